This design comes from an exercise in tuning for small area on the open sky130 flow, not from production work. RTL that was checked went through simulation tests only; none was proved equivalent to the original. Order is by start time. A run may have started before the one above it ended, and the first run may already hold edits. The series may have gaps, and a smaller design here may also do less where the tests do not look. The RTL of run 9 was laid out without a check of its function. The clock cells of runs 6 and 7 come from the design's own scripts or RTL, not from TritonCTS. The flow treats the clock pin as an ideal source. Dropping or thinning the clock tree relies on that and would not hold on a real chip. Power and IR drop assume default switching activity.

==> design/flow/design.v <==
`timescale 1ns / 1ps
module MUX21(D1, D2, S, Y );
    input         S;
    input  [31:0] D1, D2;
    output [31:0] Y;
    assign Y = S ? D2:D1;
endmodule
`timescale 1ns / 1ps
module FlipFlop(
   input  clk , reset,
   input  [7:0] d,
   output reg [7:0] q
   );
    always @(posedge clk)
    begin
    if (reset == 1'b1)
        begin
        q <= 1'b0;
        end
    else
        begin
        q <= d;
        end
    end
endmodule
`timescale 1ns / 1ps
module ImmGen(InstCode ,ImmOut);
input [31:0] InstCode;
output reg [31:0] ImmOut;
always @(InstCode)
    begin
    case (InstCode [6:0])
    7'b0000011 :
        ImmOut = {InstCode [31]? {20{1 'b1 }}:20 'b0 , InstCode [31:20]};
    7'b0010011 :
        ImmOut = {InstCode [31]? {20{1 'b1 }}:20 'b0 , InstCode [31:20]};
    7'b0100011 :
        ImmOut = {InstCode [31]? {20{1 'b1 }}:20 'b0 , InstCode [31:25] , InstCode [11:7]};
    7'b0010111 :
        ImmOut = {InstCode [31:12] , 12'b0};
    default :
        ImmOut = {32'b0};
    endcase
    end
endmodule
`timescale 1ns / 1ps
module RegFile(
  input clk, reset, rg_wrt_en,
  input [4:0] rg_wrt_addr, 
  input [4:0] rg_rd_addr1,
  input [4:0] rg_rd_addr2, 
  input [31:0] rg_wrt_data,
  output wire [31:0] rg_rd_data1,
  output wire [31:0] rg_rd_data2
);
    reg [31:0] reg16 [31:0];   
    integer i;
    always@(posedge clk) begin
        if(reset) begin
            for(i=0; i<32; i= i+1) 
                reg16[i] <= 32'b0;
        end
        else
            if(rg_wrt_en)
                reg16[rg_wrt_addr] <= rg_wrt_data;
    end
    assign rg_rd_data1 = reg16[rg_rd_addr1];
    assign rg_rd_data2 = reg16[rg_rd_addr2];
endmodule
`timescale 1ns / 1ps
module alu_32(
    input [31:0] A_in, B_in,  
    input [3:0] ALU_Sel,  
    output [31:0] ALU_Out,  
    output reg Carry_Out,
    output Zero,  
    output reg Overflow  
);
    reg [31:0] ALU_Result;
    reg [32:0] temp;
    reg [32:0] twos_com;  
    assign ALU_Out = ALU_Result;  
    assign Zero = (ALU_Result == 0);  
    always @(*)
    begin
        Overflow = 1'b0;
        Carry_Out = 1'b0;
        temp = 33'b0;
        twos_com = 33'b0;
        case (ALU_Sel)
        4'b0000:  
            ALU_Result = A_in & B_in;
        4'b0001:  
            ALU_Result = A_in | B_in;
        4'b0010:  
        begin
            ALU_Result = $signed(A_in) + $signed(B_in);
            temp = {1'b0, A_in } + {1'b0, B_in };
            Carry_Out = temp[32];
            if ((A_in[31] & B_in[31] & ~ALU_Out[31]) |
            (~A_in[31] & ~B_in[31] & ALU_Out[31]))
                Overflow = 1'b1;
            else
                Overflow = 1'b0;
        end
        4'b0110:  
        begin
            ALU_Result = $signed(A_in) - $signed(B_in);
            twos_com = ~(B_in) + 1'b1;
            if ((A_in[31] & twos_com[31] & ~ALU_Out[31]) |
            (~A_in[31] & ~twos_com[31] & ALU_Out[31]))
                Overflow = 1'b1;
            else
                Overflow = 1'b0;
        end
        4'b0111:  
            ALU_Result = ($signed(A_in) < $signed(B_in)) ? 32'd1 : 32'd0;
        4'b1100:  
            ALU_Result = ~(A_in | B_in);
        4'b1111:  
            ALU_Result = (A_in == B_in) ? 32'd1 : 32'd0;
        default:
            ALU_Result = A_in + B_in;
        endcase
    end
endmodule
`timescale 1ns / 1ps
module Controller(
    Opcode,
    ALUSrc, MemtoReg, RegWrite, MemRead, MemWrite,
    ALUOp
    );
    input [6:0] Opcode;
    output reg ALUSrc;
    output reg MemtoReg;
    output reg RegWrite;
    output reg MemRead;
    output reg MemWrite;
    output reg [1:0] ALUOp;  
    always@(*)
        case(Opcode)          
            7'b0000011 : 
                begin                   
                     MemtoReg = 1'b1;
                     MemWrite = 1'b0;
                     MemRead = 1'b1;
                     ALUSrc = 1'b1;
                     RegWrite = 1'b1;
                     ALUOp = 2'b01;
                end
        7'b0100011 : 
                begin                   
                     MemtoReg = 1'b0;
                     MemWrite = 1'b1;
                     MemRead = 1'b0;
                     ALUSrc = 1'b1;
                     RegWrite = 1'b0;
                     ALUOp = 2'b01;
                 end 
        7'b0010011 : 
                begin                   
                     MemtoReg = 1'b0;
                     MemWrite = 1'b0;
                     MemRead = 1'b0;
                     ALUSrc = 1'b1;
                     RegWrite = 1'b1;
                     ALUOp = 2'b00;
                end
        7'b0110011 :
                begin                    
                     MemtoReg = 1'b0;
                     MemWrite = 1'b0;
                     MemRead = 1'b0;
                     ALUSrc = 1'b0;
                     RegWrite = 1'b1;
                     ALUOp = 2'b10;
                end
        default    :
                begin                    
                     MemtoReg = 1'b0;
                     MemWrite = 1'b0;
                     MemRead = 1'b0;
                     ALUSrc = 1'b0;
                     RegWrite = 1'b0;
                     ALUOp = 2'b00;
                end                   
        endcase    
endmodule  
`timescale 1ns / 1ps
module ALUController(
    ALUOp, Funct7, Funct3, Operation
    );
    input  [1:0] ALUOp;
    input  [6:0] Funct7;
    input  [2:0] Funct3;
    output [3:0] Operation;  
    reg [3:0] Operation;   
    always@(*) 
    begin
        case({Funct3,ALUOp})
            5'b11110 : Operation = 4'b0000;      
            5'b11010 : Operation = 4'b0001;      
            5'b10010 : Operation = 4'b1100;      
            5'b01010 : Operation = 4'b0111;      
            5'b00010 : 
                if(Funct7 == 7'h00)              
                   Operation = 4'b0010; 
                else if (Funct7 == 7'h20)        
                   Operation = 4'b0110;
                else                             
                   Operation = 4'b0000;
            5'b11100 : Operation = 4'b0000;      
            5'b11000 : Operation = 4'b0001;      
            5'b10000 : Operation = 4'b1100;      
            5'b01000 : Operation = 4'b0111;      
            5'b00000 : Operation = 4'b0010;      
            5'b01001 : Operation = 4'b0010;      
            default  : Operation = 4'b0000;      
        endcase
    end
endmodule  
`timescale 1ns / 1ps
module data_path #(
    parameter PC_W = 8,        
    parameter INS_W = 32,      
    parameter RF_ADDRESS = 5,  
    parameter DATA_W = 32,     
    parameter DM_ADDRESS = 9,  
    parameter ALU_CC_W = 4     
 )(
    input                  clk ,     
    input                  reset,    
    input                  reg_write,    
    input                  mem2reg,      
    input                  alu_src,      
    input                  mem_write,    
    input                  mem_read,     
    input  [ALU_CC_W-1:0]  alu_cc,       
    output          [6:0]  opcode,       
    output          [6:0]  funct7,       
    output          [2:0]  funct3,       
    output   [DATA_W-1:0]  alu_result,   
    output          [5:0]  imem_addr,    
    input     [INS_W-1:0]  imem_data,    
    output          [6:0]  dmem_addr,    
    output   [DATA_W-1:0]  dmem_wdata,   
    output                 dmem_we,      
    input    [DATA_W-1:0]  dmem_rdata    
 );
    wire  [PC_W-1:0]  pc, pc_next;
    wire  [INS_W-1:0] Instruction;
    wire  [DATA_W-1:0] reg1;
    wire  [DATA_W-1:0] reg2;
    wire  [DATA_W-1:0] SrcB;
    wire  [DATA_W-1:0] ExtImm;
    wire  [DATA_W-1:0] DataMem_Read;
    wire  [DATA_W-1:0] WriteBack_Data;
    wire  [DATA_W-1:0] l_alu_result;
    assign pc_next = pc + 4;
    FlipFlop FF( .clk(clk), .reset(reset), .d(pc_next), .q(pc));
    assign imem_addr = pc[7:2];
    assign Instruction = imem_data;
    assign opcode = Instruction[6:0];
    assign funct3 = Instruction[14:12];
    assign funct7 = Instruction[31:25];
    RegFile RF( 
         .clk           (clk),
         .reset         (reset),
         .rg_wrt_en     (reg_write),
         .rg_wrt_addr   (Instruction[11:11-RF_ADDRESS+1]),
         .rg_rd_addr1   (Instruction[19:19-RF_ADDRESS+1]),
         .rg_rd_addr2   (Instruction[24:24-RF_ADDRESS+1]),
         .rg_wrt_data   (WriteBack_Data),
         .rg_rd_data1   (reg1),
         .rg_rd_data2   (reg2) );
    MUX21 M1( .D1(reg2), .D2(ExtImm), .S(alu_src), .Y(SrcB) );
    ImmGen IG( .InstCode(Instruction), .ImmOut(ExtImm) );
    alu_32 ALU( .A_in(reg1), .B_in(SrcB), .ALU_Sel(alu_cc),
    .ALU_Out(alu_result), .Carry_Out(), .Zero(), .Overflow() );
    assign dmem_addr = alu_result[DM_ADDRESS-1:2];
    assign dmem_wdata = reg2;
    assign dmem_we = mem_write & ~reset;
    assign DataMem_Read = dmem_rdata;
    MUX21 M2( .D1(alu_result), .D2(DataMem_Read), .S(mem2reg), .Y(WriteBack_Data) );
endmodule
`timescale 1ns / 1ps
module processor
(
    input clk, reset,
    output [5:0]  imem_addr,
    input  [31:0] imem_data,
    output [6:0]  dmem_addr,
    output [31:0] dmem_wdata,
    output        dmem_we,
    input  [31:0] dmem_rdata,
    output        result_valid,
    output [31:0] Result
);
    wire reg_write;
    wire mem2reg;
    wire alu_src;
    wire mem_write;
    wire mem_read;
    wire [3:0] alu_cc;
    wire [6:0] opcode, funct7;
    wire [2:0] funct3;
    wire [1:0] alu_op;
     Controller controller( .Opcode(opcode), .ALUSrc(alu_src), .MemtoReg(mem2reg),
     .MemWrite(mem_write), .MemRead(mem_read), .RegWrite(reg_write), .ALUOp(alu_op) );
     ALUController ALU_controller( .ALUOp(alu_op), .Funct3(funct3), 
     .Funct7(funct7), .Operation(alu_cc) );
     data_path datapath(  .clk(clk), .reset(reset), .reg_write(reg_write), .mem2reg(mem2reg),
     .alu_src(alu_src), .mem_write(mem_write), .mem_read(mem_read), .alu_cc(alu_cc),
     .opcode(opcode), .funct3(funct3), .funct7(funct7), .alu_result(Result),
     .imem_addr(imem_addr), .imem_data(imem_data), .dmem_addr(dmem_addr),
     .dmem_wdata(dmem_wdata), .dmem_we(dmem_we), .dmem_rdata(dmem_rdata) );
    assign result_valid = ~reset;
endmodule  
==> design/flow/run.sh <==
#!/bin/bash
# synth_recipe.tcl (not shown) runs the flow's synth.tcl, then flattens the netlist and writes it again
# the make line also repeats each setting of config.mk as NAME=value (left out here)
make -C /OpenROAD-flow-scripts/flow DESIGN_CONFIG=/design/flow/config.mk WORK_HOME=/design/flow/orfs CLKGATE_MAP_FILE= SYNTH_SCRIPT=/design/flow/synth_recipe.tcl finish
==> design/flow/config.mk <==
export PLATFORM = sky130hd
export DESIGN_NAME = processor
export DESIGN_NICKNAME = processor
export VERILOG_FILES = /design/flow/design.v
export SDC_FILE = /design/flow/constraint.sdc
export NUM_CORES = 8
export LEC_CHECK = 0
export CAP_MARGIN = 20
export CORE_MARGIN = 2
export CORE_UTILIZATION = 40
export SLEW_MARGIN = 20
==> design/flow/constraint.sdc <==
create_clock -name core_clock -period 11.0 [get_ports {clk}]
set_input_delay 2.2000 -clock core_clock [delete_from_list [all_inputs] [get_ports {clk}]]
set_output_delay 2.2000 -clock core_clock [all_outputs]
set_load 0.01 [all_outputs]
==> flow_summary.json, run 1 <==
{
  "status": "timing/DRC/antenna clean",
  "grt_pass1_vias": 40542,
  "clockPowerShare_pct": 34.6,
  "async_flop_share_pct": 0,
  "netlist.area_leader.share_pct": 51.78,
  "skew_ps": 42.34,
  "finalWorstPathRequiredPeriod_ps": 10520,
  "ff2ff_path_depth": 18,
  "min-delay-start": "datapath.FF.q[2]",
  "syn_inst": 4200,
  "h-tree-depth": 3,
  "ys_ff_latch": 1030,
  "use_met3_pct": 9.226,
  "cellInternalPower_mw": 7.342,
  "start_util_pct": 40.26,
  "viasPerCell": 6.603,
  "dp.final_hpwl_mm": 133.0,
  "cts_made_buffers": 111,
  "use_met2_pct": 44.32,
  "critPathCaptureType": "primary output",
  "cts_tree": "yes",
  "die_w_um": 389.3,
  "grt_first_pass_wirelength_mm": 314.8,
  "synth_mux_area_share_pct": 26.18,
  "power.leakage_nw": 22.64,
  "vias": 41142,
  "grt_use_total_pct": 29.59,
  "die_area_mm2": 0.1516,
  "tightestPinTransition_ps": 1037,
  "cp-start-kind": "input port",
  "ioPinCount": 145,
  "ctsHoldBuffers": 0,
  "worstHoldPathCells": 1,
  "num-fill-cells": 12979,
  "swShare_pct": 30.47,
  "synth.most_common_cell": "edfxtp_1",
  "rsz0062_at_grt": "no",
  "seq_power_share_pct": 42.6,
  "rows": 141,
  "synth_top_family_by_area": "multiplexers",
  "r2r-end": "datapath.RF.reg16[10][28]",
  "path_cells": "buf_8 > buf_12 > buf_12 > mux4_2 > mux4_2 > mux2_2 > o21ai_0 > ha_1 > nor4_1 > buf_4 > a21boi_0 > nor4b_1 > and3_1 > o211a_1 > xor2_1 > a21oi_1 > o21ai_0 > clkdlybuf4s50_1",
  "final_util_pct": 45.36,
  "hold_violations": 0,
  "synth_area_leaders": "edfxtp_1, mux4_2, nor2_1",
  "ys.flop_type": "edfxtp_1",
  "syn_nets": 4389,
  "p_per_area_mw_per_mm2": 157.8,
  "final_max_slew_viol_count": 0,
  "synth_fa_ha_area_share_pct": 2.617,
  "syn_area_per_cell_um2": 14.14,
  "die_y_um": 389.3,
  "maxCapViolations": 0,
  "yosys_warnings": 6,
  "drtAntennaViolNets": 0,
  "clock-root-buffer": "clkbuf_16",
  "seq_area_frac_synth_pct": 51.98,
  "cts_buffer_depth": 3,
  "layout.nets": 4390,
  "hold_ws_ps": 500.5,
  "drtIter0Drc": 6416,
  "slowest_stage": "clkdlybuf4s50_1",
  "r2r_start": "datapath.RF.reg16[11][0]",
  "top_usage_layer": "met2",
  "ctsResizeCount": 0,
  "drive_above_1_share_pct": 28.07,
  "io_buffers": 144,
  "drc": 0,
  "min_delay_worst_endpoint": "datapath.FF.q[2]",
  "hold_path_class": "register to register",
  "clk-insertion-delay-late_ps": 740,
  "p_sw_mw": 3.217,
  "slew_headroom_pct": 29.37,
  "comb_power_share_pct": 22.8,
  "setup_viol": 0,
  "antenna_found_initial": 11,
  "ir_worst_vdd_mv": 0.1282,
  "synth_edf_count": 1024,
  "slowest_delay_ps": 620,
  "cts_setup_buffers": 0,
  "clock_sinks": 1030,
  "path_class": "input port to primary output",
  "routedWlPerCell_um": 36.14,
  "synth_top_area_cell": "edfxtp_1",
  "synthTopCellsByCount": "edfxtp_1, nor2_1, mux4_2",
  "tns_ps": 0,
  "synth_compound_area_share_pct": 4.020,
  "gp_congestion": 0.9524,
  "syn_to_final_growth_pct": 12.67,
  "grt-ovfl-total": 0,
  "core_area_mm2": 0.1475,
  "first_pass_iters": 6,
  "crit_arrival_ps": 8320,
  "max_freq_mhz": 95.02,
  "grt_max_degree": 93,
  "clk_pin_slew_worst_paths_ps": 60,
  "synth_cell_types": 96,
  "syn_area_mm2": 0.05938,
  "synthSimpleGateAreaFrac_pct": 10.23,
  "drt-total-wl_mm": 225.2,
  "synthXorXnorAreaFrac_pct": 1.121,
  "worstPathMaxFanout": 45,
  "cp.required_ps": 8800,
  "grt_util_met1_pct": 40.09,
  "final.period_utilization_pct": 95.67,
  "r2r_slack_ps": 4730
}
-- cells by family (layout without fill, tap and decap cells) --
family / count (synthesis) / after routing
simple gates: 1376 / 1376
flops: 1030 / 1030
mux: 734 / 734
buf+inv: 527 / 623
compound gates: 334 / 334
fa+ha+maj: 123 / 123
xor+xnor: 76 / 76
other cells: 0 / 5
-- critical path: cells and delay by family --
family | cells | cell delay (ps)
and+or+nand+nor | 3 | 770
AOI/OAI and AO/OA | 5 | 1260
muxes | 3 | 1410
buffers and inverters | 5 | 1880
xor gates and xnor gates | 1 | 280
adders and majority gates | 1 | 400
-- through the flow --
stage	power, mW	setup slack, ps	cell area (um^2)	cells
final	10.56	476.0	66910	6231
after global routing	10.84	137.2	66890	6226
after CTS	10.50	524.3	66710	6219
after detailed placement	6.910	542.3	63250	6011
after global placement	6.890	552.4	63140	6007
after floorplan	6.063	1899	59380	4200
-- area by class of cell --
| type | instances | area [um^2] | area share [%] |
|---|---|---|---|
| clock inverters | 82 | 628.1 | 0.9388 |
| clock buffers | 126 | 2834 | 4.236 |
| flip-flops and latches | 1030 | 30870 | 46.14 |
| well taps | 1930 | 2415 | 3.609 |
| multi-input cells | 2643 | 26670 | 39.86 |
| inverters | 101 | 379.1 | 0.5666 |
| repair buffers | 314 | 3100 | 4.634 |
| diodes | 5 | 12.51 | 0.01870 |
-- power by group through the flow --
| stage | clock network [mW] | logic, mW | registers [mW] |
|---|---|---|---|
| finish | 3.65 | 2.41 | 4.50 |
| CTS | 3.66 | 2.33 | 4.50 |
| detailed placement | 0 | 2.33 | 4.58 |
| global route | 3.81 | 2.52 | 4.52 |
| global placement | 0 | 2.32 | 4.57 |
| floorplan | 0 | 1.50 | 4.56 |
-- per-layer routing --
layer	part of all wire, %	routed length (um)	up-vias
li1	-	-	16286
met1	37	83510	21267
met2	44	100100	3015
met3	14	30720	568
met4	4.8	10860	6
met5	0.016	36	-
-- layout by cell type (no fill, tap or decap), types with 34 or more instances in the layout --
master | Yosys | routed
nand2_1 | 115 | 51
clkbuf_16 | 0 | 112
nor2_1 | 857 | 849
nand2_2 | 0 | 47
inv_1 | 99 | 99
nor3_1 | 219 | 219
xor2_1 | 48 | 48
clkinv_1 | 1 | 44
buf_4 | 41 | 146
nor2_2 | 30 | 36
clkdlybuf4s50_1 | 0 | 133
mux2i_1 | 45 | 38
mux2_2 | 34 | 34
a21oi_1 | 54 | 53
edfxtp_1 | 1024 | 1024
ha_1 | 121 | 121
mux4_2 | 640 | 640
o21ai_0 | 68 | 68
-- flip-flops by register name, indices dropped and copies added (netlist names) --
register,flops
datapath.RF.reg16,1024
datapath.FF.q,6
-- how the worst max path moves through the flow --
stage,start,endpoint,slack (ps),cells past startpoint
5_1_grt,imem_data[20],Result[27],140,18
4_1_cts,imem_data[20],Result[15],520,15
2_1_floorplan,imem_data[20],Result[31],1900,16
3_3_place_gp,imem_data[20],Result[17],550,16
6_report,imem_data[20],Result[27],480,18
3_5_place_dp,imem_data[20],Result[15],540,15
==> run 2, diff against run 1 <==
==> design/flow/design.v (replaced) <==
`timescale 1ns / 1ps
module processor
(
    input clk, reset,
    output [5:0]  imem_addr,
    input  [31:0] imem_data,
    output [6:0]  dmem_addr,
    output [31:0] dmem_wdata,
    output        dmem_we,
    input  [31:0] dmem_rdata,
    output        result_valid,
    output [31:0] Result
);
    wire [31:0] w = imem_data;
    reg  [10:0] cnt;
    wire [4:0]  c = cnt[4:0];
    wire        last = &c;
    wire        first = ~|c;
    assign imem_addr = cnt[10:5];
    always @(posedge clk)
        if (reset) cnt <= 11'd0;
        else       cnt <= cnt + 11'd1;
    reg clr;
    always @(posedge clk)
        clr <= reset | (clr & ~last);
    wire is_r  = w[6:0] == 7'b0110011;
    wire is_i  = w[6:0] == 7'b0010011;
    wire is_l  = w[6:0] == 7'b0000011;
    wire is_s  = w[6:0] == 7'b0100011;
    wire ls    = is_l | is_s;
    wire [2:0] f3 = w[14:12];
    wire [6:0] f7 = w[31:25];
    wire op_sub = ~ls & is_r & (f3 == 3'd0) & (f7 == 7'h20);
    wire op_add = ls ? (f3 == 3'd2) : ((f3 == 3'd0) & (~is_r | (f7 == 7'h00)));
    wire op_slt = ~ls & (f3 == 3'd2);
    wire op_nor = ~ls & (f3 == 3'd4);
    wire op_or  = ~ls & (f3 == 3'd6);
    wire alu_src = ls | is_i;
    wire wr_rd  = is_r | is_i | is_l;
    reg  [4:0] rd_prev;
    reg        wb_en;
    reg  [31:0] s;           
    wire wd = s[0] & ~clr;
    reg  [1023:0] rf;
    wire [31:0] rin;         
    genvar k;
    generate
        for (k = 0; k < 32; k = k + 1) begin : g_ring
            wire we = clr | (wb_en & (rd_prev == k));
            assign rin[k] = we ? wd : rf[32*k];
            always @(posedge clk)
                rf[32*k +: 32] <= {rin[k], rf[32*k+1 +: 31]};
        end
    endgenerate
    wire a  = rin[w[19:15]];
    wire r2 = rin[w[24:20]];
    reg imm;
    always @(*) begin
        if (c >= 5'd11)            imm = w[31];
        else if (is_s && c < 5'd5) imm = w[7 + c];
        else                       imm = w[20 + c];
    end
    wire b   = alu_src ? imm : r2;
    wire inv = op_sub | op_slt;
    wire bb  = b ^ inv;
    reg  carry;
    wire cin  = first ? inv : carry;
    wire sum  = a ^ bb ^ cin;
    wire cout = (a & bb) | (a & cin) | (bb & cin);
    always @(posedge clk) carry <= cout;
    wire alu = (op_add | op_sub) ? sum :
               op_slt ? 1'b0 :
               op_or  ? (a | b) :
               op_nor ? ~(a | b) :
               (a & b);
    wire lt = a ^ bb ^ cout;
    wire slt_fix = op_slt & lt & last;
    wire ld_cap = is_l & last;
    always @(posedge clk) begin
        if (ld_cap) s <= dmem_rdata;
        else        s <= {alu, s[31:2], s[1] | slt_fix};
    end
    reg [31:1] d;
    always @(posedge clk) d <= {r2, d[31:2]};
    always @(posedge clk)
        if (last) begin
            rd_prev <= w[11:7];
            wb_en   <= wr_rd;
        end
    assign Result       = {alu, s[31:2], s[1] | slt_fix};
    assign result_valid = last & ~reset;
    assign dmem_addr    = s[9:3];
    assign dmem_wdata   = {r2, d[31:1]};
    assign dmem_we      = is_s & last & ~reset;
endmodule
==> flow_summary.json, run 2 <==
{
  "status": "timing/DRC/antenna clean",
  "syn_nets": 1644,
  "p_sw_mw": 1.519,
  "ff2ff_path_depth": 11,
  "cp.required_ps": 8800,
  "drt-total-wl_mm": 39.75,
  "rows": 92,
  "first_pass_iters": 5,
  "dp.final_hpwl_mm": 24.95,
  "grt_first_pass_wirelength_mm": 62.82,
  "final_common_cell": "dfxtp_1",
  "clock_sinks": 1106,
  "skew_ps": 21.60,
  "syn_area_per_cell_um2": 16.13,
  "clk_pin_slew_worst_paths_ps": 60,
  "maxCapViolations": 0,
  "grt_use_total_pct": 12.21,
  "die_area_mm2": 0.06546,
  "power.leakage_nw": 12.14,
  "drtAntennaViolNets": 0,
  "h-tree-depth": 3,
  "synthTopCellsByCount": "dfxtp_1, nor2_1, buf_4",
  "start_util_pct": 40.37,
  "hold_path_class": "register to register",
  "cellInternalPower_mw": 6.176,
  "worstPathMaxFanout": 10,
  "synth_top_area_cell": "dfxtp_1",
  "max_freq_mhz": 112.6,
  "top_register": "rf",
  "seq_power_share_pct": 52.8,
  "synth.most_common_cell": "dfxtp_1",
  "synth_cell_types": 75,
  "grt_pass1_vias": 11482,
  "cp-start-kind": "input port",
  "largest_reg_flops": 1024,
  "cts_setup_buffers": 0,
  "ctsResizeCount": 0,
  "seq_area_frac_synth_pct": 87.50,
  "clockPowerShare_pct": 44.9,
  "tightestPinTransition_ps": 717.8,
  "die_y_um": 255.9,
  "dp_slack_ps": 2049,
  "comb_power_share_pct": 2.3,
  "ys.flop_type": "dfxtp_1",
  "final.period_utilization_pct": 80.75,
  "drc": 0,
  "slew_headroom_pct": 52.08,
  "cts_buffer_depth": 3,
  "vias": 11244,
  "tns_ps": 0,
  "clock-root-buffer": "clkbuf_16",
  "io_buffers": 144,
  "rsz0062_at_grt": "no",
  "swShare_pct": 19.74,
  "hold_violations": 0,
  "syn_to_final_growth_pct": 21.66,
  "routedWlPerCell_um": 14.85,
  "critPathCaptureType": "primary output",
  "ioPinCount": 145,
  "die_w_um": 255.9,
  "yosys_warnings": 1,
  "crit_arrival_ps": 6680,
  "clk-insertion-delay-late_ps": 630,
  "grt-ovfl-total": 0,
  "cts_made_buffers": 99,
  "layout.nets": 1818,
  "layout_setup_ws_ps": 2118,
  "gp_congestion": 0.8107,
  "cts_tree": "yes",
  "syn_inst": 1573,
  "reg_top3": "rf: 1024 flops, s: 32 flops, d: 31 flops",
  "drtIter0Drc": 456,
  "finalWorstPathRequiredPeriod_ps": 8882,
  "setup_viol": 0,
  "antenna_found_initial": 1,
  "grt_max_degree": 40,
  "core_area_mm2": 0.06285,
  "ir_worst_vdd_mv": 0.1510,
  "synth_edf_count": 6,
  "p_per_area_mw_per_mm2": 249.3,
  "ctsHoldBuffers": 0,
  "drive_above_1_share_pct": 12.08,
  "final_cell_mix": "dfxtp_1, clkdlybuf4s50_1, clkbuf_16",
  "viasPerCell": 4.202,
  "ys_ff_latch": 1106,
  "path_class": "input port to primary output",
  "netlist.area_leader.share_pct": 86.79,
  "async_flop_share_pct": 0,
  "total_power_mw": 7.695,
  "synth_area_leaders": "dfxtp_1, mux2_2, buf_4",
  "final_max_slew_viol_count": 0,
  "worstHoldPathCells": 0,
  "syn_area_mm2": 0.02537
}
run 2: changes by cell type in the layout (fill, tap and decap cells not counted), sizes merged, moves of 47 or more:
cell	previous run	this run
inv	105	33
o21ai	84	15
nand2	115	38
nor3	249	9
buf	180	6
ha	121	3
edfxtp	1024	6
dfxtp	6	1100
mux4	640	4
clkinv	67	20
nor2	887	48
run 2: area by class of cell:
| cell class | instances | area [um^2] |
|---|---|---|
| tap | 846 | 1059 |
| sequential | 1106 | 22200 |
| clock inverter | 44 | 514.2 |
| clock buffer | 139 | 2879 |
| fill | 5339 | 31980 |
| antenna | 1 | 2.502 |
| timing repair buffer | 150 | 1486 |
| multi-input combinational | 369 | 2649 |
| inverter | 21 | 78.83 |
run 2: kinds of logic (layout without fill, tap and decap cells):
| logic type | Yosys count | in the layout | synth area share [%] |
|---|---|---|---|
| DFF | 1106 | 1106 | 87.50 |
| AOI/OAI and AO/OA | 109 | 109 | 3.033 |
| other | 0 | 1 | 0 |
| adders and majority gates | 5 | 5 | 0.3058 |
| xor gates and xnor gates | 10 | 10 | 0.3452 |
| and+or+nand+nor | 177 | 177 | 3.669 |
| buffers and inverters | 98 | 354 | 2.086 |
| muxes | 68 | 68 | 3.062 |
run 2: stage by stage:
| step | cell area (um^2) | hold slack (ps) | utilization (%) | cells |
|---|---|---|---|---|
| 3_5_place_dp | 27470 | 312.1 | 43.71 | 2492 |
| 5_1_grt | 30870 | 318.5 | 49.11 | 2675 |
| 6_report | 30870 | 318.7 | 49.12 | 2676 |
| 4_1_cts | 30870 | 312.8 | 49.11 | 2675 |
| 2_1_floorplan | 25370 | 309.6 | - | 1573 |
| 3_3_place_gp | 27470 | 309.7 | 43.71 | 2492 |
run 2: final timing paths:
check	end	slack [ps]	startpoint
min	rf[897]	320	rf[898]
max reg2reg	s[0]	6440	wb_en
min reg2reg	rf[897]	320	rf[898]
max	Result[0]	2120	imem_data[21]
run 2: critical path, cell delays in order:
cell and delay (ps):
clkdlybuf4s50_1 650, nor2_1 470, nand2_1 170, o221a_2 290
a221oi_1 340, a211oi_1 130, a221oi_2 480, xnor2_1 220
fa_1 430, o41ai_1 630, clkdlybuf4s50_1 680
run 2: power groups by stage:
stage | sequential, mW | combinational, mW | clock [mW]
after CTS | 4.06 | 0.180 | 3.55
after global placement | 4.15 | 0.179 | 0
after detailed placement | 4.15 | 0.179 | 0
after global routing | 4.06 | 0.190 | 3.73
after floorplan | 4.15 | 0.0948 | 0
final | 4.06 | 0.178 | 3.46
run 2: per-layer routing:
metal / up-vias / share of wire (%) / track usage (%)
li1: 5458 / - / -
met1: 5410 / 49 / 16.37
met5: - / 0 / 0
met4: 0 / 2.6 / 4.630
met3: 88 / 6.0 / 3.912
met2: 288 / 43 / 18.44
==> run 3, diff against run 2 <==
--- a/design/flow/config.mk
+++ b/design/flow/config.mk
@@ -9,3 +9,6 @@
 export CORE_MARGIN = 2
 export CORE_UTILIZATION = 40
+export CTS_BUF_LIST = sky130_fd_sc_hd__clkbuf_16
+export CTS_CLUSTER_DIAMETER = 100
+export CTS_CLUSTER_SIZE = 32
 export SLEW_MARGIN = 20
==> flow_summary.json, run 3 <==
{
  "synth_area_leaders": "dfxtp_1, mux2_2, buf_4",
  "rsz0062_at_grt": "no",
  "ir_worst_vdd_mv": 0.1559,
  "largest_reg_flops": 1024,
  "grt-ovfl-total": 0,
  "diodes": 0,
  "slew_headroom_pct": 50.50,
  "ys_ff_latch": 1106,
  "drtAntennaViolNets": 0,
  "finalNonFillerCells": 2543,
  "hold_violations": 0,
  "critPathCaptureType": "primary output",
  "clk-insertion-delay-late_ps": 600,
  "grt_use_total_pct": 11.63,
  "rows": 92,
  "r2r-end": "s[0]",
  "syn_inst": 1573,
  "grt_first_pass_wirelength_mm": 60.22,
  "syn_to_final_growth_pct": 13.07,
  "clockPowerShare_pct": 30.5,
  "seq_power_share_pct": 66.6,
  "finalWorstPathRequiredPeriod_ps": 8913,
  "p_per_area_mw_per_mm2": 212.5,
  "h-tree-depth": 2,
  "routedWlPerCell_um": 14.98,
  "cts_buffer_depth": 3,
  "cts_setup_buffers": 0,
  "final_common_cell": "dfxtp_1",
  "die_area_mm2": 0.06546,
  "worstHoldPathCells": 0,
  "synth_edf_count": 6,
  "async_flop_share_pct": 0,
  "min-delay-start": "rf[31]",
  "crit_arrival_ps": 6710,
  "syn_nets": 1644,
  "io_buffers": 144,
  "cts_tree": "yes",
  "comb_power_share_pct": 2.9,
  "cts_made_buffers": 42,
  "tightestPinTransition_ps": 741.5,
  "final_max_slew_viol_count": 0,
  "final_cell_mix": "dfxtp_1, clkdlybuf4s50_1, nor2_1",
  "status": "timing/DRC/antenna clean",
  "yosys_warnings": 1,
  "swShare_pct": 19.67,
  "synthTopCellsByCount": "dfxtp_1, nor2_1, buf_4",
  "ff2ff_path_depth": 11,
  "min_delay_worst_endpoint": "rf[30]",
  "gp_congestion": 0.8107,
  "ctsHoldBuffers": 0,
  "dp.final_hpwl_mm": 24.95,
  "netlist.area_leader.share_pct": 86.79,
  "cp.required_ps": 8800,
  "setup_viol": 0,
  "antenna_found_initial": 1,
  "cellInternalPower_mw": 4.896,
  "hold_path_class": "register to register",
  "p_sw_mw": 1.199,
  "synth_top_area_cell": "dfxtp_1",
  "worstPathMaxFanout": 10,
  "syn_area_mm2": 0.02537,
  "drive_above_1_share_pct": 6.070,
  "seq_area_frac_synth_pct": 87.50,
  "start_util_pct": 40.37,
  "skew_ps": 30.96,
  "wl_met1_mm": 18.68,
  "drc": 0,
  "ioPinCount": 145,
  "place_inst": 2492,
  "final.period_utilization_pct": 81.02,
  "grt_max_degree": 40,
  "clock_sinks": 1106,
  "top_register": "rf",
  "power.leakage_nw": 11.06,
  "vias": 10810,
  "max_freq_mhz": 112.2,
  "hold_ws_ps": 304.4,
  "drtIter0Drc": 485,
  "r2r_start": "rd_prev[2]",
  "cp-start-kind": "input port",
  "syn_area_per_cell_um2": 16.13,
  "dr.max_layer_used": "met5",
  "synth.most_common_cell": "dfxtp_1",
  "clock-root-buffer": "clkbuf_16",
  "ys.flop_type": "dfxtp_1",
  "synth_cell_types": 75,
  "maxCapViolations": 0,
  "grt_pass1_vias": 10779,
  "tns_ps": 0,
  "wl_met3_mm": 2.233,
  "die_w_um": 255.9,
  "layout.nets": 1761,
  "drt-total-wl_mm": 38.09,
  "clk_pin_slew_worst_paths_ps": 100,
  "reg_top3": "rf: 1024 flops, s: 32 flops, d: 31 flops",
  "die_y_um": 255.9,
  "r2r_slack_ps": 6410,
  "path_class": "input port to primary output",
  "ctsResizeCount": 0,
  "viasPerCell": 4.251,
  "first_pass_iters": 5,
  "wl_met2_mm": 16.39,
  "core_area_mm2": 0.06285
}
run 3: power groups by stage:
stage / combinational [mW] / clock (mW) / sequential, mW
after floorplan: 0.0948 / 0 / 4.15
after global placement: 0.179 / 0 / 4.15
after detailed placement: 0.179 / 0 / 4.15
after CTS: 0.180 / 1.95 / 4.06
after global routing: 0.190 / 2.10 / 4.06
final: 0.178 / 1.86 / 4.06
run 3: final cells by class:
cell class / count / area (um^2)
Fill cell: 5560 / 34160
Timing Repair Buffer: 150 / 1486
Sequential cell: 1106 / 22200
Inverter: 21 / 78.83
Multi-Input combinational cell: 369 / 2649
Clock buffer: 45 / 1126
Tap cell: 846 / 1059
Clock inverter: 6 / 90.09
run 3: cells by family after synthesis:
kind of cell | after synthesis | synth area share [%]
flops | 1106 | 87.50
simple gates | 177 | 3.669
compound gates | 109 | 3.033
buf+inv | 98 | 2.086
mux | 68 | 3.062
xor+xnor | 10 | 0.3452
fa+ha+maj | 5 | 0.3058
run 3: worst max path at each step:
| stage | startpoint | endpoint | slack, ps |
|---|---|---|---|
| final | imem_data[21] | Result[0] | 2090 |
| after global routing | imem_data[21] | Result[0] | 1700 |
| after CTS | imem_data[21] | Result[0] | 2030 |
| after detailed placement | imem_data[21] | Result[0] | 2050 |
| after global placement | imem_data[21] | Result[0] | 2100 |
| after floorplan | imem_data[3] | Result[0] | 3720 |
run 3: routing by layer:
layer,track usage [%],vias up
li1,-,5272
met1,16.24,5231
met2,17.77,243
met3,3.139,62
met4,3.363,2
met5,0,-
run 3: metrics by stage:
step | utilization, % | cell area, um^2 | worst slack (ps) | power (mW)
final | 45.65 | 28690 | 2087 | 6.096
after detailed placement | 43.71 | 27470 | 2049 | 4.328
after floorplan | - | 25370 | 3719 | 4.242
after global routing | 45.65 | 28690 | 1700 | 6.355
after CTS | 45.65 | 28690 | 2031 | 6.193
after global placement | 43.71 | 27470 | 2104 | 4.328
run 3: critical path, stage by stage:
cell and delay, ps:
clkdlybuf4s50_1 640, nor2_1 470, nand2_1 170, o221a_2 290
a221oi_1 370, a211oi_1 140, a221oi_2 470, xnor2_1 210
fa_1 430, o41ai_1 640, clkdlybuf4s50_1 680
==> run 4, diff against run 3 <==
==> design/flow/flow/run.sh (new file) <==
#!/bin/bash
# Standard ORFS flow with smaller port buffers and a leaner clock tree.
set -euo pipefail
export BUFFER_PORTS_ARGS="-buffer_cell sky130_fd_sc_hd__buf_1"
export CTS_ARGS="-sink_clustering_enable -repair_clock_nets -dont_use_dummy_load -buf_list sky130_fd_sc_hd__clkbuf_16 -sink_clustering_size 32 -sink_clustering_max_diameter 100"
bash standard.sh > standard.log 2>&1
==> design/flow/standard.sh (new file) <==
#!/bin/bash
# synth_recipe.tcl (not shown) runs the flow's synth.tcl, then flattens the netlist and writes it again
# the make line also repeats each setting of config.mk as NAME=value (left out here)
make -C /OpenROAD-flow-scripts/flow DESIGN_CONFIG=/design/flow/config.mk WORK_HOME=/design/flow/orfs CLKGATE_MAP_FILE= SYNTH_SCRIPT=/design/flow/synth_recipe.tcl "${@:-finish}"
--- a/design/flow/config.mk
+++ b/design/flow/config.mk
@@ -9,6 +9,3 @@
 export CORE_MARGIN = 2
 export CORE_UTILIZATION = 40
-export CTS_BUF_LIST = sky130_fd_sc_hd__clkbuf_16
-export CTS_CLUSTER_DIAMETER = 100
-export CTS_CLUSTER_SIZE = 32
 export SLEW_MARGIN = 20
removed: design/flow/run.sh
==> flow_summary.json, run 4 <==
{
  "syn_to_final_growth_pct": 8.901,
  "rows": 92,
  "final_common_cell": "dfxtp_1",
  "layout_setup_ws_ps": 2925,
  "hold_violations": 0,
  "yosys_warnings": 1,
  "async_flop_share_pct": 0,
  "ctsHoldBuffers": 0,
  "cp-start-kind": "input port",
  "top_register": "rf",
  "seq_power_share_pct": 68.5,
  "die_w_um": 255.9,
  "synth_area_leaders": "dfxtp_1, mux2_2, buf_4",
  "ys_ff_latch": 1106,
  "drc": 0,
  "synth.most_common_cell": "dfxtp_1",
  "drive_above_1_share_pct": 5.743,
  "grt_pass1_vias": 10885,
  "power.leakage_nw": 10.61,
  "clockPowerShare_pct": 29.5,
  "critPathCaptureType": "primary output",
  "layout.nets": 1762,
  "syn_area_mm2": 0.02537,
  "seq_area_frac_synth_pct": 87.50,
  "start_util_pct": 40.37,
  "die_area_mm2": 0.06546,
  "critPathTopFamily": "compound AO/OA/AOI/OAI gates",
  "ir_worst_vdd_mv": 0.1315,
  "p_per_area_mw_per_mm2": 214.4,
  "antenna_found_initial": 2,
  "swShare_pct": 19.38,
  "cellInternalPower_mw": 4.776,
  "max_freq_mhz": 123.8,
  "status": "timing/DRC/antenna clean",
  "synth_cell_types": 75,
  "gp_congestion": 0.8113,
  "core_area_mm2": 0.06285,
  "worstPathMaxFanout": 10,
  "dp_slack_ps": 2782,
  "synthTopCellsByCount": "dfxtp_1, nor2_1, buf_4",
  "finalWorstPathRequiredPeriod_ps": 8075,
  "syn_area_per_cell_um2": 16.13,
  "ioPinCount": 145,
  "grt-ovfl-total": 0,
  "routedWlPerCell_um": 15.21,
  "rsz0062_at_grt": "no",
  "grt_max_degree": 46,
  "viasPerCell": 4.203,
  "largest_reg_flops": 1024,
  "clk_pin_slew_worst_paths_ps": 100,
  "slew_headroom_pct": 44.76,
  "slowest_stage": "o41ai_1",
  "maxCapViolations": 0,
  "tns_ps": 0,
  "synth_edf_count": 6,
  "h-tree-depth": 2,
  "netlist.area_leader.share_pct": 86.79,
  "cts_setup_buffers": 0,
  "clock-root-buffer": "clkbuf_16",
  "tightestPinTransition_ps": 827.0,
  "dp.final_hpwl_mm": 25.28,
  "syn_inst": 1573,
  "grt_first_pass_wirelength_mm": 60.45,
  "drtIter0Drc": 481,
  "slowest_delay_ps": 590,
  "setup_viol": 0,
  "hold_path_class": "register to register",
  "path_class": "input port to primary output",
  "path_cells": "buf_1 > nand2b_1 > nand2b_1 > o221a_2 > a221oi_1 > a211oi_1 > a221oi_2 > xnor2_1 > fa_1 > o41ai_1 > buf_1",
  "first_pass_iters": 4,
  "final_max_slew_viol_count": 0,
  "grt_use_total_pct": 11.77,
  "ctsResizeCount": 0,
  "reg_top3": "rf: 1024 flops, s: 32 flops, d: 31 flops",
  "drt-total-wl_mm": 38.56,
  "clock_sinks": 1106,
  "synth_top_area_cell": "dfxtp_1",
  "diodes": 0,
  "final.period_utilization_pct": 73.40,
  "final_cell_mix": "dfxtp_1, buf_1, nor2_1",
  "p_sw_mw": 1.148,
  "cts_tree": "yes",
  "crit_arrival_ps": 5870,
  "skew_ps": 68.46,
  "comb_power_share_pct": 2.0,
  "io_buffers": 144,
  "drtAntennaViolNets": 0,
  "cts_made_buffers": 42,
  "clk-insertion-delay-late_ps": 600,
  "die_y_um": 255.9,
  "syn_nets": 1644,
  "cp.required_ps": 8800,
  "ys.flop_type": "dfxtp_1",
  "cts_buffer_depth": 3,
  "cp_num_buf_inv": 2,
  "vias": 10654
}
[run 4: cell counts after synthesis]
No cell type changed its count.
[run 4: worst paths after layout]
kind	cells past startpoint	end	start	slack, ps
hold / removal	0	rf[94]	rf[95]	260
hold reg to reg	0	rf[94]	rf[95]	260
setup reg to reg	11	s[0]	rd_prev[2]	6230
setup / recovery	11	Result[0]	imem_data[21]	2930
[run 4: routing by layer]
layer | GRT usage (%) | routed length, um | vias up
li1 | - | - | 5264
met1 | 16.03 | 18850 | 5094
met2 | 18.55 | 16670 | 243
met3 | 2.803 | 2209 | 49
met4 | 3.752 | 807 | 4
met5 | 0 | 23 | -
[run 4: power by group through the flow]
stage / sequential (mW) / combinational (mW) / clock (mW)
5_1_grt: 4.06 / 0.132 / 1.97
4_1_cts: 4.06 / 0.122 / 1.83
2_1_floorplan: 4.15 / 0.0948 / 0
6_report: 4.06 / 0.121 / 1.75
3_3_place_gp: 4.15 / 0.122 / 0
3_5_place_dp: 4.15 / 0.122 / 0
[run 4: logic make-up (layout without fill, tap and decap cells)]
family	after synthesis	in the layout	share of synthesized area (%)
adder cells (fa/ha/maj)	5	5	0.3058
AO/OA/AOI/OAI	109	109	3.033
AND/OR/NAND/NOR	177	177	3.669
flip-flops	1106	1106	87.50
multiplexers	68	68	3.062
XOR/XNOR	10	10	0.3452
buffers and inverters	98	214	2.086
[run 4: layout make-up]
cell class / count / area (um^2)
Inverter: 21 / 78.83
Tap cell: 846 / 1059
Multi-Input combinational cell: 369 / 2649
Fill cell: 5640 / 35220
Timing Repair Buffer: 151 / 593.1
Clock buffer: 42 / 1051
Sequential cell: 1106 / 22200
[run 4: metrics by stage]
stage	power, mW	hold slack, ps	cell area, um^2	std cells	utilization, %
finish	5.924	258.4	27630	2535	43.96
global route	6.168	254.7	27630	2535	43.96
global placement	4.270	309.9	26580	2493	42.29
CTS	6.008	257.5	27630	2535	43.96
floorplan	4.242	309.6	25370	1573	-
detailed placement	4.270	312.1	26580	2493	42.29
==> run 5, diff against run 4 <==
==> design/flow/flow/run.sh (replaced) <==
#!/bin/bash
# Standard ORFS flow with small port buffers and a leaner clock tree.
set -euo pipefail
export BUFFER_PORTS_ARGS="-buffer_cell sky130_fd_sc_hd__buf_1"
export CTS_ARGS="-sink_clustering_enable -repair_clock_nets -dont_use_dummy_load -buf_list sky130_fd_sc_hd__buf_4 -sink_clustering_size 12 -sink_clustering_max_diameter 40"

bash standard.sh > standard.log 2>&1
==> flow_summary.json, run 5 <==
{
  "ys_ff_latch": 1106,
  "cts_buffer_depth": 3,
  "cp.required_ps": 8800,
  "largest_reg_flops": 1024,
  "antenna_found_initial": 4,
  "syn_area_mm2": 0.02537,
  "final_cell_mix": "dfxtp_1, buf_1, buf_4",
  "r2r_slack_ps": 6320,
  "min_delay_worst_endpoint": "rf[241]",
  "grt_first_pass_wirelength_mm": 62.19,
  "grt_use_total_pct": 12.18,
  "syn_to_final_growth_pct": 8.181,
  "swShare_pct": 20.36,
  "cts_tree": "yes",
  "tns_ps": 0,
  "p_per_area_mw_per_mm2": 210.7,
  "syn_area_per_cell_um2": 16.13,
  "final.period_utilization_pct": 73.51,
  "routedWlPerCell_um": 15.08,
  "dp.final_hpwl_mm": 25.28,
  "netlist.area_leader.share_pct": 86.79,
  "cts_made_buffers": 114,
  "clockPowerShare_pct": 27.8,
  "setup_viol": 0,
  "final_max_slew_viol_count": 0,
  "power.leakage_nw": 10.64,
  "ioPinCount": 145,
  "die_y_um": 255.9,
  "synth.most_common_cell": "dfxtp_1",
  "drtIter0Drc": 503,
  "num-fill-cells": 5718,
  "syn_inst": 1573,
  "die_area_mm2": 0.06546,
  "gp_congestion": 0.8113,
  "ctsHoldBuffers": 0,
  "layout.nets": 1834,
  "status": "timing/DRC/antenna clean",
  "ff2ff_path_depth": 11,
  "grt-ovfl-total": 0,
  "start_util_pct": 40.37,
  "clock-root-buffer": "buf_4",
  "synth_area_leaders": "dfxtp_1, mux2_2, buf_4",
  "synth_edf_count": 6,
  "synth_cell_types": 75,
  "finalWorstPathRequiredPeriod_ps": 8086,
  "async_flop_share_pct": 0,
  "r2r-end": "s[0]",
  "hold_path_class": "register to register",
  "rsz0062_at_grt": "no",
  "crit_arrival_ps": 5890,
  "seq_area_frac_synth_pct": 87.50,
  "yosys_warnings": 1,
  "skew_ps": 69.96,
  "die_w_um": 255.9,
  "tightestPinTransition_ps": 812.6,
  "r2r_start": "rd_prev[0]",
  "cts_setup_buffers": 0,
  "grt_pass1_vias": 11500,
  "vias": 11048,
  "viasPerCell": 4.230,
  "min-delay-start": "rf[242]",
  "drc": 0,
  "drt-total-wl_mm": 39.38,
  "total_power_mw": 5.783,
  "comb_power_share_pct": 2.1,
  "drtAntennaViolNets": 0,
  "drive_above_1_share_pct": 9.597,
  "first_pass_iters": 5,
  "cp-start-kind": "input port",
  "core_area_mm2": 0.06285,
  "seq_power_share_pct": 70.1,
  "worstPathMaxFanout": 10,
  "synthTopCellsByCount": "dfxtp_1, nor2_1, buf_4",
  "ctsResizeCount": 0,
  "reg_top3": "rf: 1024 flops, s: 32 flops, d: 31 flops",
  "io_buffers": 144,
  "critPathCaptureType": "primary output",
  "syn_nets": 1644,
  "clock_sinks": 1106,
  "synth_top_area_cell": "dfxtp_1",
  "worstHoldPathCells": 0,
  "ir_worst_vdd_mv": 0.1467,
  "grt_max_degree": 46,
  "cellInternalPower_mw": 4.605,
  "hold_violations": 0,
  "clk-insertion-delay-late_ps": 790,
  "slew_headroom_pct": 45.72,
  "clk_pin_slew_worst_paths_ps": 100,
  "maxCapViolations": 0,
  "path_class": "input port to primary output",
  "max_freq_mhz": 123.7,
  "h-tree-depth": 3,
  "rows": 92,
  "final_common_cell": "dfxtp_1",
  "p_sw_mw": 1.178,
  "ys.flop_type": "dfxtp_1",
  "top_register": "rf"
}
## run 5: cell counts after synthesis
Identical to the previous run, type by type.
## run 5: cells by family (layout without fill, tap and decap cells)
logic type | Yosys count | after routing | share of synthesized area, %
AOI/OAI and AO/OA | 109 | 109 | 3.033
DFF | 1106 | 1106 | 87.50
other | 0 | 5 | 0
buffers and inverters | 98 | 286 | 2.086
muxes | 68 | 68 | 3.062
and+or+nand+nor | 177 | 177 | 3.669
xor gates and xnor gates | 10 | 10 | 0.3452
adders and majority gates | 5 | 5 | 0.3058
## run 5: worst max-delay path, cell delays in order
cell	delay, ps
buf_1	460
nand2b_1	250
nand2b_1	240
o221a_2	290
a221oi_1	330
a211oi_1	110
a221oi_2	500
xnor2_1	220
fa_1	460
o41ai_1	590
buf_1	220
## run 5: cell type report
cell class,instances,area [um^2],share of cell area [%]
tap,846,1059,3.856
clock buffer,114,855.8,3.118
inverter,21,78.83,0.2872
antenna,5,12.51,0.04558
multi-input combinational,369,2649,9.650
sequential,1106,22200,80.88
timing repair buffer,151,593.1,2.161
## run 5: layer usage
| layer | routed length (um) | track usage (%) |
|---|---|---|
| met1 | 18700 | 16.05 |
| met2 | 16940 | 18.52 |
| met3 | 2569 | 4.100 |
| met5 | 23 | 0 |
| met4 | 1141 | 4.760 |
## run 5: metrics by stage
step                      util [%]  setup WS, ps  hold WS (ps)  instances  instance area [um^2]
after floorplan                  -          3719         309.6       1573                 25370
after global placement       42.29          2802         309.9       2493                 26580
after detailed placement     42.29          2782         312.1       2493                 26580
after CTS                    43.65          2775         253.4       2607                 27440
after global routing         43.67          2510         250.7       2612                 27450
final                        43.67          2914         258.9       2612                 27450
## run 5: power groups by stage
stage / Combinational (mW) / Sequential, mW / Clock (mW)
after detailed placement: 0.122 / 4.15 / 0
after CTS: 0.122 / 4.06 / 1.71
after global routing: 0.132 / 4.06 / 1.87
after global placement: 0.122 / 4.15 / 0
after floorplan: 0.0948 / 4.15 / 0
final: 0.121 / 4.06 / 1.61
## run 5: worst max path at each step
| stage | from | endpoint | slack, ps | cells past startpoint |
|---|---|---|---|---|
| 2_1_floorplan | imem_data[3] | Result[0] | 3720 | 11 |
| 3_3_place_gp | imem_data[20] | Result[0] | 2800 | 11 |
| 3_5_place_dp | imem_data[21] | Result[0] | 2780 | 11 |
| 4_1_cts | imem_data[21] | Result[0] | 2780 | 11 |
| 5_1_grt | imem_data[20] | Result[0] | 2510 | 11 |
| 6_report | imem_data[21] | Result[0] | 2910 | 11 |
==> run 6, diff against run 5 <==
==> design/flow/flow/run.sh (replaced) <==
#!/bin/bash
# Standard ORFS flow, with small port buffers and a hand-built clock tree
# (flow/clocktree.tcl) in place of TritonCTS.
set -euo pipefail
HERE=$PWD
export BUFFER_PORTS_ARGS="-buffer_cell sky130_fd_sc_hd__buf_1"
bash standard.sh place > standard_place.log 2>&1
rm -rf myscripts
cp -r "$FLOW_HOME/scripts" myscripts
cp flow/cts.tcl myscripts/cts.tcl
export CT_DIR=$HERE/flow
export CT_LEAF=${CT_LEAF:-sky130_fd_sc_hd__inv_2}
export CT_LEAF_N=${CT_LEAF_N:-8}
export CT_LEAF_SPAN=${CT_LEAF_SPAN:-60}
export CT_TARGET=${CT_TARGET:-0.110}
export CT_SIZES="sky130_fd_sc_hd__inv_2 sky130_fd_sc_hd__inv_4 sky130_fd_sc_hd__inv_6 sky130_fd_sc_hd__inv_8"
export CT_MID=${CT_MID:-sky130_fd_sc_hd__clkinv_16}
export CT_MID_N=${CT_MID_N:-40}
SCRIPTS_DIR=$HERE/myscripts bash standard.sh do-4_1_cts do-4_cts > standard_cts.log 2>&1
bash standard.sh > standard_finish.log 2>&1
==> design/flow/flow/clocktree.tcl (new file) <==
# Builds the clock tree by hand: the flip-flops are split into compact
# clusters by recursive bisection of their placement; each cluster gets a
# leaf driver at its centre, the leaf drivers are clustered again under mid
# drivers, and the mid drivers hang on the clock port's net.
# Leaves and mids are inverters, so each flip-flop sees the clock through
# exactly two inversions.

proc ct_split {items maxn {maxspan 1e12}} {
  set n [llength $items]
  set xs {}; set ys {}
  foreach it $items { lappend xs [lindex $it 1]; lappend ys [lindex $it 2] }
  set dx [expr {[tcl::mathfunc::max {*}$xs] - [tcl::mathfunc::min {*}$xs]}]
  set dy [expr {[tcl::mathfunc::max {*}$ys] - [tcl::mathfunc::min {*}$ys]}]
  if {$n <= 1 || ($n <= $maxn && $dx + $dy <= $maxspan)} { return [list $items] }
  set idx [expr {$dx >= $dy ? 1 : 2}]
  set sorted [lsort -integer -index $idx $items]
  set k [expr {max(2, ($n + $maxn - 1) / $maxn)}]
  set kl [expr {$k / 2}]
  set nl [expr {int(round(double($n) * $kl / $k))}]
  return [concat [ct_split [lrange $sorted 0 [expr {$nl - 1}]] $maxn $maxspan] \
                 [ct_split [lrange $sorted $nl end] $maxn $maxspan]]
}

# Drive each cluster of sinks {iterm x y} with a new cell of master mname.
# Returns the new cells' input pins as {iterm x y}.
proc ct_level {sinks mname maxn prefix {maxspan 1e12}} {
  set db [ord::get_db]
  set block [ord::get_db_block]
  set master [$db findMaster $mname]
  set out {}
  set i 0
  foreach cl [ct_split $sinks $maxn $maxspan] {
    set sx 0; set sy 0
    foreach s $cl { incr sx [lindex $s 1]; incr sy [lindex $s 2] }
    set cx [expr {$sx / [llength $cl]}]
    set cy [expr {$sy / [llength $cl]}]
    set inst [odb::dbInst_create $block $master "${prefix}_$i"]
    set net [odb::dbNet_create $block "${prefix}_net_$i"]
    $net setSigType CLOCK
    foreach s $cl {
      set it [lindex $s 0]
      $it disconnect
      $it connect $net
    }
    foreach it [$inst getITerms] {
      set m [$it getMTerm]
      if {[$m getSigType] ne "SIGNAL"} continue
      if {[$m getIoType] eq "OUTPUT"} { $it connect $net } else { set inp $it }
    }
    $inst setLocation $cx $cy
    $inst setPlacementStatus PLACED
    lappend out [list $inp $cx $cy]
    incr i
  }
  puts "clocktree: $prefix: [llength $out] x $mname for [llength $sinks] sinks"
  return $out
}

proc build_clock_tree {clkname leaf leafn leafspan mid midn} {
  set block [ord::get_db_block]
  set clk [$block findNet $clkname]
  set sinks {}
  foreach it [$clk getITerms] {
    set bb [[$it getInst] getBBox]
    lappend sinks [list $it [expr {([$bb xMin] + [$bb xMax]) / 2}] [expr {([$bb yMin] + [$bb yMax]) / 2}]]
  }
  set l1 [ct_level $sinks $leaf $leafn ctleaf [expr {$leafspan * 1000}]]
  set midn [expr {max($midn, ([llength $l1] + 3) / 4)}]
  set l2 [ct_level $l1 $mid $midn ctmid]
  foreach s $l2 {
    set it [lindex $s 0]
    $it disconnect
    $it connect $clk
  }
  # the clock port's net keeps only the port and the mid drivers
  [ord::get_db_block] findNet $clkname
}

# Worst slew at the sinks of each leaf driver, from the current parasitics.
proc ct_leaf_slew {inst} {
  set mx 0
  set net [[$inst findITerm Y] getNet]
  foreach it [$net getITerms] {
    if {[$it isOutputSignal]} continue
    set pin [get_pins [[$it getInst] getName]/[[$it getMTerm] getName]]
    set s [get_property $pin slew_max]
    if {$s > $mx} { set mx $s }
  }
  return $mx
}

# Upsize the leaf drivers whose sinks see a slew above target (ns).
proc ct_fix_slews {target sizes} {
  set block [ord::get_db_block]
  for {set pass 0} {$pass < 4} {incr pass} {
    estimate_parasitics -placement
    set changed 0
    set worst 0
    foreach inst [$block getInsts] {
      if {![string match ctleaf_* [$inst getName]]} continue
      set s [ct_leaf_slew $inst]
      if {$s > $worst} { set worst $s }
      if {$s <= $target} continue
      set m [[$inst getMaster] getName]
      set i [lsearch $sizes $m]
      if {$i < 0 || $i + 1 >= [llength $sizes]} continue
      replace_cell [$inst getName] [lindex $sizes [expr {$i + 1}]]
      incr changed
    }
    puts "clocktree: pass $pass worst leaf slew $worst, upsized $changed"
    if {$changed == 0} break
    detailed_placement
  }
}
==> design/flow/flow/cts.tcl (new file) <==
utl::set_metrics_stage "cts__{}"
source $::env(SCRIPTS_DIR)/load.tcl
source $::env(SCRIPTS_DIR)/lec_check.tcl
erase_non_stage_variables cts
load_design 3_place.odb 3_place.sdc

source $::env(CT_DIR)/clocktree.tcl
build_clock_tree clk $::env(CT_LEAF) $::env(CT_LEAF_N) $::env(CT_LEAF_SPAN) $::env(CT_MID) $::env(CT_MID_N)
set_propagated_clock [all_clocks]

set_placement_padding -global \
  -left $::env(CELL_PAD_IN_SITES_DETAIL_PLACEMENT) \
  -right $::env(CELL_PAD_IN_SITES_DETAIL_PLACEMENT)
detailed_placement
ct_fix_slews $::env(CT_TARGET) $::env(CT_SIZES)
log_cmd estimate_parasitics -placement
report_clock_skew
repair_timing_helper
detailed_placement
check_placement -verbose
report_metrics 4 "cts final"
orfs_write_db $::env(RESULTS_DIR)/4_1_cts.odb
orfs_write_sdc $::env(RESULTS_DIR)/4_cts.sdc
==> flow_summary.json, run 6 <==
{
  "status": "timing/DRC/antenna clean",
  "seq_power_share_pct": 70.1,
  "drive_above_1_share_pct": 11.31,
  "ctsResizeCount": 0,
  "grt_max_degree": 46,
  "swShare_pct": 25.18,
  "synth_cell_types": 75,
  "syn_area_per_cell_um2": 16.13,
  "power.leakage_nw": 10.78,
  "dp.final_hpwl_mm": 25.28,
  "core_area_mm2": 0.06285,
  "seq_area_frac_synth_pct": 87.50,
  "hold_violations": 0,
  "die_y_um": 255.9,
  "ctsHoldBuffers": 0,
  "r2r_slack_ps": 6280,
  "ff2ff_path_depth": 11,
  "cts_setup_buffers": 0,
  "final.period_utilization_pct": 73.79,
  "final_common_cell": "dfxtp_1",
  "io_buffers": 144,
  "grt-ovfl-total": 0,
  "drt-total-wl_mm": 38.99,
  "worstPathMaxFanout": 10,
  "critPathCaptureType": "primary output",
  "drtIter0Drc": 488,
  "start_util_pct": 40.37,
  "clk_pin_slew_worst_paths_ps": 90,
  "largest_reg_flops": 1024,
  "synth.most_common_cell": "dfxtp_1",
  "synth_top_area_cell": "dfxtp_1",
  "setup_viol": 0,
  "routedWlPerCell_um": 14.76,
  "final_max_slew_viol_count": 0,
  "max_freq_mhz": 123.2,
  "async_flop_share_pct": 0,
  "crit_arrival_ps": 5920,
  "syn_to_final_growth_pct": 8.723,
  "slew_headroom_pct": 45.64,
  "cp.required_ps": 8800,
  "dp_slack_ps": 2782,
  "min_delay_worst_endpoint": "rf[238]",
  "ys.flop_type": "dfxtp_1",
  "syn_nets": 1644,
  "maxCapViolations": 0,
  "final_cell_mix": "dfxtp_1, buf_1, inv_4",
  "gp_congestion": 0.8113,
  "rows": 92,
  "synth_edf_count": 6,
  "r2r-end": "s[0]",
  "synth_area_leaders": "dfxtp_1, mux2_2, buf_4",
  "num-fill-cells": 5735,
  "viasPerCell": 4.264,
  "drtAntennaViolNets": 0,
  "reg_top3": "rf: 1024 flops, s: 32 flops, d: 31 flops",
  "netlist.area_leader.share_pct": 86.79,
  "comb_power_share_pct": 2.1,
  "clk-insertion-delay-late_ps": 350,
  "r2r_start": "rd_prev[2]",
  "p_per_area_mw_per_mm2": 209.8,
  "layout_setup_ws_ps": 2883,
  "layout.nets": 1868,
  "yosys_warnings": 1,
  "cp_num_buf_inv": 2,
  "vias": 11261,
  "die_area_mm2": 0.06546,
  "cellInternalPower_mw": 4.330,
  "hold_path_class": "register to register",
  "p_sw_mw": 1.457,
  "slowest_delay_ps": 590,
  "ys_ff_latch": 1106,
  "ioPinCount": 145,
  "critPathTopFamily": "compound AO/OA/AOI/OAI gates",
  "skew_ps": 44.18,
  "syn_area_mm2": 0.02537,
  "tns_ps": 0,
  "antenna_found_initial": 2,
  "total_power_mw": 5.787,
  "min-delay-start": "rf[239]",
  "finalWorstPathRequiredPeriod_ps": 8117,
  "grt_first_pass_wirelength_mm": 62.10,
  "clockPowerShare_pct": 27.8,
  "top_register": "rf",
  "path_class": "input port to primary output",
  "first_pass_iters": 6,
  "worstHoldPathCells": 0,
  "slowest_stage": "o41ai_1",
  "drc": 0,
  "grt_use_total_pct": 11.72,
  "synthTopCellsByCount": "dfxtp_1, nor2_1, buf_4",
  "diodes": 0,
  "ir_worst_vdd_mv": 0.2026,
  "die_w_um": 255.9,
  "syn_inst": 1573,
  "rsz0062_at_grt": "no",
  "path_cells": "buf_1 > nand2b_1 > nand2b_1 > o221a_2 > a221oi_1 > a211oi_1 > a221oi_2 > xnor2_1 > fa_1 > o41ai_1 > buf_1",
  "grt_pass1_vias": 11674,
  "cp-start-kind": "input port",
  "tightestPinTransition_ps": 813.7
}
[run 6: metal layers]
| metal | part of all wire [%] | up-vias | track usage [%] |
|---|---|---|---|
| li1 | - | 5526 | - |
| met1 | 47 | 5356 | 15.64 |
| met2 | 45 | 319 | 18.74 |
| met3 | 6.7 | 56 | 3.209 |
| met4 | 1.7 | 4 | 3.314 |
| met5 | 0.059 | - | 0 |
[run 6: layout make-up]
cell class | instances | area [um^2] | share of cell area, %
multi-input combinational | 369 | 2649 | 9.602
inverter | 169 | 1085 | 3.932
sequential | 1106 | 22200 | 80.48
tap | 846 | 1059 | 3.837
timing repair buffer | 151 | 593.1 | 2.150
[run 6: kinds of logic after synthesis]
group / after synthesis / synth area share, %
adder cells (fa/ha/maj): 5 / 0.3058
AO/OA/AOI/OAI: 109 / 3.033
XOR/XNOR: 10 / 0.3452
buffers and inverters: 98 / 2.086
flip-flops: 1106 / 87.50
multiplexers: 68 / 3.062
AND/OR/NAND/NOR: 177 / 3.669
[run 6: power by group through the flow]
stage	sequential (mW)	clock, mW	combinational, mW
finish	4.06	1.61	0.122
global route	4.06	1.90	0.132
CTS	4.06	1.73	0.122
detailed placement	4.15	0	0.122
global placement	4.15	0	0.122
floorplan	4.15	0	0.0948
[run 6: how the worst max path moves through the flow]
stage                     cells past startpoint         to          start
after floorplan                              11  Result[0]   imem_data[3]
after global placement                       11  Result[0]  imem_data[20]
after detailed placement                     11  Result[0]  imem_data[21]
after CTS                                    11  Result[0]  imem_data[21]
after global routing                         11  Result[0]  imem_data[20]
final                                        11  Result[0]  imem_data[21]
[run 6: per-stage QoR]
step                utilization, %  area, um^2  instances  hold WS [ps]
finish                       43.89       27590       2641         285.5
global route                 43.89       27590       2641         275.3
CTS                          43.89       27590       2641         286.5
detailed placement           42.29       26580       2493         312.1
global placement             42.29       26580       2493         309.9
floorplan                        -       25370       1573         309.6
==> run 7, diff against run 6 <==
--- a/design/flow/flow/run.sh
+++ b/design/flow/flow/run.sh
@@ -11,5 +11,5 @@
 export CT_DIR=$HERE/flow
 export CT_LEAF=${CT_LEAF:-sky130_fd_sc_hd__inv_2}
-export CT_LEAF_N=${CT_LEAF_N:-8}
+export CT_LEAF_N=${CT_LEAF_N:-10}
 export CT_LEAF_SPAN=${CT_LEAF_SPAN:-60}
 export CT_TARGET=${CT_TARGET:-0.110}
==> flow_summary.json, run 7 <==
{
  "hold_violations": 0,
  "comb_power_share_pct": 2.1,
  "syn_area_mm2": 0.02537,
  "final_max_slew_viol_count": 0,
  "syn_to_final_growth_pct": 8.191,
  "syn_nets": 1644,
  "rsz0062_at_grt": "no",
  "synth_cell_types": 75,
  "cp.required_ps": 8800,
  "grt-ovfl-total": 0,
  "cellInternalPower_mw": 4.297,
  "hold_ws_ps": 282.1,
  "power.leakage_nw": 10.68,
  "status": "timing/DRC/antenna clean",
  "rows": 92,
  "synth.most_common_cell": "dfxtp_1",
  "p_per_area_mw_per_mm2": 207.4,
  "slew_headroom_pct": 47.10,
  "ioPinCount": 145,
  "swShare_pct": 24.54,
  "setup.worst_path.start": "imem_data[21]",
  "tns_ps": 0,
  "grt_use_total_pct": 11.64,
  "async_flop_share_pct": 0,
  "die_w_um": 255.9,
  "seq_power_share_pct": 71.2,
  "seq_area_frac_synth_pct": 87.50,
  "r2r_start": "rd_prev[2]",
  "cts_setup_buffers": 0,
  "drive_above_1_share_pct": 10.21,
  "syn_area_per_cell_um2": 16.13,
  "first_pass_iters": 5,
  "ctsHoldBuffers": 0,
  "ctsResizeCount": 0,
  "reg_top3": "rf: 1024 flops, s: 32 flops, d: 31 flops",
  "maxCapViolations": 0,
  "largest_reg_flops": 1024,
  "io_buffers": 144,
  "layout.nets": 1846,
  "grt_max_degree": 46,
  "critPathCaptureType": "primary output",
  "antenna_found_initial": 2,
  "synthTopCellsByCount": "dfxtp_1, nor2_1, buf_4",
  "setup_viol": 0,
  "max_freq_mhz": 123.5,
  "place_inst": 2493,
  "synth_edf_count": 6,
  "final.period_utilization_pct": 73.61,
  "tightestPinTransition_ps": 791.9,
  "path_class": "input port to primary output",
  "die_y_um": 255.9,
  "syn_inst": 1573,
  "clockPowerShare_pct": 26.6,
  "diodes": 0,
  "clk-insertion-delay-late_ps": 310,
  "drtAntennaViolNets": 0,
  "hold_path_class": "register to register",
  "clk_pin_slew_worst_paths_ps": 80,
  "top_register": "rf",
  "die_area_mm2": 0.06546,
  "ir_worst_vdd_mv": 0.1890,
  "drt-total-wl_mm": 38.99,
  "grt_pass1_vias": 11450,
  "grt_first_pass_wirelength_mm": 61.51,
  "gp_congestion": 0.8113,
  "start_util_pct": 40.37,
  "final_common_cell": "dfxtp_1",
  "final_cell_mix": "dfxtp_1, buf_1, inv_4",
  "ys_ff_latch": 1106,
  "finalNonFillerCells": 2619,
  "core_area_mm2": 0.06285,
  "drtIter0Drc": 473,
  "crit_arrival_ps": 5900,
  "viasPerCell": 4.260,
  "yosys_warnings": 1,
  "synth_area_leaders": "dfxtp_1, mux2_2, buf_4",
  "routedWlPerCell_um": 14.89,
  "p_sw_mw": 1.398,
  "vias": 11157,
  "worstPathMaxFanout": 10,
  "min-delay-start": "rf[232]",
  "ys.flop_type": "dfxtp_1",
  "dp.final_hpwl_mm": 25.28,
  "synth_top_area_cell": "dfxtp_1",
  "finalWorstPathRequiredPeriod_ps": 8097,
  "skew_ps": 66.38,
  "cp-start-kind": "input port",
  "netlist.area_leader.share_pct": 86.79,
  "drc": 0
}
-- run 7: cell counts after synthesis --
Identical to the previous run, type by type.
-- run 7: cells by family after synthesis --
logic type	count (synthesis)	synth area share, %
flip-flops	1106	87.50
AND/OR/NAND/NOR	177	3.669
AO/OA/AOI/OAI	109	3.033
buffers and inverters	98	2.086
multiplexers	68	3.062
XOR/XNOR	10	0.3452
adder cells (fa/ha/maj)	5	0.3058
-- run 7: critical path: stages --
cell      delay (ps)
buf_1            460
nand2b_1         250
nand2b_1         240
o221a_2          290
a221oi_1         340
a211oi_1         120
a221oi_2         490
xnor2_1          220
fa_1             460
o41ai_1          590
buf_1            220
-- run 7: per-layer routing --
metal	track usage (%)	routed length, um	up-vias
li1	-	-	5474
met1	15.70	18240	5284
met2	18.56	17050	313
met3	2.961	2717	82
met4	3.363	955	4
met5	0	25	-
-- run 7: per-stage QoR --
| step | cell area [um^2] | total power, mW | setup slack [ps] | utilization, % |
|---|---|---|---|---|
| final | 27450 | 5.695 | 2903 | 43.68 |
| after global routing | 27450 | 5.971 | 2510 | 43.68 |
| after CTS | 27450 | 5.796 | 2775 | 43.68 |
| after detailed placement | 26580 | 4.270 | 2782 | 42.29 |
| after global placement | 26580 | 4.270 | 2802 | 42.29 |
| after floorplan | 25370 | 4.242 | 3719 | - |
-- run 7: final cells by class --
class	instances	area [um^2]
flip-flops and latches	1106	22200
inverters	147	949.7
fillers	5710	35400
multi-input cells	369	2649
well taps	846	1059
repair buffers	151	593.1
-- run 7: final timing paths --
path / to / slack (ps) / cells after the start
max: Result[0] / 2900 / 11
min: rf[231] / 280 / 0
max reg2reg: s[0] / 6300 / 11
min reg2reg: rf[231] / 280 / 0
-- run 7: power groups by stage --
stage	sequential, mW	combinational, mW	clock, mW
4_1_cts	4.06	0.122	1.62
6_report	4.06	0.121	1.52
3_3_place_gp	4.15	0.122	0
3_5_place_dp	4.15	0.122	0
5_1_grt	4.06	0.132	1.78
2_1_floorplan	4.15	0.0948	0
==> run 8, diff against run 7 <==
==> design/flow/flow/run.sh (replaced) <==
#!/bin/bash
# Standard ORFS flow with smaller port buffers and a leaner clock tree.
set -euo pipefail
export BUFFER_PORTS_ARGS="-buffer_cell sky130_fd_sc_hd__buf_1"
export CTS_ARGS="-sink_clustering_enable -repair_clock_nets -dont_use_dummy_load -buf_list sky130_fd_sc_hd__clkbuf_16 -sink_clustering_size 32 -sink_clustering_max_diameter 100"
bash standard.sh > standard.log 2>&1
--- a/design/flow/config.mk
+++ b/design/flow/config.mk
@@ -6,4 +6,5 @@
 export NUM_CORES = 8
 export LEC_CHECK = 0
+export ABC_AREA = 1
 export CAP_MARGIN = 20
 export CORE_MARGIN = 2
removed: design/flow/flow/clocktree.tcl
removed: design/flow/flow/cts.tcl
==> flow_summary.json, run 8 <==
{
  "ir_worst_vdd_mv": 0.1941,
  "seq_area_frac_synth_pct": 86.97,
  "r2r_slack_ps": 7460,
  "setup_viol": 0,
  "antenna_found_initial": 1,
  "grt_use_total_pct": 11.67,
  "final_util_pct": 44.02,
  "ys.flop_type": "dfxtp_1",
  "final.period_utilization_pct": 69.66,
  "tightestPinTransition_ps": 977.1,
  "cp-start-kind": "input port",
  "diodes": 0,
  "drt-total-wl_mm": 38.17,
  "status": "timing/DRC/antenna clean",
  "drtAntennaViolNets": 0,
  "syn_nets": 1915,
  "clk_pin_slew_worst_paths_ps": 100,
  "grt_max_degree": 35,
  "netlist.area_leader.share_pct": 86.27,
  "finalNonFillerCells": 2809,
  "synth.most_common_cell": "dfxtp_1",
  "viasPerCell": 4.117,
  "tns_ps": 0,
  "dp.final_hpwl_mm": 25.54,
  "synth_cell_types": 33,
  "grt_pass1_vias": 11164,
  "syn_area_mm2": 0.02553,
  "p_per_area_mw_per_mm2": 213.9,
  "rows": 92,
  "ctsHoldBuffers": 0,
  "die_y_um": 256.6,
  "postPlaceCellArea_mm2": 0.02671,
  "syn_to_final_growth_pct": 8.769,
  "top_register": "rf",
  "synthTopCellsByCount": "dfxtp_1, nand2_1, nand3_1",
  "crit_arrival_ps": 5460,
  "vias": 11564,
  "layout_setup_ws_ps": 3338,
  "h-tree-depth": 2,
  "hold_violations": 0,
  "cp.required_ps": 8800,
  "drive_above_1_share_pct": 2.955,
  "slowest_delay_ps": 660,
  "worstPathMaxFanout": 17,
  "dp_slack_ps": 3273,
  "wl_met2_mm": 15.72,
  "clk-insertion-delay-late_ps": 600,
  "slew_headroom_pct": 34.79,
  "final_common_cell": "dfxtp_1",
  "ys_ff_latch": 1106,
  "wl_met3_mm": 1.892,
  "cts_buffer_depth": 3,
  "cts_setup_buffers": 0,
  "hold_path_class": "register to register",
  "synth_edf_count": 6,
  "hold_ws_ps": 255.1,
  "synth_area_leaders": "dfxtp_1, nand2_1, nand3_1",
  "die_area_mm2": 0.06585,
  "grt_first_pass_wirelength_mm": 60.87,
  "die_w_um": 256.6,
  "ioPinCount": 145,
  "cts_made_buffers": 42,
  "io_buffers": 144,
  "routedWlPerCell_um": 13.59,
  "fin_area_mm2": 0.02777,
  "wl_met1_mm": 19.90,
  "async_flop_share_pct": 0,
  "gp_congestion": 0.8316,
  "path_cells": "buf_1 > clkinv_1 > nand3_1 > nand3_1 > nand2_1 > nand2_1 > nand3_1 > nand3_1 > nand3_2 > nand2_2 > xnor2_1 > fa_1 > o31ai_1 > buf_1",
  "core_area_mm2": 0.06308,
  "layout.nets": 2036,
  "power.leakage_nw": 11.52,
  "place_inst": 2767,
  "path_class": "input port to primary output",
  "cp_common_cell": "nand3_1",
  "cts_tree": "yes",
  "total_power_mw": 5.940,
  "drc": 0,
  "critPathCaptureType": "primary output",
  "dr.max_layer_used": "met5",
  "slowest_stage": "clkinv_1",
  "yosys_warnings": 1,
  "reg_top3": "rf: 1024 flops, s: 32 flops, d: 31 flops",
  "num-fill-cells": 5817,
  "final_max_slew_viol_count": 0,
  "clock-root-buffer": "clkbuf_16",
  "start_util_pct": 40.47,
  "final_cell_mix": "dfxtp_1, nand2_1, nand3_1",
  "largest_reg_flops": 1024,
  "first_pass_iters": 4,
  "grt-ovfl-total": 0,
  "finalWorstPathRequiredPeriod_ps": 7662,
  "max_freq_mhz": 130.5,
  "ctsResizeCount": 0,
  "syn_area_per_cell_um2": 13.84,
  "rsz0062_at_grt": "no",
  "maxCapViolations": 0,
  "synth_top_area_cell": "dfxtp_1",
  "drtIter0Drc": 680,
  "syn_inst": 1844,
  "clock_sinks": 1106,
  "skew_ps": 60.51
}
run 8: changes by cell type in the layout (fill, tap and decap cells not counted), moves of 27 or more:
cell / previous run / this run
clkbuf_16: 0 / 42
inv_1: 21 / 84
inv_4: 95 / 0
mux2_2: 36 / 0
mux2i_1: 27 / 0
nand2_1: 38 / 320
nand3_1: 17 / 157
run 8: power by group:
| group | internal [mW] | total, mW | switching (mW) |
|---|---|---|---|
| clock | 0.691 | 1.75 | 1.05 |
| sequential | 4.04 | 4.06 | 0.0206 |
| combinational | 0.0451 | 0.131 | 0.0861 |
| total | 4.78 | 5.94 | 1.16 |
run 8: final timing paths:
check,from,end,cells past startpoint
worst max-delay path,imem_data[20],Result[0],14
worst min-delay path,rf[755],rf[754],0
worst max register to register,rd_prev[2],s[0],15
worst min register to register,rf[755],rf[754],0
run 8: routing by layer:
layer	vias up	GRT usage, %
li1	5867	-
met1	5463	17.23
met2	177	17.14
met3	55	2.975
met4	2	2.713
met5	-	0
run 8: cell type report:
cell class / count / area, um^2 / area share (%)
clock buffer: 42 / 1051 / 3.785
inverter: 91 / 341.6 / 1.230
multi-input combinational: 576 / 2542 / 9.157
sequential: 1106 / 22200 / 79.96
tap: 846 / 1059 / 3.812
timing repair buffer: 148 / 570.5 / 2.055
run 8: kinds of logic after synthesis:
group           share of synthesized area (%)
simple gates                            9.288
compound gates                         0.2990
buf+inv                                 3.068
flops                                   86.97
xor+xnor                              0.06863
fa+ha+maj                              0.3039
run 8: worst max-delay path: cells and delay by family:
kind                       cells  cell delay (ps)
xor gates and xnor gates       1              190
AOI/OAI and AO/OA              1              330
buffers and inverters          3             1460
and+or+nand+nor                8              860
adders and majority gates      1              410
==> run 9, diff against run 8 <==
--- a/design/flow/design.v
+++ b/design/flow/design.v
@@ -61,18 +61,16 @@
         else                       imm = w[20 + c];
     end
-    wire b   = alu_src ? imm : r2;
-    wire inv = op_sub | op_slt;
-    wire bb  = b ^ inv;
+    wire b     = alu_src ? imm : r2;
+    wire inv   = op_sub | op_slt;
+    wire arith = op_add | inv;
+    wire bb    = b ^ inv;
     reg  carry;
-    wire cin  = first ? inv : carry;
-    wire sum  = a ^ bb ^ cin;
-    wire cout = (a & bb) | (a & cin) | (bb & cin);
-    always @(posedge clk) carry <= cout;
+    wire cin   = arith ? (first ? inv : carry) : (op_or | op_nor);
+    wire sum   = a ^ bb ^ cin;
+    wire maj   = (a & bb) | (a & cin) | (bb & cin);
+    always @(posedge clk) carry <= maj;
     wire alu = (op_add | op_sub) ? sum :
-               op_slt ? 1'b0 :
-               op_or  ? (a | b) :
-               op_nor ? ~(a | b) :
-               (a & b);
-    wire lt = a ^ bb ^ cout;
+               op_slt ? 1'b0 : (maj ^ op_nor);
+    wire lt = a ^ bb ^ maj;
     wire slt_fix = op_slt & lt & last;
     wire ld_cap = is_l & last;
--- a/design/flow/config.mk
+++ b/design/flow/config.mk
@@ -6,5 +6,4 @@
 export NUM_CORES = 8
 export LEC_CHECK = 0
-export ABC_AREA = 1
 export CAP_MARGIN = 20
 export CORE_MARGIN = 2
==> flow_summary.json, run 9 <==
{
  "die_area_mm2": 0.06471,
  "critPathTopFamily": "simple AND/OR/NAND/NOR gates",
  "first_pass_iters": 4,
  "top_register": "rf",
  "core_area_mm2": 0.06183,
  "synth_area_leaders": "dfxtp_1, mux2_2, buf_4",
  "synth.most_common_cell": "dfxtp_1",
  "final_common_cell": "dfxtp_1",
  "grt_first_pass_wirelength_mm": 55.34,
  "synth_edf_count": 6,
  "max_freq_mhz": 116.0,
  "worstPathMaxFanout": 6,
  "setup.worst_path.start": "imem_data[3]",
  "syn_area_mm2": 0.02508,
  "start_util_pct": 40.56,
  "drive_above_1_share_pct": 6.511,
  "die_w_um": 254.4,
  "wl_met3_mm": 2.068,
  "critPathCaptureType": "primary output",
  "cp-start-kind": "input port",
  "grt_use_total_pct": 11.15,
  "final_max_slew_viol_count": 0,
  "rows": 91,
  "die_y_um": 254.4,
  "layout_setup_ws_ps": 2379,
  "ys.flop_type": "dfxtp_1",
  "drc": 0,
  "syn_inst": 1505,
  "skew_ps": 95.30,
  "cp_num_buf_inv": 3,
  "finalWorstPathRequiredPeriod_ps": 8621,
  "synth_cell_types": 62,
  "cts_buffer_depth": 3,
  "clk-insertion-delay-late_ps": 610,
  "ctsHoldBuffers": 0,
  "p_per_area_mw_per_mm2": 216.8,
  "dr.max_layer_used": "met4",
  "ioPinCount": 145,
  "cts_made_buffers": 43,
  "hold_ws_ps": 247.6,
  "slowest_stage": "or4b_2",
  "path_cells": "buf_1 > or3_1 > nor3_2 > and4_1 > mux4_2 > or4b_2 > o311ai_0 > o211ai_1 > xor2_1 > fa_1 > inv_1 > nor4_1 > o21ai_0 > o21ai_0 > mux2_2 > buf_1",
  "ctsResizeCount": 0,
  "rsz0062_at_grt": "no",
  "status": "timing/DRC/antenna clean",
  "io_buffers": 144,
  "grt_pass1_vias": 9873,
  "cts_tree": "yes",
  "synthTopCellsByCount": "dfxtp_1, nor2_1, buf_4",
  "tightestPinTransition_ps": 972.4,
  "drt-total-wl_mm": 35.37,
  "ys_ff_latch": 1106,
  "grt-ovfl-total": 0,
  "netlist.area_leader.share_pct": 87.82,
  "async_flop_share_pct": 0,
  "vias": 9998,
  "largest_reg_flops": 1024,
  "final.period_utilization_pct": 78.38,
  "hold_path_class": "register to register",
  "setup_viol": 0,
  "tns_ps": 0,
  "ir_worst_vdd_mv": 0.1166,
  "drtIter0Drc": 483,
  "min-delay-start": "rf[287]",
  "seq_area_frac_synth_pct": 88.53,
  "routedWlPerCell_um": 14.34,
  "h-tree-depth": 2,
  "cts_setup_buffers": 0,
  "power.leakage_nw": 10.45,
  "gp_congestion": 0.8476,
  "layout.nets": 1701,
  "yosys_warnings": 1,
  "wl_met1_mm": 17.53,
  "viasPerCell": 4.054,
  "dp_slack_ps": 2379,
  "dp.final_hpwl_mm": 22.86,
  "fin_area_mm2": 0.02736,
  "slowest_delay_ps": 600,
  "wl_met2_mm": 14.85,
  "clock_sinks": 1106,
  "postPlaceCellArea_mm2": 0.02628,
  "path_class": "input port to primary output",
  "hold_violations": 0,
  "syn_to_final_growth_pct": 9.116,
  "drtAntennaViolNets": 0,
  "grt_max_degree": 38,
  "synth_top_area_cell": "dfxtp_1",
  "slew_headroom_pct": 35.08,
  "r2r_start": "cnt[0]",
  "syn_area_per_cell_um2": 16.66,
  "syn_nets": 1576,
  "antenna_found_initial": 1,
  "clock-root-buffer": "clkbuf_16",
  "cp.required_ps": 8800,
  "maxCapViolations": 0,
  "clk_pin_slew_worst_paths_ps": 110,
  "crit_arrival_ps": 6420,
  "final_cell_mix": "dfxtp_1, buf_1, nor2_1",
  "total_power_mw": 5.932,
  "reg_top3": "rf: 1024 flops, s: 32 flops, d: 31 flops"
}
-- run 9: changes by cell type after synthesis, sizes merged, moves of 13 or more --
cell and change:
nand2 -292, nand3 -142, inv -73, mux2 +35, a21oi +26, mux2i +25, mux4 +13, o21ai +13
-- run 9: area by class of cell --
class                           instances  area, um^2
Antenna cell                            1       2.502
Clock buffer                           43        1076
Fill cell                            5442       34460
Inverter                               13       48.80
Multi-Input combinational cell        317        2409
Sequential cell                      1106       22200
Tap cell                              837        1047
Timing Repair Buffer                  149       578.1
-- run 9: cell families after synthesis --
group,Yosys count,share of synthesized area (%)
buffers and inverters,82,1.886
multiplexers,73,3.737
adder cells (fa/ha/maj),5,0.3094
XOR/XNOR,9,0.3143
flip-flops,1106,88.53
AND/OR/NAND/NOR,147,3.074
AO/OA/AOI/OAI,83,2.145
-- run 9: final timing paths --
kind / endpoint / slack (ps) / depth (start not counted)
min: rf[286] / 250 / 0
min reg2reg: rf[286] / 250 / 0
max reg2reg: s[31] / 6430 / 14
max: Result[31] / 2380 / 16
-- run 9: layer usage --
layer / vias up / GRT usage (%)
li1: 5012 / -
met1: 4687 / 15.58
met2: 242 / 16.82
met3: 57 / 2.776
met4: 0 / 4.017
met5: - / 0
-- run 9: where the power goes --
group          internal, mW  switching (mW)
Clock                 0.707            1.07
Combinational        0.0440          0.0628
Sequential             4.03          0.0187
-- run 9: through the flow --
step	util (%)	std cells
6_report	44.26	2466
3_5_place_dp	42.51	2422
4_1_cts	44.25	2465
2_1_floorplan	-	1505
3_3_place_gp	42.51	2422
5_1_grt	44.25	2465
==> run 10, diff against run 9 <==
--- a/design/flow/design.v
+++ b/design/flow/design.v
@@ -42,17 +42,27 @@
     reg  [31:0] s;           
     wire wd = s[0] & ~clr;
+    wire [3:0] Pn;
+    wire [7:0] Qn;
+    genvar k;
+    generate
+        for (k = 0; k < 4; k = k + 1) begin : g_p
+            assign Pn[k] = ~(clr | (wb_en & (rd_prev[1:0] == k)));
+        end
+        for (k = 0; k < 8; k = k + 1) begin : g_q
+            assign Qn[k] = ~(clr | (rd_prev[4:2] == k));
+        end
+    endgenerate
     reg  [1023:0] rf;
     wire [31:0] rin;         
-    genvar k;
     generate
         for (k = 0; k < 32; k = k + 1) begin : g_ring
-            wire we = clr | (wb_en & (rd_prev == k));
-            assign rin[k] = we ? wd : rf[32*k];
+            ring_in u_in (.h(rf[32*k]), .d(wd), .pn(Pn[k%4]), .qn(Qn[k/4]), .y(rin[k]));
             always @(posedge clk)
                 rf[32*k +: 32] <= {rin[k], rf[32*k+1 +: 31]};
         end
     endgenerate
-    wire a  = rin[w[19:15]];
-    wire r2 = rin[w[24:20]];
+    wire a, r2;
+    mux32 u_ra (.x(rin), .s(w[19:15]), .y(a));
+    mux32 u_rb (.x(rin), .s(w[24:20]), .y(r2));
     reg imm;
     always @(*) begin
@@ -75,8 +85,12 @@
     wire slt_fix = op_slt & lt & last;
     wire ld_cap = is_l & last;
-    always @(posedge clk) begin
-        if (ld_cap) s <= dmem_rdata;
-        else        s <= {alu, s[31:2], s[1] | slt_fix};
-    end
+    wire [31:0] s_sh = {alu, s[31:2], s[1] | slt_fix};
+    wire [31:0] s_nx;
+    generate
+        for (k = 0; k < 16; k = k + 1) begin : g_s
+            mux2x2 u_s (.a(s_sh[2*k +: 2]), .b(dmem_rdata[2*k +: 2]), .s(ld_cap), .y(s_nx[2*k +: 2]));
+        end
+    endgenerate
+    always @(posedge clk) s <= s_nx;
     reg [31:1] d;
     always @(posedge clk) d <= {r2, d[31:2]};
@@ -92,2 +106,28 @@
     assign dmem_we      = is_s & last & ~reset;
 endmodule
+module ring_in(input h, input d, input pn, input qn, output y);
+    assign y = ~(pn | qn) ? d : h;
+endmodule
+module mux2x2(input [1:0] a, input [1:0] b, input s, output [1:0] y);
+    assign y = s ? b : a;
+endmodule
+module mux2(input a, input b, input s, output y);
+    assign y = s ? b : a;
+endmodule
+module mux4(input [3:0] x, input [1:0] s, output y);
+    assign y = x[s];
+endmodule
+module mux32(input [31:0] x, input [4:0] s, output y);
+    wire [7:0] m;
+    wire [1:0] n;
+    genvar i;
+    generate
+        for (i = 0; i < 8; i = i + 1) begin : g_l1
+            mux4 u (.x(x[4*i +: 4]), .s(s[1:0]), .y(m[i]));
+        end
+        for (i = 0; i < 2; i = i + 1) begin : g_l2
+            mux4 u (.x(m[4*i +: 4]), .s(s[3:2]), .y(n[i]));
+        end
+    endgenerate
+    mux2 u_l3 (.a(n[0]), .b(n[1]), .s(s[4]), .y(y));
+endmodule
--- a/design/flow/config.mk
+++ b/design/flow/config.mk
@@ -10,2 +10,4 @@
 export CORE_UTILIZATION = 40
 export SLEW_MARGIN = 20
+export SYNTH_HIERARCHICAL = 1
+export SYNTH_MINIMUM_KEEP_SIZE = 0
==> flow_summary.json, run 10 <==
{
  "crit_arrival_ps": 6260,
  "final_common_cell": "dfxtp_1",
  "cp_num_buf_inv": 3,
  "hold_ws_ps": 264.4,
  "cts_tree": "yes",
  "slew_headroom_pct": 36.47,
  "syn_nets": 1487,
  "ys.flop_type": "dfxtp_1",
  "critPathCaptureType": "primary output",
  "first_pass_iters": 5,
  "drc": 0,
  "reg_top3": "rf: 1024 flops, s: 32 flops, d: 31 flops",
  "ys_ff_latch": 1106,
  "status": "timing/DRC/antenna clean",
  "largest_reg_flops": 1024,
  "cts_buffer_depth": 3,
  "start_util_pct": 40.31,
  "clock-root-buffer": "clkbuf_16",
  "seq_area_frac_synth_pct": 89.58,
  "grt_use_total_pct": 10.02,
  "layout.nets": 1631,
  "tightestPinTransition_ps": 940.6,
  "syn_to_final_growth_pct": 9.157,
  "hold_violations": 0,
  "viasPerCell": 4.116,
  "grt_pass1_vias": 9240,
  "syn_area_per_cell_um2": 17.50,
  "gp_congestion": 0.8246,
  "die_y_um": 252.9,
  "final.period_utilization_pct": 76.93,
  "critPathTopFamily": "compound AO/OA/AOI/OAI gates",
  "path_class": "input port to primary output",
  "skew_ps": 95.40,
  "die_area_mm2": 0.06397,
  "synth_top_area_cell": "dfxtp_1",
  "cts_made_buffers": 42,
  "syn_inst": 1416,
  "cp_common_cell": "a31oi_1",
  "power.leakage_nw": 10.47,
  "async_flop_share_pct": 0,
  "synth_area_leaders": "dfxtp_1, mux4_2, mux2_1",
  "p_per_area_mw_per_mm2": 215.4,
  "synth.most_common_cell": "dfxtp_1",
  "drive_above_1_share_pct": 6.739,
  "hold_path_class": "register to register",
  "final_util_pct": 44.00,
  "dp.final_hpwl_mm": 21.05,
  "cts_setup_buffers": 0,
  "ir_worst_vdd_mv": 0.1503,
  "grt-ovfl-total": 0,
  "die_w_um": 252.9,
  "tns_ps": 0,
  "routedWlPerCell_um": 13.66,
  "syn_area_mm2": 0.02479,
  "antenna_found_initial": 3,
  "path_cells": "buf_1 > mux4_2 > mux4_2 > mux2_4 > inv_1 > a31oi_1 > a31oi_1 > nor3_1 > a31oi_1 > o211ai_1 > fa_1 > o41ai_1 > buf_1",
  "synth_cell_types": 51,
  "clk-insertion-delay-late_ps": 610,
  "drtIter0Drc": 441,
  "max_freq_mhz": 118.2,
  "io_buffers": 144,
  "slowest_delay_ps": 830,
  "synthTopCellsByCount": "dfxtp_1, nor2_1, buf_4",
  "cp-start-kind": "input port",
  "num-fill-cells": 5460,
  "worstPathMaxFanout": 9,
  "vias": 9686,
  "ctsResizeCount": 0,
  "slowest_stage": "o41ai_1",
  "setup_viol": 0,
  "final_max_slew_viol_count": 0,
  "drt-total-wl_mm": 32.14,
  "top_register": "rf",
  "maxCapViolations": 0,
  "r2r_slack_ps": 5670,
  "core_area_mm2": 0.06148,
  "h-tree-depth": 2,
  "ioPinCount": 145,
  "final_cell_mix": "dfxtp_1, buf_1, nor2_1",
  "clock_sinks": 1106,
  "grt_first_pass_wirelength_mm": 49.63,
  "ctsHoldBuffers": 0,
  "finalWorstPathRequiredPeriod_ps": 8462,
  "drtAntennaViolNets": 0,
  "synth_edf_count": 6,
  "rows": 91,
  "clk_pin_slew_worst_paths_ps": 110,
  "cp.required_ps": 8800,
  "grt_max_degree": 33,
  "rsz0062_at_grt": "no",
  "netlist.area_leader.share_pct": 88.85,
  "yosys_warnings": 7
}
## run 10: changes by cell type after synthesis, sizes merged, moves of 4 or more
cell and delta:
mux2 +31, a21oi -22, nand2 -22, mux2i -17
a31oi +15, clkbuf -12, o21ai -12, buf -11
nand3 -8, mux4 +7, nand2b -5, inv +4
## run 10: report_power, final
group          switching, mW  internal, mW  leakage [nW]
clock network           1.05         0.691         0.518
registers            0.00974          4.02          8.92
logic                 0.0333        0.0267          1.04
## run 10: modules after synthesis (local to each module, per instance), a selection
module     area [um^2]  copies in the design
mux2             15.01                     2
mux2x2           22.52                    16
mux4             22.52                    20
processor        23460                     1
ring_in          15.01                    32
## run 10: final cells by class
cell class / instances / area (um^2) / share of cell area (%)
antenna: 5 / 12.51 / 0.04625
clock buffer: 42 / 1051 / 3.885
inverter: 17 / 63.81 / 0.2359
multi-input combinational: 247 / 2182 / 8.065
sequential: 1106 / 22200 / 82.06
tap: 790 / 988.4 / 3.654
timing repair buffer: 146 / 555.5 / 2.053
## run 10: metrics by stage
| stage | setup slack, ps | std cells | power (mW) | area (um^2) |
|---|---|---|---|---|
| floorplan | 3687 | 1416 | 4.162 | 24790 |
| global placement | 2565 | 2306 | 4.175 | 25990 |
| detailed placement | 2454 | 2306 | 4.177 | 25990 |
| CTS | 2458 | 2348 | 5.911 | 27040 |
| global route | 2148 | 2348 | 6.049 | 27040 |
| finish | 2538 | 2353 | 5.828 | 27050 |
## run 10: worst paths after layout
path,startpoint,to,depth (start not counted)
worst max-delay path,imem_data[20],Result[0],13
worst min-delay path,rf[215],rf[214],0
worst max register to register,rd_prev[2],s[0],16
worst min register to register,rf[215],rf[214],0
## run 10: cells by family after synthesis
logic type                 share of synthesized area [%]
xor gates and xnor gates                          0.1767
and+or+nand+nor                                    1.888
DFF                                                89.58
adders and majority gates                         0.3130
buffers and inverters                              1.641
muxes                                              5.169
AOI/OAI and AO/OA                                  1.237
## run 10: worst register-to-register path: stages (launching register included)
cell	delay (ps)
edfxtp_1	440
inv_1	110
a31oi_1	520
nor2_1	180
mux2_1	470
mux4_2	490
mux4_2	460
mux2_4	300
inv_1	60
a31oi_1	40
a31oi_1	190
nor3_1	80
a31oi_1	240
o211ai_1	170
fa_1	410
o41ai_1	830
mux2_2	290
## run 10: layer usage
metal,share of wire (%),global-route usage [%],vias up
met5,0,0,-
met4,3.5,4.007,0
met3,4.9,2.405,83
met2,41,14.05,200
met1,51,14.82,4622
li1,-,-,4781

## separate check: timing with driven ports
The results above use ideal ports. As a check the final layouts listed here were re-extracted and re-timed, cells and wires unchanged. Step 1: set_driving_cell puts a clkbuf_16 on clk and a buf_2 on each other input, an assumption about the parent block. Step 2 times the ports against the registers' clock, not the clock port: input delays grow and output delays shrink by t, the midpoint of the rising clock arrivals with the driver on. Three values: no drivers, after step 1, after step 2; two values: the first two.
| run | t, ns | slack for setup (ns) | worst setup path after step 2 |
|---|---|---|---|
| run 1 | 0.794 | 0.476 / 0.413 / 0.413 | input to output |
| run 2 | 0.684 | 2.118 / 2.071 / 2.071 | input to output |
| run 3 | 0.641 | 2.087 / 2.041 / 2.041 | input to output |
| run 4 | 0.622 | 2.925 / 2.867 / 2.867 | input to output |
| run 5 | 0.792 | 2.914 / 2.855 / 2.855 | input to output |
| run 6 | 0.601 | 2.883 / 2.824 / 2.824 | input to output |
| run 7 | 0.550 | 2.903 / 2.844 / 2.844 | input to output |
| run 8 | 0.629 | 3.338 / 3.295 / 3.295 | input to output |
| run 9 | 0.621 | 2.379 / 2.355 / 2.355 | input to output |
| run 10 | 0.621 | 2.538 / 2.495 / 2.495 | input to output |
After both steps setup and hold are still met in every run listed. The setup slack of run 1, which loses most, moves by -0.063 ns with the drivers and by -0.063 ns with both steps.
